Background: an optimization exercise with open tools, aiming at small area. Do not read the settings as production practice. RTL that was checked went through simulation tests only; none was proved equivalent to the original. Runs are listed by start time; runs that overlapped did not see each other's results, and the first one shown may already differ from the original design. The series may have gaps, and a smaller design here may also do less where the tests do not look. The RTL of run 8 was laid out without a check of its function. Power is estimated from default activity; no workload was simulated.

### design/flow/run.sh
#!/bin/bash
# synth_recipe.tcl (not shown) runs the flow's synth.tcl, then flattens the netlist and writes it again
# the make line also repeats each setting of config.mk as NAME=value (left out here)
make -C /OpenROAD-flow-scripts/flow DESIGN_CONFIG=/design/flow/config.mk WORK_HOME=/design/flow/orfs CLKGATE_MAP_FILE= SYNTH_SCRIPT=/design/flow/synth_recipe.tcl finish
### design/flow/config.mk
export PLATFORM = sky130hd
export DESIGN_NAME = PongWithSound
export DESIGN_NICKNAME = PongWithSound
export VERILOG_FILES = /design/flow/design.v
export SDC_FILE = /design/flow/constraint.sdc
export NUM_CORES = 4
export LEC_CHECK = 0
export CAP_MARGIN = 20
export CORE_MARGIN = 2
export CORE_UTILIZATION = 40
export SLEW_MARGIN = 20
### design/flow/design.v
`timescale 1ns / 1ps
module UniversalCounter10bitsV5(P,BeginCount, EndCount, Q,S1,S0,TerminalCount, Reset, CLOCK) ;
parameter	length = 10;
input		S1, S0, Reset, CLOCK;
input	[length-1:0]	P, BeginCount, EndCount;
output 	reg [length-1:0]	Q;
output reg TerminalCount;	 
reg	[length-1:0]	NextQ;
always @ (posedge CLOCK or posedge Reset)
	if(Reset==1)	Q <= BeginCount;
	else	Q<=NextQ;
always@(Q or S1 or S0 or P or EndCount or BeginCount)
	case ({S1,S0})
	2'b00:	begin NextQ <= Q;	TerminalCount<=0; end  
	2'b01:	begin if (Q>=EndCount) begin TerminalCount<=1; NextQ<=0; end
		else begin TerminalCount<=0; NextQ <= Q+1'b1;	end
		end  
	2'b10:	begin if (Q==BeginCount) begin TerminalCount<=1; NextQ<=EndCount; end
		else begin TerminalCount<=0; NextQ <= Q-1'b1;	end
		end  
	2'b11:	begin NextQ <= P; TerminalCount<=1'b0; end				 
	endcase
endmodule
`timescale 1ns / 1ps
module ClockedNegativeOneShot(InputPulse, OneShot, Reset, CLOCK) ;
input		InputPulse, Reset, CLOCK;
output reg OneShot;
parameter State0=0, State1=1, State2=2, State3=3;
reg [1:0] State;
always@(State)
	if(State==State1) OneShot<=1;
	else OneShot<=0;
always @ (posedge CLOCK)
	if(Reset==1)	State <= 1; else
	case (State)
	0:	if (InputPulse==1) State<=State0; else State<=State1;
	1:	if (InputPulse==1) State<=State0; else State<=State3;
	2:	State<=State0;
	3:	if (InputPulse==1) State<=State0; else State<=State3;
	endcase
endmodule
`timescale 1ns / 1ps
module CRTClock(SystemClockFreq, CRTClockFreq, PixelClock, Reset, Clock);
	parameter SystemClockSize=10;
	input  [SystemClockSize-1:0] SystemClockFreq;
	input  [SystemClockSize-1:0] CRTClockFreq;
	output PixelClock;
	input  Reset;
	input  Clock;
	reg  [SystemClockSize-1:0] counter;
	wire [SystemClockSize-1:0] MaxCounter;
	assign MaxCounter = (SystemClockFreq / CRTClockFreq) - 1;
	assign PixelClock = counter > (MaxCounter >> 1);
	always @ (posedge Clock or posedge Reset)
		if (Reset) counter <= 0;
		else begin
			if (counter == MaxCounter) counter <= 0;
			else counter <= counter + 1'd1;
			end
endmodule
`timescale 1ns / 1ps
module hsyncModule(PixelClock, SynchPulse, BackPorch, ActiveVideo, FrontPorch, hsync, LineEnd, xposition, reset, clock);
	parameter xresolution=10;
	input [xresolution-1:0] SynchPulse, FrontPorch, ActiveVideo, BackPorch;
	input PixelClock, reset, clock;
	output hsync, LineEnd;
	output reg [xresolution-1:0] xposition;
	wire [xresolution-1:0] xcount;
	ClockedNegativeOneShot PixelClockUnit(PixelClock, PixelClockOneShot, reset, clock);
	assign LineEnd=xcount==EndCount;	 
	wire [xresolution-1:0] EndCount=SynchPulse+FrontPorch+ActiveVideo+BackPorch;
	assign hsync = ~(xcount>=(ActiveVideo+FrontPorch)&&xcount<=(ActiveVideo+FrontPorch+SynchPulse));
	always@(xcount, SynchPulse, BackPorch, ActiveVideo, FrontPorch) 
		xposition<=xcount;	 
	UniversalCounter10bitsV5 XPositionCounter(10'd0,10'd0, EndCount, xcount, LineEnd,LineEnd||PixelClockOneShot,   , reset, clock) ;
endmodule
`timescale 1ns / 1ps
module vsyncModule(LineEnd, SynchPulse, FrontPorch, ActiveVideo, BackPorch, vsync, yposition, reset, clock);
	parameter yresolution=10;
	input [yresolution-1:0] SynchPulse, FrontPorch, ActiveVideo, BackPorch;
	input reset, clock, LineEnd;
	output vsync;
	output reg [yresolution-1:0] yposition;
	wire [yresolution-1:0] ycount;
	ClockedNegativeOneShot RestartUnit(LineEnd, NextLineOneShot, reset, clock);
	assign vsync = ~((ycount > ActiveVideo+FrontPorch) && (ycount <= ActiveVideo+FrontPorch+SynchPulse));
	always@(ycount, SynchPulse, BackPorch, ActiveVideo, FrontPorch) 
		yposition<=ycount;
	wire [yresolution-1:0] EndCount = SynchPulse + FrontPorch + ActiveVideo + BackPorch;
	assign done = ycount == EndCount;
	UniversalCounter10bitsV5 YPositionCounter(10'd0,10'd0, EndCount, ycount, done,done||NextLineOneShot,   , reset, clock) ;
endmodule
`timescale 1ns / 1ps
module CRTcontroller2015fall(Xresolution, Yresolution, SystemClockFreq, CRTClockFreq, hsync, vsync, xpos, ypos, reset, clock);
	parameter ResolutionSize=10, SystemClockSize=10;
	input [ResolutionSize-1:0] Xresolution, Yresolution;
	input [SystemClockSize-1:0] SystemClockFreq, CRTClockFreq;
	input reset, clock;
	output hsync, vsync;
	output [ResolutionSize-1:0] xpos, ypos;	 
	parameter vSynchPulse=10'd2, vFrontPorch=10'd9, vBackPorch=10'd29;  
	parameter hSynchPulse=10'd95, hFrontPorch=10'd25, hBackPorch=10'd40;  
	wire LineEnd;
	wire PixelClock;
	hsyncModule hsyncModule(PixelClock, hSynchPulse, hBackPorch,  Xresolution, hFrontPorch, hsync, LineEnd, xpos, reset, clock);
	vsyncModule vsyncModule(LineEnd, vSynchPulse, vFrontPorch, Yresolution, vBackPorch, vsync, ypos, reset, clock);
	CRTClock CRTclockUnit2015fall(SystemClockFreq, CRTClockFreq, PixelClock, reset, clock);
endmodule
`timescale 1ns / 1ps
module GameWithSound(input clk25, input Reset,
				input [9:0] xpos,
				input [9:0] ypos,
				input rota,
				input rotb,
				output [2:0] red,
				output [2:0] green,
				output [1:0] blue);
reg [8:0] paddlePosition;
reg [2:0] quadAr, quadBr;
always @(posedge clk25) quadAr <= Reset ? 3'b000 : {quadAr[1:0], rota};
always @(posedge clk25) quadBr <= Reset ? 3'b000 : {quadBr[1:0], rotb};
always @(posedge clk25)
if(Reset)
	paddlePosition <= 0;
else if(quadAr[2] ^ quadAr[1] ^ quadBr[2] ^ quadBr[1])
begin
	if(quadAr[2] ^ quadBr[1]) begin
		if(paddlePosition < 508)         
			paddlePosition <= paddlePosition + 3'd4;
	end
	else begin
		if(paddlePosition > 2'd3)         
			paddlePosition <= paddlePosition - 3'd4;
	end
end
reg [9:0] ballX;
reg [8:0] ballY;
reg ballXdir, ballYdir;
reg bounceX, bounceY;
wire endOfFrame = (xpos == 0 && ypos == 480);
always @(posedge clk25) begin
	if (Reset) begin
		ballX <= 0;
		ballY <= 0;
	end
	else if (endOfFrame) begin  
		if (ballX == 0 && ballY == 0) begin  
			ballX <= 480;
			ballY <= 300;
		end
		else begin
			if (ballXdir ^ bounceX) 
				ballX <= ballX + 2'd2;
			else 
				ballX <= ballX - 2'd2;	
			if (ballYdir ^ bounceY) 
				ballY <= ballY + 2'd2;
			else
				ballY <= ballY - 2'd2;	
		end
	end	
end		
reg [5:0] missTimer;	
wire visible = (xpos < 640 && ypos < 480);
wire top = (visible && ypos <= 3);
wire bottom = (visible && ypos >= 476);
wire left = (visible && xpos <= 3);
wire right = (visible && xpos >= 636);
wire border = (visible && (left || right || top));
wire paddle = (xpos >= paddlePosition+4 && xpos <= paddlePosition+124 && ypos >= 440 && ypos <= 447);
wire ball = (xpos >= ballX && xpos <= ballX+7 && ypos >= ballY && ypos <= ballY+7);
wire background = (visible && !(border || paddle || ball));
wire checkerboard = (xpos[5] ^ ypos[5]);
wire missed = visible && missTimer != 0;
assign red   = { missed || border || paddle, 2'b00 };
assign green = { !missed && (border || paddle || ball), 2'b00 };
assign blue  = { !missed && (border || ball), background && checkerboard}; 
always @(posedge clk25) begin
	if (Reset) begin
		ballXdir <= 0;
		ballYdir <= 0;
		bounceX <= 0;
		bounceY <= 0;
		missTimer <= 0;
	end
	else if (!endOfFrame) begin
		if (ball && (left || right))
			bounceX <= 1;
		if (ball && (top || bottom || (paddle && ballYdir)))
			bounceY <= 1;
		if (ball && bottom)
			missTimer <= 63;
	end
	else begin
		if (ballX == 0 && ballY == 0) begin  
			ballXdir <= 1;
			ballYdir <= 1;
			bounceX <= 0;
			bounceY <= 0;
		end 
		else begin
			if (bounceX)
				ballXdir <= ~ballXdir;
			if (bounceY)
				ballYdir <= ~ballYdir;			
			bounceX <= 0;
			bounceY <= 0;
			if (missTimer != 0)
				missTimer <= missTimer - 1'b1;
		end
	end
end
endmodule
`timescale 1ns / 1ps
module PongWithSound(
   input Clock, Reset, rota, rotb,
	output [2:0] red,
   output [2:0] green,
   output [1:0] blue,
   output hsync, vsync
);
	wire [9:0] xpos;
	wire [9:0] ypos;
	parameter [9:0] NumberofPixels=10'd640, NumberofLines=10'd480;
	parameter [9:0] SystemClockFreq=10'd100, CRTClockFreq=10'd25;  
	CRTcontroller2015fall VGAdisplay(NumberofPixels, NumberofLines, SystemClockFreq, CRTClockFreq, hsync, vsync, xpos, ypos, Reset, Clock);
	GameWithSound game_inst(Clock, Reset, xpos, ypos, rota, rotb, red, green, blue);
endmodule
### design/flow/constraint.sdc
create_clock -name core_clock -period 10.0 [get_ports {Clock}]
set_input_delay 2.0000 -clock core_clock [delete_from_list [all_inputs] [get_ports {Clock}]]
set_output_delay 2.0000 -clock core_clock [all_outputs]
set_load 0.01 [all_outputs]
==> flow_summary_export.csv, run 1 <==
group,metric,value,unit
sta,final-hold-violation-count,0,
synth,syn-instance-count,678,
critical_path,crit_chain,"inv_1 -> ha_1 -> nor3_1 -> nand3_1 -> xnor2_1 -> ha_1 -> a211oi_1 -> o21ai_0 -> a221oi_1 -> a211oi_1 -> nand4bb_1 -> a21oi_1 -> clkdlybuf4s50_1",
floorplanning,die_area,15500,sq um
critical_path,path_max_fanout,8,
critical_path,critPathKind,"reg -> out",
placed_design,port_buffers,9,
critical_path,end_kind,"output port",
floorplanning,core_area,14400,sq um
clock_tree,postCtsHoldBufs,0,
floorplanning,start_util,40.4,%
clock_tree,worstSkewPairLatency,0.34,ns
synth,synthFlopType,"dfxtp_1",
sta,tns,0,ns
grt,grt_pass1_vias,4739,
critical_path,cp_slowest_cell,"clkdlybuf4s50_1",
clock_tree,cts_buffer_depth,2,
clock_tree,cts_made_buffers,9,
run,cap_violations,0,
clock_tree,root_buffer,"clkbuf_16",
sta,rsz0062_at_grt,"false",
critical_path,worst-endpoint-arrival,3.96,ns
synth,synth_edf_count,0,
route,wirelength_met1,6660,microns
grt,grt_pass1_wl,23600,microns
grt,grt_max_degree,40,
cells_and_area,multiInputGateArea,3900,sq um
synth,synth_area_per_cell,8.57,sq um
cells_and_area,fin_nets,773,
route,drt-vias-per-instance,5.49,
placed_design,dp.final_hpwl,10400,microns
route,wire_per_inst,15.7,microns
floorplanning,ios,14,
synth,synth_top_family_by_area,"simple AND/OR/NAND/NOR gates",
synth,ys_seq_area_share,28.1,%
cells_and_area,register_area,1630,sq um
placed_design,place_area,6060,sq um
grt,grtUsageTotal,18.4,%
sta,finalSetupViolCount,0,
synth,synth_adder_area_share,19.5,%
synth,synth_compound_area_share,16.1,%
power,leakagePower,2.76,nW
sta,min_period_over_period,59.6,%
status,status,"complete, no violations",
clock_tree,cts_resized,0,
cells_and_area,fillers,1400,
min_path,hp-class,"reg -> reg",
synth,synthXorXnorAreaFrac,9.49,%
sta,clock.fmax,168,MHz
clock_tree,ctsHtreeMaxLevel,3,
cells_and_area,drive_gt1_share,4.23,%
sta,worst_slew_pin_slew,0.897,ns
clock_tree,cts_setup_buffers,0,
route,ant_nets,0,
route,drc,0,
synth,synth_top_area_share,18.5,%
route,drt_wl_total,13700,microns
floorplanning,die_y,125,microns
critical_path,slowest_delay,0.55,ns
power,power_density,185,nW/um^2
synth,yosys.area.top_type,"ha_1",
power,ir_drop,92.4,uV
critical_path,required,8.00,ns
synth,synth_cell_type_count,63,
synth,ys_warn_count,10,
clock_tree,clock-sinks,74,
sta,relSlewSlack,39.8,%
grt,grt_overflow_total,0,
floorplanning,rows,44,
synth,synthSimpleGateAreaFrac,19.8,%
cells_and_area,area_growth_syn_to_layout,9.52,%
synth,synthTopCellsByArea,"ha_1 (19%), dfxtp_1 (15%), dfrtp_1 (13%), xnor2_1 (5.7%), nor2_1 (4.4%)",
sta,slew_violations,0,
synth,synth_area,5810,sq um
floorplanning,fp.dieW,125,microns
sta,fin_crit,5.96,ns
cells_and_area,diodes,0,
critical_path,worstSetupStartpointType,"flop",
route,met2_length,6280,microns
sta,skew,0.00752,ns
clock_tree,cts_tree,"done",
route,drtPass1Iterations,5,
route,drtIter0Drc,278,
route,dr_total_vias,4773,
grt,antenna_found_initial,0,
synth,synth_mux_area_share,1.74,%
clock_tree,path_clk_slew,0.06,ns
synth,yosys_register_bits,74,
route,met3_length,465,microns
route,routed.top_layer,"met4",
synth,synthArstFlopShare,40.5,%
cells_and_area,final_area,6360,sq um
placed_design,gp_congestion,0.889,
[placed cells by master (no fill, tap or decap), types with 24 or more instances in the layout]
cell / synthesis / routed
inv_1: 48 / 48
nor3_1: 24 / 24
nor2_1: 68 / 68
dfxtp_1: 44 / 44
a21oi_1: 31 / 31
xnor2_1: 38 / 38
nand3_1: 28 / 28
nand2_1: 36 / 36
xor2_1: 25 / 25
ha_1: 86 / 86
o21ai_0: 28 / 28
dfrtp_1: 30 / 30
[per-layer routing]
layer  track usage, %  up-vias
li1                 -     2428
met4             5.95        0
met2             30.0       69
met5                0        -
met1             24.8     2257
met3             3.26       19
[where the power goes]
group | total [mW] | internal [mW] | switching (mW)
combinational | 0.442 | 0.214 | 0.228
sequential | 0.401 | 0.325 | 0.0755
clock | 0.336 | 0.201 | 0.136
[state kept, by name, indices dropped and copies added, names as in the netlist]
name	count
game_inst.quadAr	3
game_inst.ballX	9
game_inst.missTimer	6
game_inst.ballXdir	1
VGAdisplay.vsyncModule.YPositionCounter.Q	10
game_inst.bounceX	1
VGAdisplay.vsyncModule.RestartUnit.State	2
game_inst.paddlePosition	7
VGAdisplay.CRTclockUnit2015fall.counter	10
VGAdisplay.hsyncModule.XPositionCounter.Q	10
game_inst.ballY	8
VGAdisplay.hsyncModule.PixelClockUnit.State	2
game_inst.ballYdir	1
game_inst.quadBr	3
game_inst.bounceY	1
[cell usage after synthesis (8+ instances only)]
master / instances
a211oi_1: 13
a21o_1: 9
a21oi_1: 31
a221oi_1: 8
and3_1: 9
clkbuf_1: 18
dfrtp_1: 30
dfxtp_1: 44
ha_1: 86
inv_1: 48
mux2i_1: 9
nand2_1: 36
nand3_1: 28
nand4_1: 14
nor2_1: 68
nor2b_1: 14
nor3_1: 24
nor4_1: 8
o21ai_0: 28
xnor2_1: 38
xor2_1: 25
[path summary, 6_finish.rpt]
path / startpoint / cells past startpoint / slack (ns) / to
worst max-delay path: game_inst.ballX[1]$_SDFFE_PP0P_ / 13 / 4.04 / blue[1]
worst min-delay path: game_inst.quadAr[0]$_SDFF_PP0_ / 1 / 0.44 / game_inst.quadAr[1]$_SDFF_PP0_
worst max register to register: game_inst.ballX[1]$_SDFFE_PP0P_ / 12 / 6.49 / game_inst.bounceY$_SDFFE_PP0P_
worst min register to register: game_inst.quadAr[0]$_SDFF_PP0_ / 1 / 0.44 / game_inst.quadAr[1]$_SDFF_PP0_
max in group asynchronous: Reset / 4 / 7.05 / VGAdisplay.CRTclockUnit2015fall.counter[5]$_DFF_PP0_
min in group asynchronous: Reset / 3 / 2.25 / VGAdisplay.hsyncModule.XPositionCounter.Q[2]$_DFFE_PP0P_
[stage by stage]
step           hold WS, ns  power [mW]  setup slack (ns)  instances  util (%)
2_1_floorplan        0.414       0.718              5.28        681         -
3_3_place_gp         0.432       0.835              4.49        853      42.2
4_1_cts              0.439        1.19              4.01        869      44.3
6_report             0.437        1.18              4.04        869      44.3
5_1_grt              0.456        1.27              3.72        869      44.3
3_5_place_dp         0.425       0.847              4.39        853      42.2
[kinds of logic after synthesis]
logic type               count (synthesis)
AO/OA/AOI/OAI                          139
XOR/XNOR                                63
adder cells (fa/ha/maj)                 89
buffers and inverters                   74
flip-flops                              74
multiplexers                            10
other                                    1
AND/OR/NAND/NOR                        228
[critical path, delay by kind of cell (launching register included)]
kind	cells	cell delay, ns
buffers and inverters	2	0.70
adder cells (fa/ha/maj)	2	0.56
AO/OA/AOI/OAI	5	0.89
XOR/XNOR	1	0.15
AND/OR/NAND/NOR	3	0.83
flip-flops	1	0.48
[area by class of cell]
cell class	instances	area share, %
flip-flops and latches	74	25.6
multi-input cells	533	61.2
clock inverters	6	1.00
repair buffers	13	1.89
inverters	49	2.89
well taps	184	3.62
clock buffers	10	3.75
==> inputs of run 2 (changes only) <==
==> design/flow/design.v (replaced) <==
`timescale 1ns / 1ps
module PongWithSound(
	input Clock, Reset, rota, rotb,
	output [2:0] red,
	output [2:0] green,
	output [1:0] blue,
	output hsync, vsync
);
	reg [11:0] c;
	reg [9:0]  y;
	wire [9:0] x = c[11:2];
	wire lineEnd = c[11] & c[10] & c[7];         
	wire yEnd    = y[9] & y[3];                  
	wire x0      = (x == 10'd0);
	always @(posedge Clock or posedge Reset)
		if (Reset) c <= 12'd2;
		else if (lineEnd) c <= 12'd1;
		else c <= c + 1'b1;
	always @(posedge Clock or posedge Reset)
		if (Reset) y <= 10'd0;
		else if (yEnd) y <= 10'd0;
		else if (x0 && c[1:0] == 2'd2) y <= y + 1'b1;
	assign hsync = ~(x >= 10'd665 && x <= 10'd760);
	assign vsync = ~(y[9:1] == 9'd245);          
	reg [2:0] quadAr, quadBr;
	reg [6:0] pad;
	always @(posedge Clock) begin
		quadAr <= Reset ? 3'b000 : {quadAr[1:0], rota};
		quadBr <= Reset ? 3'b000 : {quadBr[1:0], rotb};
	end
	always @(posedge Clock)
		if (Reset) pad <= 7'd0;
		else if (quadAr[2] ^ quadAr[1] ^ quadBr[2] ^ quadBr[1]) begin
			if (quadAr[2] ^ quadBr[1]) begin
				if (pad != 7'd127) pad <= pad + 1'b1;
			end
			else begin
				if (pad != 7'd0) pad <= pad - 1'b1;
			end
		end
	reg [8:0] bx;
	reg [7:0] by;
	reg ballXdir, ballYdir, bounceX, bounceY;
	reg [5:0] miss;      
	wire endOfFrame = x0 && (y == 10'd480);
	wire ballZero   = (bx == 9'd0) && (by == 8'd0);
	always @(posedge Clock)
		if (Reset) begin
			bx <= 9'd0;
			by <= 8'd0;
		end
		else if (endOfFrame) begin
			if (ballZero) begin
				bx <= 9'd240;
				by <= 8'd150;
			end
			else begin
				bx <= (ballXdir ^ bounceX) ? bx + 1'b1 : bx - 1'b1;
				by <= (ballYdir ^ bounceY) ? by + 1'b1 : by - 1'b1;
			end
		end
	wire yvis    = ~y[9] & ~(y[8] & y[7] & y[6] & y[5]);     
	wire xvis    = ~(x[9] & (x[8] | x[7]));                  
	wire visible = xvis & yvis;
	wire top     = visible & (y[9:2] == 8'd0);
	wire bottom  = visible & (y[9:2] == 8'd119);
	wire left    = visible & (x[9:2] == 8'd0);
	wire right   = visible & (x[9:2] == 8'd159);
	wire border  = left | right | top;
	wire [8:0] pd = {1'b0, x[9:2]} - {2'b00, pad};             
	wire paddle  = (y[9:3] == 7'd55) && (pd[8:5] == 4'd0) && (pd[4:0] != 5'd0)
	               && !(pd[4:0] == 5'd31 && x[1:0] != 2'd0);
	wire [9:0] bdx = {1'b0, x[9:1]} - {1'b0, bx};
	wire [9:0] bdy = {1'b0, y[9:1]} - {2'b00, by};
	wire ball    = (bdx[9:2] == 8'd0) && (bdy[9:2] == 8'd0);
	wire missing    = (miss != 6'd0);
	wire missed     = visible & missing;
	wire background = visible & ~(border | paddle | ball);
	wire checkerboard    = x[5] ^ y[5];
	assign red   = { missed | border | paddle, 2'b00 };
	assign green = { ~missed & (border | paddle | ball), 2'b00 };
	assign blue  = { ~missed & (border | ball), background & checkerboard };
	always @(posedge Clock)
		if (Reset) begin
			ballXdir <= 1'b0;
			ballYdir <= 1'b0;
			bounceX <= 1'b0;
			bounceY <= 1'b0;
			miss <= 6'd0;
		end
		else if (!endOfFrame) begin
			if (ball && (left || right))
				bounceX <= 1'b1;
			if (ball && (top || bottom || (paddle && ballYdir)))
				bounceY <= 1'b1;
			if (ball && bottom)
				miss <= 6'b000001;
		end
		else begin
			if (ballZero) begin
				ballXdir <= 1'b1;
				ballYdir <= 1'b1;
			end
			else begin
				if (bounceX) ballXdir <= ~ballXdir;
				if (bounceY) ballYdir <= ~ballYdir;
				miss <= {miss[4:0], (miss[5] ^ miss[4]) & (miss[4:0] != 5'd0)};
			end
			bounceX <= 1'b0;
			bounceY <= 1'b0;
		end
endmodule
==> flow_summary_export.csv, run 2 <==
group,metric,value,unit
route,wire_per_inst,15.5,microns
synth,synthTopCellsByArea,"dfxtp_1 (17%), ha_1 (12%), dfrtp_1 (11%), xnor2_1 (4.8%), nor2_1 (4.8%)",
synth,synth_edf_count,0,
cells_and_area,register_area,1350,sq um
route,drtPass1Iterations,4,
sta,fin_crit,5.69,ns
synth,ys_warn_count,1,
grt,gr-max-usage-layer,"met2",
synth,ys_seq_area_share,28.7,%
placed_design,gp_congestion,0.865,
power,p_sw_share,26.5,%
clock_tree,ctsHtreeMaxLevel,3,
power,power_density,137,nW/um^2
cells_and_area,diodes,0,
grt,grt_use_met1,23.9,%
cells_and_area,fillers,1118,
synth,synthFlopType,"dfxtp_1",
critical_path,cp_slowest_cell,"clkdlybuf4s50_1",
grt,met2_usage,30.3,%
placed_design,port_buffers,9,
grt,grt_pass1_wl,19200,microns
route,drt-vias-per-instance,5.66,
route,drc,0,
sta,finalSetupViolCount,0,
sta,slew_violations,0,
power,intPower,529,uW
grt,grtUsageTotal,18.7,%
clock_tree,root_buffer,"clkbuf_16",
cells_and_area,area_growth_syn_to_layout,11.5,%
critical_path,required,8.00,ns
status,status,"complete, no violations",
cells_and_area,final_area,5260,sq um
critical_path,crit_top_cell,"inv_1",
power,switchingPower,191,uW
grt,grt_max_degree,29,
power,clkPwrFrac,48.0,%
clock_tree,clock-sinks,62,
clock_tree,cts_tree,"done",
run,cap_violations,0,
synth,yosysMostFrequentCell,"nor2_1",
synth,netlist_top_cells_count,"nor2_1 (60), ha_1 (45), inv_1 (42)",
sta,rsz0062_at_grt,"false",
cells_and_area,largest-register,"c",
critical_path,critical_path.top_delay_family,"simple AND/OR/NAND/NOR gates",
cells_and_area,final_cell_mix,"nor2_1 (60), ha_1 (45), inv_1 (42), dfxtp_1 (40), nand2_1 (36)",
clock_tree,postCtsHoldBufs,0,
grt,use_met3,4.64,%
min_path,hp-class,"reg -> reg",
synth,synth_cell_type_count,67,
placed_design,dp.final_hpwl,8490,microns
sta,relSlewSlack,33.4,%
sta,tns,0,ns
critical_path,worst-endpoint-arrival,3.69,ns
cells_and_area,fin_nets,627,
route,drtIter0Drc,234,
route,dr_total_vias,4083,
critical_path,crit_buf_inv,3,
critical_path,rrSetupSlack,6.37,ns
clock_tree,cts_setup_buffers,0,
floorplanning,die_y,113,microns
power,ir_drop,95.1,uV
synth,yosys.area.top_type,"dfxtp_1",
grt,grt_overflow_total,0,
route,ant_nets,0,
sta,skew,0.00851,ns
cells_and_area,multiInputGateArea,3110,sq um
clock_tree,cts_made_buffers,9,
floorplanning,core_area,11500,sq um
clock_tree,worstSkewPairLatency,0.35,ns
synth,synthArstFlopShare,35.5,%
floorplanning,die_area,12700,sq um
cells_and_area,drive_gt1_share,6.22,%
synth,yosys_register_bits,62,
cells_and_area,final_common_cell,"nor2_1",
floorplanning,rows,39,
clock_tree,cts_buffer_depth,2,
synth,syn-instance-count,570,
power,leakagePower,2.23,nW
sta,clock.fmax,176,MHz
critical_path,worstSetupStartpointType,"flop",
grt,grt_pass1_vias,4037,
synth,synth_top_area_share,17.0,%
sta,min_period_over_period,56.9,%
critical_path,crit_chain,"inv_1 -> ha_1 -> inv_1 -> fa_1 -> a211oi_1 -> nor2_1 -> nand4_1 -> or4_1 -> a31o_2 -> o31a_1 -> a21oi_1 -> clkdlybuf4s50_1",
power,combPwrFrac,15.5,%
floorplanning,ios,14,
sta,worst_slew_pin_slew,0.990,ns
floorplanning,start_util,41.1,%
critical_path,slowest_delay,0.55,ns
critical_path,path_max_fanout,7,
floorplanning,fp.dieW,113,microns
sta,final-hold-violation-count,0,
cells_and_area,largest_register_ff_count,12,
placed_design,place_area,4920,sq um
synth,synth_area_per_cell,8.27,sq um
critical_path,end_kind,"output port",
critical_path,critPathKind,"reg -> out",
cells_and_area,largestRegisters,"c x12, y x10, bx x9",
clock_tree,path_clk_slew,0.06,ns
power,seqPwrFrac,36.5,%
synth,synth_area,4710,sq um
grt,antenna_found_initial,0,
clock_tree,cts_resized,0,
route,drt_wl_total,11200,microns
run 2: changes by cell type in the layout (fill, tap and decap cells not counted), moves of 6 or more:
cell / before / now
ha_1: 86 / 45
dfrtp_1: 30 / 21
xnor2_1: 38 / 26
inv_1: 48 / 42
nor2_1: 68 / 60
a32o_1: 0 / 6
xor2_1: 25 / 16
nor3_1: 24 / 14
nand3_1: 28 / 14
a211oi_1: 13 / 6
run 2: cells by family after synthesis:
logic type | count (synthesis) | synth area share (%)
multiplexers | 6 | 1.30
flip-flops | 62 | 28.7
AO/OA/AOI/OAI | 143 | 21.0
buffers and inverters | 66 | 5.68
AND/OR/NAND/NOR | 201 | 21.8
XOR/XNOR | 42 | 7.80
other | 1 | 0.0795
adder cells (fa/ha/maj) | 49 | 13.6
run 2: final timing paths:
kind / from / to / cells after the start
setup / recovery: c[4]$_DFF_PP0_ / green[2] / 12
hold reg to reg: quadBr[0]$_SDFF_PP0_ / quadBr[1]$_SDFF_PP0_ / 1
max in group asynchronous: Reset / c[1]$_DFF_PP1_ / 4
setup reg to reg: c[6]$_DFF_PP0_ / miss[0]$_SDFFE_PP0P_ / 7
min in group asynchronous: Reset / y[6]$_DFFE_PP0P_ / 4
hold / removal: quadBr[0]$_SDFF_PP0_ / quadBr[1]$_SDFF_PP0_ / 1
run 2: metal layers:
metal | share of wire [%] | routed length (microns)
met3 | 3.3 | 368
met2 | 46 | 5200
met5 | 0 | 0
met4 | 2.8 | 310
met1 | 48 | 5350
run 2: power by group through the flow:
stage               registers (mW)  clock network [mW]  logic [mW]
floorplan                    0.265                   0      0.0898
global placement             0.267                   0       0.107
detailed placement           0.267                   0       0.111
CTS                          0.262               0.354       0.112
global route                 0.263               0.366       0.126
finish                       0.262               0.346       0.112
run 2: worst reg2reg max path, cell delays in order (launching register included):
cell and delay (ns):
dfrtp_1 0.47, or4_4 0.60, nor4b_4 0.41, nand4_1 0.67, nor2_1 0.69, buf_4 0.27, a21oi_2 0.08, o311a_1 0.34
run 2: area by class of cell:
class	instances	area share, %
clock inverter	5	1.17
sequential	62	25.7
inverter	43	3.07
multi-input combinational	445	59.1
timing repair buffer	13	2.29
tap	143	3.40
clock buffer	11	5.24
run 2: metrics by stage:
stage / cells / hold WS (ns) / setup WS [ns] / util, % / power (mW)
after floorplan: 573 / 0.414 / 5.41 / - / 0.355
after global placement: 706 / 0.426 / 4.79 / 42.9 / 0.374
after detailed placement: 706 / 0.429 / 4.70 / 42.9 / 0.378
after CTS: 722 / 0.442 / 4.31 / 45.8 / 0.728
after global routing: 722 / 0.459 / 4.13 / 45.8 / 0.755
final: 722 / 0.436 / 4.31 / 45.8 / 0.720
==> inputs of run 3 (changes only) <==
==> design/flow/design.v (replaced) <==
`timescale 1ns / 1ps
module PongWithSound(
	input Clock, Reset, rota, rotb,
	output [2:0] red,
	output [2:0] green,
	output [1:0] blue,
	output hsync, vsync
);
	reg [11:0] c;
	reg [9:0]  y;
	wire [9:0] x = c[11:2];
	wire lineEnd = c[11] & c[10] & c[7];         
	wire yEnd    = y[9] & y[3];                  
	wire x0      = ~|x;
	wire yInc    = x0 & c[1] & ~c[0];            
	reg [11:0] cNext;
	reg [9:0]  yNext;
	always @* begin : comb1
		reg t;
		integer i;
		t = 1'b1;
		for (i = 0; i < 12; i = i + 1) begin
			cNext[i] = c[i] ^ t;
			t = t & c[i];
		end
		if (lineEnd) begin              
			cNext[11] = 1'b0;
			cNext[10] = 1'b0;
			cNext[7]  = 1'b0;
		end
		t = yInc;
		for (i = 0; i < 10; i = i + 1) begin
			yNext[i] = y[i] ^ t;
			t = t & y[i];
		end
		if (yEnd) begin                 
			yNext[9] = 1'b0;
			yNext[3] = 1'b0;
		end
	end
	always @(posedge Clock or posedge Reset)
		if (Reset) begin
			c <= 12'd2;
			y <= 10'd0;
		end
		else begin
			c <= cNext;
			y <= yNext;
		end
	wire [7:0] xl = x[7:0];
	wire hsArea = x[9] & ~x[8] & (xl >= 8'd153) & (xl <= 8'd248);
	assign hsync = ~hsArea;
	assign vsync = ~(y[8] & y[7] & y[6] & y[5] & ~y[4] & y[3] & ~y[2] & y[1]);
	reg [2:0] quadAr, quadBr;
	reg [6:0] npad;
	always @(posedge Clock or posedge Reset)
		if (Reset) begin
			quadAr <= 3'b000;
			quadBr <= 3'b000;
		end
		else begin
			quadAr <= {quadAr[1:0], rota};
			quadBr <= {quadBr[1:0], rotb};
		end
	wire padUp = quadAr[2] ^ quadBr[1];                  
	wire padEn = padUp ^ quadAr[1] ^ quadBr[2];
	reg [6:0] npadNext;
	always @* begin : comb2
		reg t;
		integer i;
		t = padEn;
		for (i = 0; i < 7; i = i + 1) t = t & (npad[i] ^ padUp);
		t = padEn & ~t;
		for (i = 0; i < 7; i = i + 1) begin
			npadNext[i] = npad[i] ^ t;
			t = t & (npad[i] ^ padUp);
		end
	end
	always @(posedge Clock or posedge Reset)
		if (Reset) npad <= 7'h7f;
		else npad <= npadNext;
	reg [8:0] nbx;
	reg [7:0] nby;
	reg ballXdir, ballYdir, bounceX, bounceY;
	reg [5:0] miss;      
	wire y480       = y[8] & y[7] & y[6] & y[5] & ~|y[4:0];
	wire endOfFrame = x0 & y480;
	wire ballZero   = &nbx & &nby;
	wire xUp = ballXdir ^ bounceX;
	wire yUp = ballYdir ^ bounceY;
	reg [8:0] nbxStep;
	reg [7:0] nbyStep;
	always @* begin : comb3
		reg t;
		integer i;
		t = 1'b1;
		for (i = 0; i < 9; i = i + 1) begin
			nbxStep[i] = nbx[i] ^ t;
			t = t & (nbx[i] ^ xUp);
		end
		t = 1'b1;
		for (i = 0; i < 8; i = i + 1) begin
			nbyStep[i] = nby[i] ^ t;
			t = t & (nby[i] ^ yUp);
		end
	end
	always @(posedge Clock)
		if (Reset) begin
			nbx <= 9'h1ff;
			nby <= 8'hff;
		end
		else if (endOfFrame) begin
			if (ballZero) begin
				nbx <= ~9'd240;
				nby <= ~8'd150;
			end
			else begin
				nbx <= nbxStep;
				nby <= nbyStep;
			end
		end
	wire yvis    = ~y[9] & ~(y[8] & y[7] & y[6] & y[5]);     
	wire xvis    = ~(x[9] & (x[8] | x[7]));                  
	wire visible = xvis & yvis;
	wire top     = visible & ~|y[9:2];
	wire bottom  = visible & (y[9:2] == 8'd119);
	wire left    = visible & ~|x[9:2];
	wire right   = visible & (x[9:2] == 8'd159);
	wire border  = left | right | top;
	reg [8:0] s;
	always @* begin : comb4
		reg t;
		integer i;
		t = 1'b0;
		for (i = 0; i < 8; i = i + 1) begin
			s[i] = x[i+2] ^ (i < 7 ? npad[i] : 1'b0) ^ t;
			t = (x[i+2] & (i < 7 ? npad[i] : 1'b0)) | ((x[i+2] ^ (i < 7 ? npad[i] : 1'b0)) & t);
		end
		s[8] = t;
	end
	wire paddleRow = (y[9:3] == 7'd55);
	wire paddle = paddleRow & ~s[8] & s[7] & ~s[6] & ~s[5]
	              & ~(s[4] & s[3] & s[2] & s[1] & (s[0] | x[1] | x[0]));
	reg [8:0] dx, dy;
	reg cx, cy;
	always @* begin : comb5
		reg t;
		integer i;
		cx = 1'b1;
		for (i = 0; i < 9; i = i + 1) begin
			dx[i] = x[i+1] ^ nbx[i] ^ cx;
			cx = (x[i+1] & nbx[i]) | ((x[i+1] ^ nbx[i]) & cx);
		end
		cy = 1'b1;
		for (i = 0; i < 9; i = i + 1) begin
			dy[i] = y[i+1] ^ (i < 8 ? nby[i] : 1'b1) ^ cy;
			cy = (y[i+1] & (i < 8 ? nby[i] : 1'b1)) | ((y[i+1] ^ (i < 8 ? nby[i] : 1'b1)) & cy);
		end
	end
	wire ball = cx & ~|dx[8:2] & cy & ~|dy[8:2];
	wire missed     = visible & |miss;
	wire background = visible & ~(border | paddle | ball);
	wire checkerboard = x[5] ^ y[5];
	assign red   = { missed | border | paddle, 2'b00 };
	assign green = { ~missed & (border | paddle | ball), 2'b00 };
	assign blue  = { ~missed & (border | ball), background & checkerboard };
	always @(posedge Clock)
		if (Reset) begin
			ballXdir <= 1'b0;
			ballYdir <= 1'b0;
			bounceX <= 1'b0;
			bounceY <= 1'b0;
			miss <= 6'd0;
		end
		else if (!endOfFrame) begin
			if (ball && (left || right))
				bounceX <= 1'b1;
			if (ball && (top || bottom || (paddle && ballYdir)))
				bounceY <= 1'b1;
			if (ball && bottom)
				miss <= 6'b000001;
		end
		else begin
			if (ballZero) begin
				ballXdir <= 1'b1;
				ballYdir <= 1'b1;
			end
			else begin
				if (bounceX) ballXdir <= ~ballXdir;
				if (bounceY) ballYdir <= ~ballYdir;
				miss <= {miss[4:0], (miss[5] ^ miss[4]) & |miss[4:0]};
			end
			bounceX <= 1'b0;
			bounceY <= 1'b0;
		end
endmodule
==> flow_summary_export.csv, run 3 <==
group,metric,value,unit
status,status,"complete, no violations",
synth,yosys.area.top_type,"dfrtp_1",
clock_tree,cts_tree,"done",
floorplanning,core_area,9640,sq um
route,dr_total_vias,2970,
floorplanning,rows,36,
floorplanning,ios,14,
grt,grt_pass1_wl,14200,microns
sta,skew,0.0149,ns
critical_path,cp_slowest_cell,"clkdlybuf4s50_1",
synth,netlist_top_cells_count,"dfrtp_1 (27), dfxtp_1 (27), ha_1 (25)",
route,drt-vias-per-instance,5.55,
power,ir_drop,71.6,uV
synth,synth_top_area_share,17.3,%
route,wire_per_inst,15.7,microns
synth,ys_seq_area_share,36.5,%
sta,final-hold-violation-count,0,
cells_and_area,drive_gt1_share,10.2,%
placed_design,port_buffers,9,
critical_path,end_kind,"output port",
synth,synth_cell_type_count,74,
floorplanning,start_util,40.5,%
cells_and_area,largest-register,"c",
route,drt_wl_total,8400,microns
critical_path,worstSetupStartpointType,"flop",
cells_and_area,fillers,951,
grt,grt_max_degree,46,
clock_tree,cts_made_buffers,9,
synth,synth_area,3900,sq um
route,drc,0,
clock_tree,cts_setup_buffers,0,
sta,min_period_over_period,74.7,%
grt,grt_overflow_total,0,
floorplanning,die_y,103,microns
placed_design,dpl.cell_count,519,
synth,ys_warn_count,1,
grt,grt_pass1_vias,2759,
synth,synthTopCellsByArea,"dfrtp_1 (17%), dfxtp_1 (14%), fa_1 (9.7%), ha_1 (8.0%), dfstp_2 (5.4%)",
critical_path,required,8.00,ns
route,drtPass1Iterations,5,
grt,grtUsageTotal,17.7,%
critical_path,slowest_delay,0.61,ns
placed_design,dp.final_hpwl,6000,microns
sta,rsz0062_at_grt,"false",
critical_path,critPathKind,"reg -> out",
cells_and_area,largestRegisters,"c x12, y x10, nbx x9",
cells_and_area,largest_register_ff_count,12,
sta,worst_slew_pin_slew,0.878,ns
clock_tree,path_clk_slew,0.08,ns
grt,antenna_found_initial,0,
sta,fin_crit,7.47,ns
synth,synth_edf_count,0,
synth,synth_area_per_cell,9.91,sq um
critical_path,crit_chain,"ha_1 -> o21ai_0 -> nand2b_1 -> fa_1 -> fa_1 -> fa_1 -> fa_1 -> fa_1 -> fa_1 -> inv_1 -> fa_1 -> nor4b_1 -> nand4_1 -> nand4_1 -> nor3_1 -> clkdlybuf4s50_1",
min_path,hp-class,"reg -> reg",
sta,relSlewSlack,41.4,%
clock_tree,postCtsHoldBufs,0,
cells_and_area,multiInputGateArea,2270,sq um
critical_path,worst-endpoint-arrival,5.47,ns
floorplanning,die_area,10600,sq um
synth,syn-instance-count,394,
clock_tree,worstSkewPairLatency,0.36,ns
cells_and_area,register_area,1430,sq um
power,power_density,147,nW/um^2
sta,slew_violations,0,
cells_and_area,area_growth_syn_to_layout,9.07,%
cells_and_area,final_cell_mix,"dfxtp_1 (27), dfrtp_1 (27), ha_1 (25), nand2_1 (24), inv_1 (23)",
run,cap_violations,0,
sta,finalSetupViolCount,0,
placed_design,gp_congestion,0.909,
clock_tree,ctsHtreeMaxLevel,3,
floorplanning,fp.dieW,103,microns
synth,synthFlopType,"dfxtp_1",
route,drtIter0Drc,148,
synth,yosys_register_bits,62,
clock_tree,cts_resized,0,
cells_and_area,diodes,0,
critical_path,path_max_fanout,10,
synth,synthArstFlopShare,56.5,%
clock_tree,clock-sinks,62,
clock_tree,cts_buffer_depth,2,
cells_and_area,fin_cells,535,
clock_tree,root_buffer,"clkbuf_8",
route,ant_nets,0,
cells_and_area,fin_nets,445,
critical_path,crit_top_cell,"fa_1",
power,leakagePower,1.82,nW
sta,tns,0,ns
sta,clock.fmax,134,MHz
==> run 3: cell count changes after synthesis, sizes merged, moves of 10 or more <==
cell   change
a21o      -10
a21oi     -12
dfxtp     -13
fa        +15
ha        -20
inv       -19
nand2     -13
nor2      -41
nor2b     -11
nor3      -10
xnor2     -14
xor2      -12
==> run 3: layout make-up <==
cell class	instances	share of cell area (%)
Clock buffer	11	3.56
Clock inverter	5	1.32
Timing Repair Buffer	11	2.47
Multi-Input combinational cell	290	53.2
Inverter	23	2.03
Sequential cell	62	33.5
Tap cell	133	3.91
==> run 3: routing by layer <==
layer / track usage (%) / share of wire (%) / vias up
li1: - / - / 1449
met2: 26.5 / 46 / 71
met5: 0 / 0 / -
met3: 4.27 / 5.2 / 14
met1: 24.8 / 47 / 1436
met4: 6.88 / 1.8 / 0
==> run 3: where the power goes <==
group          internal, mW  total (mW)  switching, mW
combinational        0.0401      0.0864         0.0464
sequential            0.275       0.303         0.0274
clock                 0.128       0.235          0.107
total                 0.444       0.624          0.181
==> run 3: cell families (layout without fill, tap and decap cells) <==
kind of cell,after synthesis,in the layout,synth area share (%)
compound gates,86,86,15.0
mux,2,2,0.545
other cells,1,4,0.0961
buf+inv,45,50,5.71
flops,62,62,36.5
fa+ha+maj,44,44,17.8
simple gates,138,138,20.8
xor+xnor,16,16,3.59
==> run 3: path summary, 6_finish.rpt <==
kind                                           from                   end  slack (ns)  depth (start not counted)
worst max-delay path            nbx[1]$_SDFFE_PP1P_               blue[0]        2.53                         16
worst min-delay path            quadAr[0]$_DFF_PP0_   quadAr[1]$_DFF_PP0_        0.36                          0
worst max register to register  nby[1]$_SDFFE_PP1P_  miss[0]$_SDFFE_PP0P_        5.03                         16
worst min register to register  quadAr[0]$_DFF_PP0_   quadAr[1]$_DFF_PP0_        0.36                          0
max in group asynchronous                     Reset   quadBr[0]$_DFF_PP0_        6.89                          3
min in group asynchronous                     Reset        y[0]$_DFF_PP0_        2.71                          3
==> run 3: metrics by stage <==
stage	total power [mW]	setup slack [ns]	util [%]	hold WS, ns	area, sq um
6_report	0.624	2.53	44.2	0.356	4260
5_1_grt	0.662	2.32	44.2	0.363	4260
4_1_cts	0.632	2.55	44.2	0.360	4260
3_3_place_gp	0.392	3.08	42.0	0.343	4050
2_1_floorplan	0.373	3.76	-	0.331	3920
3_5_place_dp	0.393	2.96	42.0	0.339	4050
==> run 3: critical path: cells and delay by family (launching register included) <==
family / cells / cell delay [ns]
AO/OA/AOI/OAI: 1 / 0.07
adder cells (fa/ha/maj): 8 / 2.96
buffers and inverters: 2 / 0.68
flip-flops: 1 / 0.50
AND/OR/NAND/NOR: 5 / 0.90
==> inputs of run 4 (changes only) <==
==> design/flow/flow/run.sh (new file) <==
#!/bin/bash
# Layout flow: the standard ORFS flow with three changes that only
# affect cell area:
#  - input/output ports are buffered with buf_1 instead of the default cell,
#  - clock tree built from clkbuf_4 without dummy loads,
#  - power recovery (downsizing of cells with positive slack) after global route.
# Each tool's output goes to a log file in the work folder.
set -euo pipefail
export BUFFER_PORTS_ARGS="-buffer_cell sky130_fd_sc_hd__buf_1"
export CTS_ARGS="-sink_clustering_enable -repair_clock_nets -dont_use_dummy_load -buf_list sky130_fd_sc_hd__clkbuf_4"
export RECOVER_POWER=100
bash standard.sh synth > synth.log 2>&1
bash standard.sh floorplan > floorplan.log 2>&1
bash standard.sh place > place.log 2>&1
bash standard.sh cts > cts.log 2>&1
bash standard.sh route > route.log 2>&1
bash standard.sh finish > finish.log 2>&1
test -f out/final.def
==> design/flow/standard.sh (new file) <==
#!/bin/bash
# synth_recipe.tcl (not shown) runs the flow's synth.tcl, then flattens the netlist and writes it again
# the make line also repeats each setting of config.mk as NAME=value (left out here)
make -C /OpenROAD-flow-scripts/flow DESIGN_CONFIG=/design/flow/config.mk WORK_HOME=/design/flow/orfs CLKGATE_MAP_FILE= SYNTH_SCRIPT=/design/flow/synth_recipe.tcl "${@:-finish}"
removed: design/flow/run.sh
==> flow_summary_export.csv, run 4 <==
group,metric,value,unit
cells_and_area,largestRegisters,"c x12, y x10, nbx x9",
cells_and_area,final_area,4030,sq um
cells_and_area,register_area,1430,sq um
sta,worst_slew_pin_slew,2.35,ns
route,dr_total_vias,2938,
cells_and_area,final_cell_mix,"dfxtp_1 (27), dfrtp_1 (27), ha_1 (25), nand2_1 (24), inv_1 (23)",
placed_design,dpl.cell_count,520,
placed_design,gp_congestion,0.925,
clock_tree,cts_buffer_depth,2,
clock_tree,clock-sinks,62,
synth,syn-instance-count,394,
clock_tree,cts_setup_buffers,0,
clock_tree,ctsHtreeMaxLevel,3,
floorplanning,rows,36,
cells_and_area,area_growth_syn_to_layout,3.27,%
clock_tree,postCtsHoldBufs,0,
cells_and_area,fin_nets,446,
sta,final-hold-violation-count,0,
synth,ys_warn_count,1,
sta,relSlewSlack,-56.9,%
critical_path,worstSetupStartpointType,"flop",
grt,grt_pass1_vias,2846,
cells_and_area,multiInputGateArea,2240,sq um
synth,synthArstFlopShare,56.5,%
route,wire_per_inst,15.5,microns
status,status,"failed layout checks",
synth,yosys_register_bits,62,
power,power_density,127,nW/um^2
cells_and_area,largest_register_ff_count,12,
synth,synth_top_area_share,17.3,%
status,violations,"capacitance limit, slew limit",
clock_tree,worstSkewPairLatency,0.43,ns
critical_path,required,8.00,ns
cells_and_area,largest-register,"c",
clock_tree,root_buffer,"clkbuf_4",
clock_tree,path_clk_slew,0.10,ns
clock_tree,cts_resized,0,
cells_and_area,fillers,973,
synth,yosys.area.top_type,"dfrtp_1",
power,leakagePower,1.72,nW
clock_tree,cts_made_buffers,9,
sta,min_period_over_period,71.5,%
critical_path,cp_slowest_cell,"dfxtp_1",
placed_design,pre_cts_ws,3.35,ns
sta,clock.fmax,140,MHz
floorplanning,core_area,9640,sq um
cells_and_area,fin_cells,529,
critical_path,path_max_fanout,10,
critical_path,slowest_delay,0.51,ns
synth,ys_seq_area_share,36.5,%
sta,fin_crit,7.15,ns
run,cap_violations,2,
critical_path,crit_chain,"ha_1 -> o21ai_0 -> nand2b_1 -> fa_1 -> fa_1 -> fa_1 -> fa_1 -> fa_1 -> fa_1 -> inv_1 -> fa_1 -> nor4b_1 -> nand4_1 -> nand4_1 -> nor3_1 -> buf_1",
grt,grt_overflow_total,0,
route,drc,0,
critical_path,worst-endpoint-arrival,5.15,ns
route,drtPass1Iterations,4,
floorplanning,ios,14,
synth,netlist_top_cells_count,"dfrtp_1 (27), dfxtp_1 (27), ha_1 (25)",
grt,grt_pass1_wl,14100,microns
route,drtIter0Drc,157,
synth,synthFlopType,"dfxtp_1",
sta,tns,0,ns
power,ir_drop,67.5,uV
synth,synth_cell_type_count,74,
floorplanning,die_area,10600,sq um
placed_design,place_area,4000,sq um
min_path,hp-class,"reg -> reg",
route,drt_wl_total,8210,microns
floorplanning,start_util,40.5,%
sta,skew,0.0308,ns
placed_design,port_buffers,9,
route,ant_nets,0,
synth,synth_edf_count,0,
grt,grtUsageTotal,17.5,%
placed_design,dp.final_hpwl,5960,microns
cells_and_area,diodes,0,
critical_path,end_kind,"output port",
synth,synth_area_per_cell,9.91,sq um
grt,antenna_found_initial,0,
floorplanning,die_y,103,microns
sta,slew_violations,62,
sta,worst_slack,2.85,ns
floorplanning,fp.dieW,103,microns
critical_path,critPathKind,"reg -> out",
synth,synth_area,3900,sq um
grt,grt_max_degree,46,
clock_tree,cts_tree,"done",
sta,finalSetupViolCount,0,
sta,rsz0062_at_grt,"false",
route,drt-vias-per-instance,5.55,
synth,synthTopCellsByArea,"dfrtp_1 (17%), dfxtp_1 (14%), fa_1 (9.7%), ha_1 (8.0%), dfstp_2 (5.4%)",
cells_and_area,drive_gt1_share,6.57,%
critical_path,crit_top_cell,"fa_1",
-- run 4: metal layers --
| layer | track usage (%) | up-vias | share of wire [%] |
|---|---|---|---|
| li1 | - | 1444 | - |
| met1 | 23.9 | 1435 | 49 |
| met2 | 27.0 | 45 | 45 |
| met3 | 4.54 | 14 | 3.5 |
| met4 | 6.07 | 0 | 1.9 |
| met5 | 0 | - | 0 |
-- run 4: area by class of cell --
class	count	share of cell area [%]
timing repair buffer	12	1.12
inverter	23	2.14
tap	133	4.13
clock buffer	9	1.68
sequential	62	35.4
multi-input combinational	290	55.6
-- run 4: kinds of logic (layout without fill, tap and decap cells) --
| group | count (synthesis) | in the layout | synth area share, % |
|---|---|---|---|
| XOR/XNOR | 16 | 16 | 3.59 |
| flip-flops | 62 | 62 | 36.5 |
| buffers and inverters | 45 | 44 | 5.71 |
| AO/OA/AOI/OAI | 86 | 86 | 15.0 |
| other | 1 | 4 | 0.0961 |
| adder cells (fa/ha/maj) | 44 | 44 | 17.8 |
| AND/OR/NAND/NOR | 138 | 138 | 20.8 |
| multiplexers | 2 | 2 | 0.545 |
-- run 4: worst paths after layout --
| check | start | to | slack (ns) | cells after the start |
|---|---|---|---|---|
| max in group asynchronous | Reset | y[1]$_DFF_PP0_ | 5.72 | 4 |
| hold / removal | quadAr[0]$_DFF_PP0_ | quadAr[1]$_DFF_PP0_ | 0.37 | 0 |
| setup reg to reg | nby[1]$_SDFFE_PP1P_ | miss[0]$_SDFFE_PP0P_ | 5.03 | 16 |
| setup / recovery | nbx[1]$_SDFFE_PP1P_ | blue[0] | 2.85 | 16 |
| min in group asynchronous | Reset | c[10]$_DFF_PP0_ | 2.93 | 4 |
| hold reg to reg | quadAr[0]$_DFF_PP0_ | quadAr[1]$_DFF_PP0_ | 0.37 | 0 |
-- run 4: worst max-delay path: cells and delay by family, from the launching register on --
| family | cells | cell delay, ns |
|---|---|---|
| adder cells (fa/ha/maj) | 8 | 2.98 |
| AND/OR/NAND/NOR | 5 | 0.90 |
| AO/OA/AOI/OAI | 1 | 0.08 |
| flip-flops | 1 | 0.51 |
| buffers and inverters | 2 | 0.26 |
-- run 4: through the flow --
step / hold slack [ns] / power (mW) / utilization (%)
floorplan: 0.331 / 0.373 / -
global placement: 0.344 / 0.392 / 41.5
detailed placement: 0.341 / 0.394 / 41.5
CTS: 0.376 / 0.520 / 42.2
global route: 0.388 / 0.547 / 41.8
finish: 0.373 / 0.512 / 41.8
-- run 4: report_power, final --
group	internal (mW)	switching [mW]
logic	0.0397	0.0473
registers	0.275	0.0269
clock network	0.0417	0.0823
total	0.356	0.156
==> inputs of run 5 (changes only) <==
--- a/design/flow/design.v
+++ b/design/flow/design.v
@@ -54,3 +54,3 @@
 	reg [2:0] quadAr, quadBr;
-	reg [6:0] npad;
+	reg [6:0] pad;
 	always @(posedge Clock or posedge Reset)
@@ -66,4 +66,4 @@
 	wire padEn = padUp ^ quadAr[1] ^ quadBr[2];
-	reg [6:0] npadNext;
-	always @* begin : comb2
+	reg [6:0] padNext;
+	always @* begin : padstep
 		reg t;
@@ -71,7 +71,7 @@
 		t = padEn;
-		for (i = 0; i < 7; i = i + 1) t = t & (npad[i] ^ padUp);
+		for (i = 0; i < 7; i = i + 1) t = t & (pad[i] ^ ~padUp);
 		t = padEn & ~t;
 		for (i = 0; i < 7; i = i + 1) begin
-			npadNext[i] = npad[i] ^ t;
-			t = t & (npad[i] ^ padUp);
+			padNext[i] = pad[i] ^ t;
+			t = t & (pad[i] ^ ~padUp);
 		end
@@ -79,6 +79,6 @@
 	always @(posedge Clock or posedge Reset)
-		if (Reset) npad <= 7'h7f;
-		else npad <= npadNext;
-	reg [8:0] nbx;
-	reg [7:0] nby;
+		if (Reset) pad <= 7'd0;
+		else pad <= padNext;
+	reg [8:0] bx;
+	reg [7:0] by;
 	reg ballXdir, ballYdir, bounceX, bounceY;
@@ -87,35 +87,33 @@
 	wire endOfFrame = x0 & y480;
-	wire ballZero   = &nbx & &nby;
+	wire ballZero   = ~|bx & ~|by;
 	wire xUp = ballXdir ^ bounceX;
 	wire yUp = ballYdir ^ bounceY;
-	reg [8:0] nbxStep;
-	reg [7:0] nbyStep;
-	always @* begin : comb3
+	wire ballGo   = endOfFrame & ~ballZero;
+	wire ballLoad = endOfFrame & ballZero;
+	localparam [8:0] LOADX = 9'd240;
+	localparam [7:0] LOADY = 8'd150;
+	reg [8:0] bxNext;
+	reg [7:0] byNext;
+	always @* begin : ballstep
 		reg t;
 		integer i;
-		t = 1'b1;
+		t = ballGo;
 		for (i = 0; i < 9; i = i + 1) begin
-			nbxStep[i] = nbx[i] ^ t;
-			t = t & (nbx[i] ^ xUp);
+			bxNext[i] = bx[i] ^ (t | (LOADX[i] & ballLoad));
+			t = t & (bx[i] ^ ~xUp);
 		end
-		t = 1'b1;
+		t = ballGo;
 		for (i = 0; i < 8; i = i + 1) begin
-			nbyStep[i] = nby[i] ^ t;
-			t = t & (nby[i] ^ yUp);
+			byNext[i] = by[i] ^ (t | (LOADY[i] & ballLoad));
+			t = t & (by[i] ^ ~yUp);
 		end
 	end
-	always @(posedge Clock)
+	always @(posedge Clock or posedge Reset)
 		if (Reset) begin
-			nbx <= 9'h1ff;
-			nby <= 8'hff;
+			bx <= 9'd0;
+			by <= 8'd0;
 		end
-		else if (endOfFrame) begin
-			if (ballZero) begin
-				nbx <= ~9'd240;
-				nby <= ~8'd150;
-			end
-			else begin
-				nbx <= nbxStep;
-				nby <= nbyStep;
-			end
+		else begin
+			bx <= bxNext;
+			by <= byNext;
 		end
@@ -129,4 +127,5 @@
 	wire border  = left | right | top;
-	reg [8:0] s;
-	always @* begin : comb4
+	wire [8:0] nxh = ~x[9:1];
+	reg [8:0] u;
+	always @* begin : padcmp
 		reg t;
@@ -135,27 +134,28 @@
 		for (i = 0; i < 8; i = i + 1) begin
-			s[i] = x[i+2] ^ (i < 7 ? npad[i] : 1'b0) ^ t;
-			t = (x[i+2] & (i < 7 ? npad[i] : 1'b0)) | ((x[i+2] ^ (i < 7 ? npad[i] : 1'b0)) & t);
+			u[i] = (i < 7 ? pad[i] : 1'b0) ^ nxh[i+1] ^ t;
+			t = ((i < 7 ? pad[i] : 1'b0) & nxh[i+1]) | (((i < 7 ? pad[i] : 1'b0) ^ nxh[i+1]) & t);
 		end
-		s[8] = t;
+		u[8] = t;
 	end
 	wire paddleRow = (y[9:3] == 7'd55);
-	wire paddle = paddleRow & ~s[8] & s[7] & ~s[6] & ~s[5]
-	              & ~(s[4] & s[3] & s[2] & s[1] & (s[0] | x[1] | x[0]));
-	reg [8:0] dx, dy;
-	reg cx, cy;
-	always @* begin : comb5
+	wire paddle = paddleRow & ~u[8] & u[7] & u[6] & u[5] & ~(&u[4:0])
+	              & ~(~|u[4:0] & (x[1] | x[0]));
+	reg [9:0] vx, vy;
+	always @* begin : ballcmp
 		reg t;
 		integer i;
-		cx = 1'b1;
+		t = 1'b0;
 		for (i = 0; i < 9; i = i + 1) begin
-			dx[i] = x[i+1] ^ nbx[i] ^ cx;
-			cx = (x[i+1] & nbx[i]) | ((x[i+1] ^ nbx[i]) & cx);
+			vx[i] = bx[i] ^ nxh[i] ^ t;
+			t = (bx[i] & nxh[i]) | ((bx[i] ^ nxh[i]) & t);
 		end
-		cy = 1'b1;
+		vx[9] = t;
+		t = 1'b0;
 		for (i = 0; i < 9; i = i + 1) begin
-			dy[i] = y[i+1] ^ (i < 8 ? nby[i] : 1'b1) ^ cy;
-			cy = (y[i+1] & (i < 8 ? nby[i] : 1'b1)) | ((y[i+1] ^ (i < 8 ? nby[i] : 1'b1)) & cy);
+			vy[i] = (i < 8 ? by[i] : 1'b0) ^ ~y[i+1] ^ t;
+			t = ((i < 8 ? by[i] : 1'b0) & ~y[i+1]) | (((i < 8 ? by[i] : 1'b0) ^ ~y[i+1]) & t);
 		end
+		vy[9] = t;
 	end
-	wire ball = cx & ~|dx[8:2] & cy & ~|dy[8:2];
+	wire ball = ~vx[9] & (&vx[8:2]) & ~vy[9] & (&vy[8:2]);
 	wire missed     = visible & |miss;
@@ -166,11 +166,11 @@
 	assign blue  = { ~missed & (border | ball), background & checkerboard };
+	always @(posedge Clock or posedge Reset)
+		if (Reset) miss <= 6'd0;
+		else if (!endOfFrame) begin
+			if (ball && bottom) miss <= 6'b000001;
+		end
+		else if (!ballZero)
+			miss <= {miss[4:0], (miss[5] ^ miss[4]) & |miss[4:0]};
 	always @(posedge Clock)
-		if (Reset) begin
-			ballXdir <= 1'b0;
-			ballYdir <= 1'b0;
-			bounceX <= 1'b0;
-			bounceY <= 1'b0;
-			miss <= 6'd0;
-		end
-		else if (!endOfFrame) begin
+		if (!endOfFrame) begin
 			if (ball && (left || right))
@@ -179,4 +179,2 @@
 				bounceY <= 1'b1;
-			if (ball && bottom)
-				miss <= 6'b000001;
 		end
@@ -190,3 +188,2 @@
 				if (bounceY) ballYdir <= ~ballYdir;
-				miss <= {miss[4:0], (miss[5] ^ miss[4]) & |miss[4:0]};
 			end
--- a/design/flow/flow/run.sh
+++ b/design/flow/flow/run.sh
@@ -5,3 +5,3 @@
 #  - clock tree built from clkbuf_4 without dummy loads,
-#  - power recovery (downsizing of cells with positive slack) after global route.
+
 # Each tool's output goes to a log file in the work folder.
@@ -10,3 +10,2 @@
 export CTS_ARGS="-sink_clustering_enable -repair_clock_nets -dont_use_dummy_load -buf_list sky130_fd_sc_hd__clkbuf_4"
-export RECOVER_POWER=100
 bash standard.sh synth > synth.log 2>&1
==> flow_summary_export.csv, run 5 <==
group,metric,value,unit
cells_and_area,fillers,922,
sta,min_period_over_period,76.6,%
clock_tree,cts_setup_buffers,0,
sta,hold_ws,0.332,ns
floorplanning,start_util,41.3,%
synth,synth_area,3830,sq um
status,status,"complete, no violations",
power,ir_drop,83.7,uV
route,drt_wl_total,7130,microns
synth,yosysMostFrequentCell,"dfrtp_1",
cells_and_area,fin_nets,394,
synth,ys_seq_area_share,40.5,%
synth,synth_area_per_cell,11.5,sq um
cells_and_area,largest-register,"c",
power,seqPwrFrac,59.9,%
placed_design,pre_cts_ws,2.82,ns
route,ant_nets,0,
clock_tree,worstSkewPairLatency,0.42,ns
clock_tree,cts_resized,0,
route,drc,0,
floorplanning,fp.dieW,102,microns
cells_and_area,area_growth_syn_to_layout,3.30,%
sta,skew,0.0278,ns
synth,synth_edf_count,2,
cells_and_area,multiInputGateArea,2040,sq um
critical_path,required,8.00,ns
run,cap_violations,0,
sta,worst_slew_pin_slew,0.960,ns
clock_tree,path_clk_slew,0.11,ns
synth,synthArstFlopShare,93.5,%
power,clkPwrFrac,25.5,%
sta,fin_crit,7.66,ns
critical_path,worst-endpoint-arrival,5.66,ns
synth,ys_warn_count,1,
route,drtPass1Iterations,4,
critical_path,path_max_fanout,5,
clock_tree,root_buffer,"clkbuf_4",
min_path,hp-class,"reg -> reg",
clock_tree,cts_buffer_depth,2,
critical_path,r2r_cells,15,
cells_and_area,drive_gt1_share,9.01,%
floorplanning,ios,14,
grt,grt_max_degree,59,
power,p_sw_share,29.9,%
grt,grt_pass1_vias,2567,
synth,synthFlopType,"dfrtp_1",
power,intPower,345,uW
clock_tree,ctsHtreeMaxLevel,3,
sta,clock.fmax,131,MHz
route,wire_per_inst,15.1,microns
grt,antenna_found_initial,0,
sta,tns,0,ns
floorplanning,rows,35,
clock_tree,cts_tree,"done",
clock_tree,clock-sinks,62,
power,total_power,492,uW
critical_path,worstSetupStartpointType,"flop",
floorplanning,die_area,10400,sq um
synth,synth_cell_type_count,60,
grt,grtUsageTotal,15.7,%
cells_and_area,largest_register_ff_count,12,
cells_and_area,finish.utilization,42.7,%
synth,synthTopCellsByArea,"dfrtp_1 (37%), fa_1 (9.9%), ha_1 (8.2%), xor2_1 (4.1%), xnor2_1 (3.9%)",
power,leakagePower,1.80,nW
route,drt-vias-per-instance,5.27,
sta,worst_slack,2.34,ns
sta,finalSetupViolCount,0,
clock_tree,postCtsHoldBufs,0,
sta,slew_violations,0,
power,power_density,124,nW/um^2
floorplanning,core_area,9280,sq um
sta,relSlewSlack,35.8,%
critical_path,end_kind,"output port",
cells_and_area,diodes,0,
route,drtIter0Drc,97,
min_path,hold_depth,0,
cells_and_area,final_common_cell,"dfrtp_1",
grt,grt_pass1_wl,12700,microns
route,dr_total_vias,2491,
cells_and_area,largestRegisters,"c x12, y x10, bx x9",
power,combPwrFrac,14.6,%
cells_and_area,register_area,1550,sq um
power,switchingPower,147,uW
synth,yosys_register_bits,62,
synth,syn-instance-count,334,
synth,synth_top_area_share,37.2,%
placed_design,dp.final_hpwl,5350,microns
cells_and_area,final_cell_mix,"dfrtp_1 (57), ha_1 (25), inv_1 (24), fa_1 (19)",
synth,netlist_top_cells_count,"dfrtp_1 (57), ha_1 (25), inv_1 (25)",
grt,grt_overflow_total,0,
clock_tree,cts_made_buffers,9,
placed_design,gp_congestion,0.790,
synth,yosys.area.top_type,"dfrtp_1",
placed_design,port_buffers,9,
floorplanning,die_y,102,microns
critical_path,critPathKind,"reg -> out",
sta,final-hold-violation-count,0,
sta,rsz0062_at_grt,"false",
[run 5: cell count changes in the layout (fill, tap and decap cells not counted), moves of 14 or more]
| cell | delta |
|---|---|
| a21oi_1 | -14 |
| dfrtp_1 | +30 |
| dfxtp_1 | -25 |
| nand2_1 | -14 |
| o21ai_0 | -16 |
| xor2_1 | +14 |
[run 5: critical path, cell delays in order (launching register included)]
cell and delay [ns]:
dfrtp_1 0.44, inv_1 0.10, ha_1 0.30, a31o_2 0.25
fa_1 0.38, fa_1 0.39, fa_1 0.40, fa_1 0.39
fa_1 0.39, fa_1 0.39, fa_1 0.44, nand4_1 0.10
or4_1 0.15, inv_1 0.07, nor4_1 0.54, nor3b_1 0.31
buf_1 0.20
[run 5: final timing paths]
check	start	endpoint	slack (ns)
setup / recovery	c[4]$_DFF_PP0_	blue[0]	2.34
hold / removal	quadAr[0]$_DFF_PP0_	quadAr[1]$_DFF_PP0_	0.33
setup reg to reg	c[4]$_DFF_PP0_	miss[3]$_DFFE_PP0P_	4.67
hold reg to reg	quadAr[0]$_DFF_PP0_	quadAr[1]$_DFF_PP0_	0.33
max in group asynchronous	Reset	pad[1]$_DFF_PP0_	7.71
min in group asynchronous	Reset	bx[2]$_DFF_PP0_	1.73
[run 5: metal layers]
metal | wire length [microns] | GRT usage, %
met1 | 3620 | 23.0
met2 | 3120 | 22.9
met3 | 257 | 3.21
met4 | 137 | 6.26
met5 | 0 | 0
[run 5: layout make-up]
cell class | instances | area share, %
tap | 129 | 4.07
inverter | 25 | 2.37
multi-input combinational | 238 | 51.6
timing repair buffer | 10 | 1.04
clock buffer | 9 | 1.71
sequential | 62 | 39.2
[run 5: cells by family (layout without fill, tap and decap cells)]
kind of cell,after synthesis,in the layout,share of synthesized area (%)
flops,62,62,40.5
xor+xnor,36,36,8.42
compound gates,43,43,8.55
fa+ha+maj,44,44,18.1
other cells,1,4,0.0978
mux,7,7,1.89
buf+inv,37,44,6.49
simple gates,104,104,16.0
[run 5: per-stage QoR]
stage / std cells / area (sq um)
floorplan: 337 / 3850
global placement: 464 / 3890
detailed placement: 464 / 3890
CTS: 473 / 3960
global route: 473 / 3960
finish: 473 / 3960
[run 5: power groups by stage]
stage          clock network (mW)  registers, mW  logic (mW)
2_1_floorplan                   0          0.293      0.0615
3_3_place_gp                    0          0.299      0.0692
3_5_place_dp                    0          0.300      0.0728
4_1_cts                     0.131          0.295      0.0731
5_1_grt                     0.143          0.299      0.0857
6_report                    0.126          0.295      0.0720
==> inputs of run 6 (changes only) <==
--- a/design/flow/flow/run.sh
+++ b/design/flow/flow/run.sh
@@ -1,8 +1,7 @@
 #!/bin/bash
-# Layout flow: the standard ORFS flow with three changes that only
-# affect cell area:
+# Layout flow: the standard ORFS flow (standard.sh, unchanged synthesis)
+# with two changes that only affect cell area:
 #  - input/output ports are buffered with buf_1 instead of the default cell,
-#  - clock tree built from clkbuf_4 without dummy loads,
-
-# Each tool's output goes to a log file in the work folder.
+#  - the clock tree is built from clkbuf_4 without dummy loads.
+# Each step's output goes to a log file of its own in the work folder.
 set -euo pipefail
==> flow_summary_export.csv, run 6 <==
group,metric,value,unit
placed_design,dpl.cell_count,464,
critical_path,crit_buf_inv,3,
synth,synth_area_per_cell,11.5,sq um
sta,slew_violations,0,
sta,worst_slack,2.34,ns
cells_and_area,final_common_cell,"dfrtp_1",
power,ir_drop,83.7,uV
critical_path,cp_slowest_cell,"nor4_1",
critical_path,worst-endpoint-arrival,5.66,ns
synth,ys_warn_count,1,
synth,synth_cell_type_count,60,
clock_tree,postCtsHoldBufs,0,
min_path,hold_path_end,"quadAr[1]$_DFF_PP0_",
synth,synthTopCellsByArea,"dfrtp_1 (37%), fa_1 (9.9%), ha_1 (8.2%), xor2_1 (4.1%), xnor2_1 (3.9%)",
critical_path,end_kind,"output port",
cells_and_area,largest_register_ff_count,12,
synth,synth_mux_area_share,1.89,%
cells_and_area,diodes,0,
synth,synth_compound_area_share,8.55,%
critical_path,critPathKind,"reg -> out",
sta,clock.fmax,131,MHz
clock_tree,ctsHtreeMaxLevel,3,
floorplanning,ios,14,
sta,skew,0.0278,ns
grt,grt_pass1_wl,12700,microns
clock_tree,root_buffer,"clkbuf_4",
sta,worst_slew_pin_slew,0.960,ns
clock_tree,cts_made_buffers,9,
critical_path,crit_chain,"inv_1 -> ha_1 -> a31o_2 -> fa_1 -> fa_1 -> fa_1 -> fa_1 -> fa_1 -> fa_1 -> fa_1 -> nand4_1 -> or4_1 -> inv_1 -> nor4_1 -> nor3b_1 -> buf_1",
synth,synthXorXnorAreaFrac,8.42,%
placed_design,port_buffers,9,
sta,hold_ws,0.332,ns
cells_and_area,register_area,1550,sq um
synth,synth_area,3830,sq um
grt,grt_overflow_total,0,
sta,min_period_over_period,76.6,%
route,drtPass1Iterations,4,
route,ant_nets,0,
clock_tree,cts_tree,"done",
placed_design,gp_congestion,0.790,
cells_and_area,largest-register,"c",
synth,synthSimpleGateAreaFrac,16.0,%
floorplanning,die_y,102,microns
critical_path,crit_top_cell,"fa_1",
critical_path,required,8.00,ns
cells_and_area,finish.utilization,42.7,%
floorplanning,rows,35,
cells_and_area,drive_gt1_share,9.01,%
grt,grt_max_degree,59,
critical_path,r2r_cells,15,
clock_tree,cts_setup_buffers,0,
floorplanning,die_area,10400,sq um
placed_design,dp.final_hpwl,5350,microns
synth,synth_adder_area_share,18.1,%
synth,synthArstFlopShare,93.5,%
sta,final-hold-violation-count,0,
min_path,hold_depth,0,
synth,netlist_top_cells_count,"dfrtp_1 (57), ha_1 (25), inv_1 (25)",
critical_path,slowest_delay,0.54,ns
status,status,"complete, no violations",
floorplanning,core_area,9280,sq um
synth,synth_edf_count,2,
clock_tree,cts_resized,0,
power,leakagePower,1.80,nW
grt,grtUsageTotal,15.7,%
synth,yosys.area.top_type,"dfrtp_1",
sta,relSlewSlack,35.8,%
floorplanning,fp.dieW,102,microns
synth,synthFlopType,"dfrtp_1",
synth,syn-instance-count,334,
critical_path,r2r_start,"c[4]$_DFF_PP0_",
sta,tns,0,ns
critical_path,rrSetupSlack,4.67,ns
cells_and_area,largestRegisters,"c x12, y x10, bx x9",
synth,ys_seq_area_share,40.5,%
floorplanning,start_util,41.3,%
critical_path,worstSetupStartpointType,"flop",
route,drt-vias-per-instance,5.27,
sta,fin_crit,7.66,ns
clock_tree,worstSkewPairLatency,0.42,ns
route,drc,0,
sta,finalSetupViolCount,0,
critical_path,critical_path.top_delay_family,"adder cells",
cells_and_area,fillers,922,
clock_tree,clock-sinks,62,
min_path,hp-class,"reg -> reg",
cells_and_area,multiInputGateArea,2040,sq um
power,power_density,124,nW/um^2
critical_path,path_max_fanout,5,
cells_and_area,fin_nets,394,
sta,rsz0062_at_grt,"false",
synth,yosysMostFrequentCell,"dfrtp_1",
critical_path,r2r-end,"miss[3]$_DFFE_PP0P_",
run,cap_violations,0,
route,dr_total_vias,2491,
clock_tree,path_clk_slew,0.11,ns
synth,synth_top_area_share,37.2,%
grt,grt_pass1_vias,2567,
grt,antenna_found_initial,0,
synth,yosys_register_bits,62,
route,drtIter0Drc,97,
synth,synth_top_family_by_area,"adder cells",
cells_and_area,area_growth_syn_to_layout,3.30,%
route,drt_wl_total,7130,microns
cells_and_area,fin_cells,473,
cells_and_area,final_cell_mix,"dfrtp_1 (57), ha_1 (25), inv_1 (24), fa_1 (19)",
route,wire_per_inst,15.1,microns
min_path,min-delay-start,"quadAr[0]$_DFF_PP0_",
clock_tree,cts_buffer_depth,2,
placed_design,pre_cts_ws,2.82,ns
## run 6: through the flow
stage	cell area (sq um)	power, mW
after floorplan	3850	0.354
after global placement	3890	0.368
after detailed placement	3890	0.373
after CTS	3960	0.499
after global routing	3960	0.527
final	3960	0.492
## run 6: how the worst max path moves through the flow
stage / startpoint / endpoint / slack [ns] / cells after the start
2_1_floorplan: c[4]$_DFF_PP0_ / green[2] / 3.31 / 15
3_5_place_dp: c[4]$_DFF_PP0_ / blue[0] / 2.82 / 16
3_3_place_gp: c[4]$_DFF_PP0_ / green[2] / 3.00 / 16
6_report: c[4]$_DFF_PP0_ / blue[0] / 2.34 / 16
4_1_cts: c[4]$_DFF_PP0_ / blue[0] / 2.33 / 16
5_1_grt: c[4]$_DFF_PP0_ / blue[0] / 2.12 / 16
## run 6: cell type report
| class | instances | share of cell area, % |
|---|---|---|
| clock buffers | 9 | 1.71 |
| repair buffers | 10 | 1.04 |
| flip-flops and latches | 62 | 39.2 |
| well taps | 129 | 4.07 |
| inverters | 25 | 2.37 |
| multi-input cells | 238 | 51.6 |
## run 6: cell families (layout without fill, tap and decap cells)
group           Yosys count  after routing
fa+ha+maj                44             44
other cells               1              4
xor+xnor                 36             36
compound gates           43             43
flops                    62             62
buf+inv                  37             44
mux                       7              7
simple gates            104            104
## run 6: routing by layer
metal | up-vias | share of wire (%) | track usage [%]
li1 | 1204 | - | -
met2 | 44 | 44 | 22.9
met3 | 12 | 3.6 | 3.21
met1 | 1231 | 51 | 23.0
met4 | 0 | 1.9 | 6.26
met5 | - | 0 | 0
## run 6: power by group
group / internal, mW / switching, mW / total, mW
clock: 0.0418 / 0.0837 / 0.126
sequential: 0.267 / 0.0280 / 0.295
combinational: 0.0365 / 0.0355 / 0.0720
==> inputs of run 7 (changes only) <==
==> design/flow/flow/run.sh (replaced) <==
#!/bin/bash
# Layout flow: the standard ORFS flow (standard.sh) with changes that
# only affect cell area:
#  - synthesis runs the standard flow's synthesis script on a copy of ORFS's scripts in
#    which ABC maps the logic with an area-oriented script (flow/abc.script)
#    and Yosys does not extract full/half adder cells; everything before
#    technology mapping (and so every register, its name and its cell) is
#    the same as in the standard synthesis,
#  - input/output ports are buffered with buf_1 instead of the default cell,
#  - the clock tree is built from clkbuf_2/clkbuf_4 without dummy loads.
# Each step's output goes to a log file of its own in the work folder.
set -euo pipefail
W=$PWD
rm -rf "$W/scripts_area"
cp -r "$FLOW_HOME/scripts" "$W/scripts_area"
cp "$W/flow/abc.script" "$W/scripts_area/abc_speed.script"
sed -i '/^[[:space:]]*extract_fa /d' "$W/scripts_area/synth.tcl"
export BUFFER_PORTS_ARGS="-buffer_cell sky130_fd_sc_hd__buf_1"
export CTS_ARGS="-sink_clustering_enable -repair_clock_nets -dont_use_dummy_load -buf_list {sky130_fd_sc_hd__clkbuf_2 sky130_fd_sc_hd__clkbuf_4}"
bash standard.sh SCRIPTS_DIR="$W/scripts_area" synth > synth.log 2>&1
bash standard.sh floorplan > floorplan.log 2>&1
bash standard.sh place > place.log 2>&1
bash standard.sh cts > cts.log 2>&1
bash standard.sh route > route.log 2>&1
bash standard.sh finish > finish.log 2>&1
test -f out/final.def
==> design/flow/flow/abc.script (new file) <==
strash
&get -n
&fraig -x
&put
scorr
dc2
strash
dch -f
amap
topo
==> flow_summary_export.csv, run 7 <==
group,metric,value,unit
placed_design,port_buffers,9,
route,drc,0,
clock_tree,postCtsHoldBufs,0,
critical_path,required,8.00,ns
critical_path,r2r_start,"c[9]$_DFF_PP0_",
power,switchingPower,154,uW
critical_path,end_kind,"output port",
sta,worst_slack,4.59,ns
sta,finalSetupViolCount,0,
clock_tree,worstSkewPairLatency,0.40,ns
grt,grt_overflow_total,0,
sta,rsz0062_at_grt,"false",
route,drtIter0Drc,225,
route,ant_nets,0,
clock_tree,path_clk_slew,0.11,ns
synth,syn-instance-count,454,
placed_design,gp_congestion,0.879,
critical_path,r2r-end,"by[7]$_DFF_PP0_",
synth,yosys.area.top_type,"dfrtp_1",
run,cap_violations,0,
cells_and_area,register_area,1550,sq um
floorplanning,die_area,9440,sq um
cells_and_area,multiInputGateArea,1620,sq um
sta,relSlewSlack,50.9,%
power,p_sw_share,31.2,%
route,drt_wl_total,8260,microns
power,ir_drop,56.7,uV
synth,synth_cell_type_count,36,
placed_design,pre_cts_ws,5.04,ns
critical_path,worstSetupStartpointType,"flop",
sta,tns,0,ns
floorplanning,ios,14,
power,leakagePower,1.45,nW
critical_path,path_max_fanout,6,
clock_tree,ctsHtreeMaxLevel,3,
sta,skew,0.0271,ns
synth,synth_edf_count,2,
critical_path,r2r_cells,15,
cells_and_area,largest_register_ff_count,12,
sta,clock.fmax,185,MHz
floorplanning,die_y,97.2,microns
synth,synth_area,3470,sq um
cells_and_area,final_cell_mix,"nor2_1 (75), clkinv_1 (74), dfrtp_1 (57), nand2_1 (50), o21ai_0 (39)",
clock_tree,cts_made_buffers,9,
grt,grt_pass1_wl,14400,microns
power,intPower,339,uW
cells_and_area,fillers,843,
floorplanning,fp.dieW,97.2,microns
min_path,min-delay-start,"quadAr[0]$_DFF_PP0_",
clock_tree,root_buffer,"clkbuf_4",
synth,synth_area_per_cell,7.65,sq um
cells_and_area,area_growth_syn_to_layout,6.38,%
floorplanning,rows,33,
power,combPwrFrac,18.3,%
sta,fin_crit,5.41,ns
synth,ys_warn_count,1,
power,seqPwrFrac,57.3,%
cells_and_area,largest-register,"c",
cells_and_area,fin_nets,478,
power,clkPwrFrac,24.3,%
cells_and_area,finish.utilization,44.5,%
power,power_density,134,nW/um^2
cells_and_area,largestRegisters,"c x12, y x10, bx x9",
sta,slew_violations,0,
synth,synthArstFlopShare,93.5,%
route,drt-vias-per-instance,5.50,
cells_and_area,diodes,0,
placed_design,dp.final_hpwl,6300,microns
synth,ys_seq_area_share,44.7,%
sta,final-hold-violation-count,0,
critical_path,critPathKind,"reg -> out",
synth,netlist_top_cells_count,"clkinv_1 (75), nor2_1 (75), dfrtp_1 (57)",
power,total_power,493,uW
clock_tree,cts_resized,0,
min_path,hp-class,"reg -> reg",
synth,yosys_register_bits,62,
min_path,hold_path_end,"quadAr[1]$_DFF_PP0_",
clock_tree,cts_buffer_depth,2,
synth,synth_top_area_share,41.1,%
cells_and_area,final_common_cell,"nor2_1",
grt,antenna_found_initial,0,
floorplanning,start_util,41.9,%
clock_tree,clock-sinks,62,
synth,synthFlopType,"dfrtp_1",
route,dr_total_vias,3171,
sta,min_period_over_period,54.1,%
clock_tree,cts_setup_buffers,0,
min_path,hold_depth,0,
grt,grt_pass1_vias,2912,
clock_tree,cts_tree,"done",
synth,synthTopCellsByArea,"dfrtp_1 (41%), clkinv_1 (8.1%), nor2_1 (8.1%), o21ai_0 (5.6%), nand2_1 (5.4%)",
floorplanning,core_area,8300,sq um
grt,grtUsageTotal,18.9,%
critical_path,rrSetupSlack,6.06,ns
route,drtPass1Iterations,4,
sta,worst_slew_pin_slew,0.736,ns
grt,grt_max_degree,59,
route,wire_per_inst,14.3,microns
critical_path,worst-endpoint-arrival,3.41,ns
status,status,"complete, no violations",
cells_and_area,drive_gt1_share,2.54,%
-- run 7: worst max path at each step --
stage / to / cells after the start / from
final: green[2] / 15 / c[5]$_DFF_PP0_
after global routing: green[2] / 15 / c[5]$_DFF_PP0_
after CTS: green[2] / 15 / c[5]$_DFF_PP0_
after detailed placement: green[2] / 15 / c[5]$_DFF_PP0_
after global placement: green[2] / 15 / c[5]$_DFF_PP0_
after floorplan: blue[0] / 14 / c[5]$_DFF_PP0_
-- run 7: logic make-up after synthesis --
family / after synthesis / synth area share [%]
AND/OR/NAND/NOR: 170 / 21.1
flip-flops: 62 / 44.7
buffers and inverters: 79 / 8.97
AO/OA/AOI/OAI: 142 / 25.1
other: 1 / 0.108
-- run 7: metrics by stage --
step | hold slack [ns] | cells | area, sq um
final | 0.362 | 577 | 3690
after global routing | 0.362 | 577 | 3690
after CTS | 0.366 | 577 | 3690
after detailed placement | 0.350 | 568 | 3630
after global placement | 0.334 | 568 | 3630
after floorplan | 0.331 | 457 | 3480
-- run 7: layout make-up --
cell class	instances	area share, %
Timing Repair Buffer	10	1.12
Multi-Input combinational cell	316	43.9
Tap cell	105	3.56
Clock buffer	9	1.83
Sequential cell	62	42.0
Inverter	75	7.62
-- run 7: per-layer routing --
layer	vias to the layer above	part of all wire, %	GRT usage [%]
li1	1638	-	-
met1	1483	49	26.5
met2	44	47	29.5
met3	6	3.0	4.75
met4	0	1.2	4.33
met5	-	0	0
-- run 7: critical path: stages (launching register included) --
cell      delay [ns]
dfrtp_1         0.45
clkinv_1        0.20
o22ai_1         0.25
nor3_1          0.09
o21bai_1        0.17
nand2_1         0.07
o21ai_0         0.10
nand2_1         0.09
o21ai_0         0.10
nand2_1         0.09
o21ai_0         0.10
and4_1          0.22
nor4_1          0.55
clkinv_1        0.20
a21oi_1         0.17
buf_1           0.16
-- run 7: power groups by stage --
| stage | clock network [mW] | logic (mW) | registers, mW |
|---|---|---|---|
| 3_5_place_dp | 0 | 0.0893 | 0.287 |
| 5_1_grt | 0.139 | 0.104 | 0.286 |
| 2_1_floorplan | 0 | 0.0746 | 0.283 |
| 3_3_place_gp | 0 | 0.0867 | 0.288 |
| 6_report | 0.120 | 0.0904 | 0.283 |
| 4_1_cts | 0.129 | 0.0899 | 0.282 |
==> inputs of run 8 (changes only) <==
--- a/design/flow/design.v
+++ b/design/flow/design.v
@@ -40,3 +40,3 @@
 	end
-	always @(posedge Clock or posedge Reset)
+	always @(posedge Clock)
 		if (Reset) begin
@@ -49,4 +49,4 @@
 		end
-	wire [7:0] xl = x[7:0];
-	wire hsArea = x[9] & ~x[8] & (xl >= 8'd153) & (xl <= 8'd248);
+	wire hsArea = x[9] & ~x[8] & x[7] & (x[6] | x[5] | (x[4] & x[3] & |x[2:0]))
+	              & ~(x[6] & x[5] & x[4] & x[3] & |x[2:0]);
 	assign hsync = ~hsArea;
@@ -55,3 +55,3 @@
 	reg [6:0] pad;
-	always @(posedge Clock or posedge Reset)
+	always @(posedge Clock)
 		if (Reset) begin
@@ -78,3 +78,3 @@
 	end
-	always @(posedge Clock or posedge Reset)
+	always @(posedge Clock)
 		if (Reset) pad <= 7'd0;
@@ -110,3 +110,3 @@
 	end
-	always @(posedge Clock or posedge Reset)
+	always @(posedge Clock)
 		if (Reset) begin
@@ -166,3 +166,3 @@
 	assign blue  = { ~missed & (border | ball), background & checkerboard };
-	always @(posedge Clock or posedge Reset)
+	always @(posedge Clock)
 		if (Reset) miss <= 6'd0;
==> flow_summary_export.csv, run 8 <==
group,metric,value,unit
sta,clock.fmax,179,MHz
clock_tree,cts_made_buffers,9,
synth,yosys_register_bits,62,
critical_path,worst-endpoint-arrival,3.59,ns
synth,synth_edf_count,2,
floorplanning,ios,14,
cells_and_area,largestRegisters,"c x12, y x10, bx x9",
cells_and_area,diodes,0,
critical_path,worstSetupStartpointType,"flop",
clock_tree,cts_buffer_depth,2,
critical_path,rrSetupSlack,6.03,ns
grt,grtUsageTotal,20.1,%
clock_tree,clock-sinks,62,
sta,skew,0.0327,ns
cells_and_area,multiInputGateArea,1850,sq um
placed_design,gp_congestion,0.884,
floorplanning,fp.dieW,95.9,microns
cells_and_area,final_common_cell,"nor2_1",
critical_path,endpoint,"green[2]",
cells_and_area,drive_gt1_share,2.21,%
grt,grt_max_degree,42,
synth,ys_warn_count,1,
critical_path,end_kind,"output port",
cells_and_area,register_area,1260,sq um
route,drc,0,
synth,synth_top_area_share,35.6,%
critical_path,path_max_fanout,7,
critical_path,crit_top_cell,"o21ai_0",
route,dr_total_vias,3378,
cells_and_area,fillers,865,
cells_and_area,largest-register,"c",
clock_tree,cts_tree,"done",
synth,syn-instance-count,479,
cells_and_area,largest_register_ff_count,12,
synth,synthFlopType,"dfxtp_1",
critical_path,critPathKind,"reg -> out",
cells_and_area,area_growth_syn_to_layout,6.59,%
synth,synth_area_per_cell,7.05,sq um
floorplanning,rows,33,
synth,synth_cell_type_count,34,
critical_path,r2r_cells,19,
clock_tree,path_clk_slew,0.12,ns
critical_path,r2r-end,"pad[6]$_SDFF_PP0_",
critical_path,slowest_delay,0.76,ns
synth,ys_seq_area_share,37.3,%
grt,grt_overflow_total,0,
route,drt-vias-per-instance,5.61,
sta,min_period_over_period,55.9,%
sta,fin_crit,5.59,ns
floorplanning,die_y,95.9,microns
clock_tree,cts_setup_buffers,0,
sta,rsz0062_at_grt,"false",
critical_path,cp_slowest_cell,"a2111oi_0",
power,leakagePower,1.17,nW
placed_design,port_buffers,9,
sta,tns,0,ns
route,drt_wl_total,8500,microns
floorplanning,start_util,41.1,%
floorplanning,core_area,8220,sq um
grt,grt_pass1_vias,3060,
synth,netlist_top_cells_count,"nor2_1 (91), clkinv_1 (66), dfxtp_1 (60)",
sta,finalSetupViolCount,0,
cells_and_area,final_cell_mix,"nor2_1 (91), clkinv_1 (66), dfxtp_1 (60), o21ai_0 (40), nand2_1 (34)",
synth,synth_area,3380,sq um
synth,yosys.area.top_type,"dfxtp_1",
cells_and_area,final_area,3600,sq um
clock_tree,postCtsHoldBufs,0,
route,wire_per_inst,14.1,microns
critical_path,crit_chain,"clkinv_1 -> o22ai_1 -> o22ai_1 -> nand2_1 -> o21ai_0 -> nand2_1 -> o21ai_0 -> nand2_1 -> o21ai_0 -> nand4_1 -> o21ai_0 -> a2111oi_0 -> clkinv_1 -> a21oi_1 -> buf_1",
clock_tree,worstSkewPairLatency,0.42,ns
sta,final-hold-violation-count,0,
sta,slew_violations,0,
run,cap_violations,0,
floorplanning,die_area,9200,sq um
synth,yosysMostFrequentCell,"nor2_1",
min_path,hp-class,"reg -> reg",
synth,synthArstFlopShare,0,%
grt,antenna_found_initial,0,
sta,relSlewSlack,34.9,%
critical_path,r2r_start,"quadBr[1]$_SDFF_PP0_",
critical_path,required,8.00,ns
clock_tree,cts_resized,0,
clock_tree,root_buffer,"clkbuf_4",
cells_and_area,fin_nets,503,
route,drtPass1Iterations,4,
status,status,"complete, no violations",
synth,synthTopCellsByArea,"dfxtp_1 (36%), nor2_1 (10%), clkinv_1 (7.3%), o21ai_0 (5.9%), a211oi_1 (4.7%)",
critical_path,cp-startpoint,"c[5]$_SDFF_PP0_",
power,power_density,121,nW/um^2
power,ir_drop,66.4,uV
sta,worst_slew_pin_slew,0.952,ns
placed_design,dp.final_hpwl,6360,microns
placed_design,place_area,3530,sq um
grt,grt_pass1_wl,14300,microns
route,drtIter0Drc,198,
clock_tree,ctsHtreeMaxLevel,3,
route,ant_nets,0,
[run 8: cell count changes after synthesis, moves of 3 or more]
cell / before / now
nand2_1: 50 / 34
dfxtp_1: 2 / 60
o32ai_1: 5 / 0
dfrtp_1: 57 / 0
nand4_1: 4 / 8
clkinv_1: 75 / 66
o22ai_1: 22 / 19
nor2b_1: 3 / 9
a21oi_1: 36 / 29
a211oi_1: 6 / 21
nor3_1: 12 / 23
a221oi_1: 5 / 11
nor2_1: 75 / 91
a22oi_1: 7 / 11
[run 8: final cells by class]
type	count	area share, %
multi-input cells	350	51.4
flip-flops and latches	62	35.0
inverters	66	6.88
well taps	105	3.65
clock buffers	9	1.88
repair buffers	10	1.18
[run 8: worst min path at each step]
stage	slack, ns	cells past startpoint	end	start
2_1_floorplan	0.41	1	quadAr[1]$_SDFF_PP0_	quadAr[0]$_SDFF_PP0_
3_3_place_gp	0.42	1	quadAr[1]$_SDFF_PP0_	quadAr[0]$_SDFF_PP0_
3_5_place_dp	0.42	1	quadBr[1]$_SDFF_PP0_	quadBr[0]$_SDFF_PP0_
4_1_cts	0.45	1	quadBr[1]$_SDFF_PP0_	quadBr[0]$_SDFF_PP0_
5_1_grt	0.46	1	quadBr[1]$_SDFF_PP0_	quadBr[0]$_SDFF_PP0_
6_report	0.45	1	quadAr[1]$_SDFF_PP0_	quadAr[0]$_SDFF_PP0_
[run 8: critical path: cells and delay by family (launching register included)]
kind	cells	cell delay [ns]
simple gates	4	0.36
buf+inv	3	0.57
compound gates	8	1.79
flops	1	0.45
[run 8: per-layer routing]
layer  track usage (%)  wire (microns)
met4              6.90             130
met3              3.99             432
met5                 0               0
met1              27.8            4250
met2              31.2            3690
[run 8: cell families after synthesis]
logic type      synth area share (%)
compound gates                  28.6
xor+xnor                       0.259
buf+inv                         8.22
flops                           37.3
other cells                    0.111
simple gates                    25.5
[run 8: power by group]
| group | internal [mW] | switching, mW |
|---|---|---|
| Sequential | 0.255 | 0.00628 |
| Clock | 0.0417 | 0.0804 |
| Combinational | 0.0184 | 0.0341 |
[run 8: through the flow]
step	setup slack [ns]	total power, mW	utilization, %	hold WS, ns	cells
floorplan	5.54	0.307	-	0.414	482
global placement	4.91	0.317	43.0	0.419	593
detailed placement	4.82	0.319	43.0	0.424	593
CTS	4.36	0.441	43.8	0.453	602
global route	4.06	0.461	43.8	0.461	602
finish	4.41	0.436	43.8	0.449	602
==> inputs of run 9 (changes only) <==
--- a/design/flow/design.v
+++ b/design/flow/design.v
@@ -53,15 +53,22 @@
 	assign vsync = ~(y[8] & y[7] & y[6] & y[5] & ~y[4] & y[3] & ~y[2] & y[1]);
-	reg [2:0] quadAr, quadBr;
+	reg qa, qb, en1, up1, en2, up2;
 	reg [6:0] pad;
-	always @(posedge Clock)
+	always @(posedge Clock) begin
 		if (Reset) begin
-			quadAr <= 3'b000;
-			quadBr <= 3'b000;
-		end
-		else begin
-			quadAr <= {quadAr[1:0], rota};
-			quadBr <= {quadBr[1:0], rotb};
-		end
-	wire padUp = quadAr[2] ^ quadBr[1];                  
-	wire padEn = padUp ^ quadAr[1] ^ quadBr[2];
+			qa <= 1'b0;
+			qb <= 1'b0;
+			en1 <= 1'b0;
+			en2 <= 1'b0;
+		end
+		else begin
+			qa <= rota;
+			qb <= rotb;
+			en1 <= qa ^ rota ^ qb ^ rotb;
+			en2 <= en1;
+		end
+		up1 <= qa ^ rotb;
+		up2 <= up1;
+	end
+	wire padUp = up2;                                    
+	wire padEn = en2;
 	reg [6:0] padNext;
==> flow_summary_export.csv, run 9 <==
group,metric,value,unit
synth,synth_top_area_share,35.5,%
route,dr_total_vias,3314,
sta,fin_crit,5.57,ns
critical_path,critPathKind,"reg -> out",
route,drc,0,
placed_design,gp_congestion,0.896,
power,leakagePower,1.20,nW
cells_and_area,largestRegisters,"c x12, y x10, bx x9",
clock_tree,root_buffer,"clkbuf_4",
clock_tree,cts_made_buffers,9,
critical_path,cp_slowest_cell,"a2111oi_1",
route,drtIter0Drc,205,
grt,grt_pass1_vias,2988,
sta,rsz0062_at_grt,"false",
clock_tree,cts_buffer_depth,2,
synth,synth_area,3380,sq um
clock_tree,path_clk_slew,0.11,ns
synth,synthTopCellsByArea,"dfxtp_1 (36%), nor2_1 (10%), clkinv_1 (8.0%), o21ai_0 (6.4%), a21oi_1 (4.7%)",
cells_and_area,fin_cells,607,
route,drt_wl_total,8600,microns
cells_and_area,final_common_cell,"nor2_1",
clock_tree,clock-sinks,62,
grt,grt_pass1_wl,14300,microns
grt,grt_max_degree,38,
grt,grtUsageTotal,20.2,%
synth,ys_warn_count,1,
cells_and_area,register_area,1260,sq um
synth,synth_area_per_cell,7.00,sq um
sta,final-hold-violation-count,0,
clock_tree,cts_tree,"done",
route,wire_per_inst,14.2,microns
synth,synthFlopType,"dfxtp_1",
clock_tree,ctsHtreeMaxLevel,3,
synth,yosys_register_bits,62,
cells_and_area,multiInputGateArea,1830,sq um
critical_path,crit_chain,"clkinv_1 -> o22ai_1 -> o22ai_1 -> nand2_1 -> o21ai_0 -> nand2_1 -> o21ai_0 -> o21ai_0 -> nor2_1 -> a2111oi_1 -> clkinv_1 -> nand2_1 -> nor3_1 -> buf_1",
floorplanning,fp.dieW,95.9,microns
route,drtPass1Iterations,5,
placed_design,dp.final_hpwl,6600,microns
route,drt-vias-per-instance,5.46,
power,total_power,407,uW
critical_path,worst-endpoint-arrival,3.57,ns
synth,syn-instance-count,483,
cells_and_area,area_growth_syn_to_layout,6.81,%
synth,synthArstFlopShare,0,%
critical_path,required,8.00,ns
critical_path,slowest_delay,0.86,ns
sta,worst_slew_pin_slew,0.949,ns
grt,antenna_found_initial,0,
synth,synth_cell_type_count,37,
grt,grt_overflow_total,0,
synth,yosys.area.top_type,"dfxtp_1",
cells_and_area,drive_gt1_share,2.19,%
floorplanning,ios,14,
placed_design,pre_cts_ws,4.92,ns
floorplanning,die_y,95.9,microns
power,ir_drop,70.8,uV
sta,min_period_over_period,55.7,%
min_path,hp-class,"reg -> reg",
placed_design,dpl.cell_count,598,
critical_path,end_kind,"output port",
synth,yosysMostFrequentCell,"nor2_1",
floorplanning,die_area,9200,sq um
sta,finalSetupViolCount,0,
cells_and_area,final_cell_mix,"nor2_1 (92), clkinv_1 (72), dfxtp_1 (60), o21ai_0 (42), nand2_1 (35)",
synth,synth_edf_count,2,
floorplanning,start_util,41.1,%
sta,skew,0.0357,ns
sta,clock.fmax,180,MHz
floorplanning,core_area,8220,sq um
cells_and_area,diodes,0,
synth,ys_seq_area_share,37.3,%
sta,slew_violations,0,
clock_tree,cts_setup_buffers,0,
sta,relSlewSlack,36.5,%
clock_tree,cts_resized,0,
sta,worst_slack,4.43,ns
sta,tns,0,ns
run,cap_violations,0,
power,power_density,113,nW/um^2
clock_tree,postCtsHoldBufs,0,
route,ant_nets,0,
cells_and_area,fillers,903,
cells_and_area,fin_nets,508,
status,status,"complete, no violations",
synth,netlist_top_cells_count,"nor2_1 (92), clkinv_1 (72), dfxtp_1 (60)",
critical_path,worstSetupStartpointType,"flop",
critical_path,path_max_fanout,5,
clock_tree,worstSkewPairLatency,0.42,ns
cells_and_area,largest-register,"c",
cells_and_area,largest_register_ff_count,12,
placed_design,port_buffers,9,
floorplanning,rows,33,
==> run 9: cell types whose count changed in the layout (fill, tap and decap cells not counted), sizes merged, moves of 2 or more <==
cell	change
nor4	-2
nor2b	-5
buf	+2
o22ai	-2
clkinv	+6
a221oi	-3
or3	+2
a211oi	-2
or4	-2
a21oi	+3
nand4	-5
o21ai	+3
==> run 9: routing by layer <==
metal  vias up  routed length (microns)  share of wire (%)  GRT usage [%]
li1       1790                        -                  -              -
met4         0                      126                1.5           5.83
met2        57                     3990                 46           33.7
met1      1457                     4130                 48           25.6
met3        10                      355                4.1           5.40
met5         -                        0                  0              0
==> run 9: kinds of logic (layout without fill, tap and decap cells) <==
| family | Yosys count | in the layout | share of synthesized area, % |
|---|---|---|---|
| other | 1 | 4 | 0.111 |
| buffers and inverters | 76 | 92 | 8.88 |
| flip-flops | 62 | 62 | 37.3 |
| AND/OR/NAND/NOR | 184 | 184 | 23.7 |
| AO/OA/AOI/OAI | 159 | 159 | 29.8 |
| XOR/XNOR | 1 | 1 | 0.259 |
==> run 9: power by group <==
part           internal (mW)  switching, mW  total [mW]
Combinational        0.00956         0.0192      0.0287
Clock                 0.0417         0.0793       0.121
Sequential             0.253        0.00434       0.257
Total                  0.304          0.103       0.407
==> run 9: layout make-up <==
type	instances	share of cell area (%)
Timing Repair Buffer	11	1.35
Sequential cell	62	34.9
Multi-Input combinational cell	348	50.7
Tap cell	105	3.64
Inverter	72	7.48
Clock buffer	9	1.87
==> run 9: through the flow <==
step	utilization (%)	hold WS [ns]	cell area (sq um)
4_1_cts	43.9	0.369	3610
2_1_floorplan	-	0.310	3390
6_report	43.9	0.365	3610
5_1_grt	43.9	0.383	3610
3_3_place_gp	43.1	0.313	3540
3_5_place_dp	43.1	0.321	3540
==> run 9: worst paths after layout <==
path	depth (start not counted)	slack (ns)	from	end
worst min register to register	0	0.37	up1$_DFF_P_	up2$_DFF_P_
worst max-delay path	14	4.43	c[5]$_SDFF_PP0_	blue[0]
worst max register to register	14	5.99	c[4]$_SDFF_PP0_	by[7]$_SDFF_PP0_
worst min-delay path	0	0.37	up1$_DFF_P_	up2$_DFF_P_
==> run 9: worst max-delay path: cells and delay by family (launching register included) <==
kind / cells / cell delay (ns)
AO/OA/AOI/OAI: 6 / 1.72
flip-flops: 1 / 0.43
AND/OR/NAND/NOR: 5 / 0.50
buffers and inverters: 3 / 0.53
==> inputs of run 10 (changes only) <==
--- a/design/flow/design.v
+++ b/design/flow/design.v
@@ -90,3 +90,3 @@
 	reg [7:0] by;
-	reg ballXdir, ballYdir, bounceX, bounceY;
+	reg dirX, dirY, bounceX, bounceY;    
 	reg [5:0] miss;      
@@ -95,4 +95,5 @@
 	wire ballZero   = ~|bx & ~|by;
-	wire xUp = ballXdir ^ bounceX;
-	wire yUp = ballYdir ^ bounceY;
+	wire xUp = dirX;
+	wire yUp = dirY;
+	wire ballYdir = dirY ^ bounceY;
 	wire ballGo   = endOfFrame & ~ballZero;
@@ -182,6 +183,10 @@
 		if (!endOfFrame) begin
-			if (ball && (left || right))
+			if (ball && (left || right) && !bounceX) begin
 				bounceX <= 1'b1;
-			if (ball && (top || bottom || (paddle && ballYdir)))
+				dirX <= ~dirX;
+			end
+			if (ball && (top || bottom || (paddle && ballYdir)) && !bounceY) begin
 				bounceY <= 1'b1;
+				dirY <= ~dirY;
+			end
 		end
@@ -189,8 +194,4 @@
 			if (ballZero) begin
-				ballXdir <= 1'b1;
-				ballYdir <= 1'b1;
-			end
-			else begin
-				if (bounceX) ballXdir <= ~ballXdir;
-				if (bounceY) ballYdir <= ~ballYdir;
+				dirX <= 1'b1;
+				dirY <= 1'b1;
 			end
--- a/design/flow/flow/run.sh
+++ b/design/flow/flow/run.sh
@@ -4,6 +4,7 @@
 #  - synthesis runs the standard flow's synthesis script on a copy of ORFS's scripts in
-#    which ABC maps the logic with an area-oriented script (flow/abc.script)
-#    and Yosys does not extract full/half adder cells; everything before
-#    technology mapping (and so every register, its name and its cell) is
-#    the same as in the standard synthesis,
+#    which ABC restructures and maps the logic with an area-oriented script
+#    (flow/abc.script: AIG rewriting, a 20 s &deepsyn search, then the amap
+#    area mapper) and Yosys does not extract full/half adder cells;
+#    everything before technology mapping (and so every register, its name
+#    and its cell) is the same as in the standard synthesis,
 #  - input/output ports are buffered with buf_1 instead of the default cell,
==> design/flow/flow/abc.script (replaced) <==
strash
&get -n
&fraig -x
&put
scorr
dc2
&get -n
&deepsyn -T 20
&put
dch -f
amap
topo
==> flow_summary_export.csv, run 10 <==
group,metric,value,unit
status,status,"complete, no violations",
synth,yosys.area.top_type,"dfxtp_1",
grt,met2_usage,32.9,%
floorplanning,rows,32,
power,total_power,408,uW
cells_and_area,largestRegisters,"c x12, y x10, bx x9",
placed_design,dp.final_hpwl,6640,microns
route,drt_wl_total,8770,microns
synth,synth_cell_type_count,33,
run,cap_violations,0,
synth,yosys_register_bits,62,
sta,rsz0062_at_grt,"false",
route,wire_per_inst,15.1,microns
sta,min_period_over_period,49.2,%
grt,grt_use_met1,31.4,%
clock_tree,ctsHtreeMaxLevel,3,
sta,slew_violations,0,
synth,synth_mux_area_share,0,%
critical_path,crit_buf_inv,3,
critical_path,slowest_delay,0.40,ns
power,power_density,118,nW/um^2
cells_and_area,drive_gt1_share,2.08,%
route,drc,0,
route,drt-vias-per-instance,5.65,
grt,grt_max_degree,37,
synth,netlist_top_cells_count,"nor2_1 (116), clkinv_1 (78), dfxtp_1 (60)",
clock_tree,postCtsHoldBufs,0,
synth,synth_compound_area_share,25.6,%
cells_and_area,area_growth_syn_to_layout,6.72,%
sta,tns,0,ns
power,leakagePower,1.17,nW
min_path,hp-class,"reg -> reg",
synth,ys_seq_area_share,38.9,%
floorplanning,fp.dieW,94.0,microns
synth,synthSimpleGateAreaFrac,25.4,%
synth,synthXorXnorAreaFrac,0,%
floorplanning,start_util,41.5,%
grt,grt_pass1_wl,15200,microns
grt,grt_pass1_vias,3055,
clock_tree,cts_tree,"done",
sta,finalSetupViolCount,0,
cells_and_area,final_area,3460,sq um
synth,synth_top_area_share,37.1,%
cells_and_area,fillers,828,
synth,synth_top_family_by_area,"compound AO/OA/AOI/OAI gates",
route,ant_nets,0,
clock_tree,path_clk_slew,0.11,ns
clock_tree,cts_setup_buffers,0,
route,dr_total_vias,3289,
sta,final-hold-violation-count,0,
clock_tree,cts_made_buffers,9,
clock_tree,clock-sinks,62,
synth,yosysMostFrequentCell,"nor2_1",
placed_design,gp_congestion,0.909,
cells_and_area,largest_register_ff_count,12,
synth,synth_edf_count,2,
grt,grt_overflow_total,0,
power,ir_drop,72.5,uV
critical_path,required,8.00,ns
floorplanning,die_area,8840,sq um
clock_tree,worstSkewPairLatency,0.42,ns
critical_path,cp_slowest_cell,"dfxtp_1",
cells_and_area,diodes,0,
sta,worst_slew_pin_slew,0.489,ns
synth,syn-instance-count,462,
cells_and_area,final_common_cell,"nor2_1",
critical_path,end_kind,"output port",
clock_tree,cts_resized,0,
floorplanning,die_y,94.0,microns
sta,clock.fmax,203,MHz
grt,use_met3,3.37,%
floorplanning,ios,14,
floorplanning,core_area,7810,sq um
synth,synth_adder_area_share,0,%
sta,relSlewSlack,67.1,%
cells_and_area,largest-register,"c",
synth,synth_area,3240,sq um
critical_path,path_max_fanout,7,
critical_path,worst-endpoint-arrival,2.92,ns
critical_path,critPathKind,"reg -> out",
route,drtIter0Drc,295,
critical_path,worstSetupStartpointType,"flop",
synth,synthFlopType,"dfxtp_1",
clock_tree,root_buffer,"clkbuf_4",
sta,fin_crit,4.92,ns
route,drtPass1Iterations,4,
synth,ys_warn_count,1,
grt,antenna_found_initial,0,
synth,synth_area_per_cell,7.02,sq um
synth,synthTopCellsByArea,"dfxtp_1 (37%), nor2_1 (13%), clkinv_1 (9.0%), o21ai_0 (4.9%), a211oi_1 (4.2%)",
sta,skew,0.0385,ns
synth,synthArstFlopShare,0,%
placed_design,port_buffers,9,
critical_path,crit_chain,"clkinv_1 -> nor4_1 -> clkinv_1 -> o211ai_1 -> o21bai_1 -> nor2b_1 -> o31ai_1 -> nor4_1 -> buf_1",
cells_and_area,fin_nets,486,
grt,grtUsageTotal,22.0,%
clock_tree,cts_buffer_depth,2,
placed_design,place_area,3390,sq um
cells_and_area,final_cell_mix,"nor2_1 (116), clkinv_1 (78), dfxtp_1 (60), o21ai_0 (32), nor3_1 (22)",
grt,gr-max-usage-layer,"met2",
critical_path,critical_path.top_delay_family,"simple AND/OR/NAND/NOR gates",
run 10: final cells by class:
cell class	count	area, sq um	area share (%)
Multi-Input combinational cell	321	1670	48.2
Inverter	78	293	8.46
Clock buffer	9	67.6	1.95
Sequential cell	62	1260	36.5
Tap cell	102	128	3.69
Timing Repair Buffer	10	41.3	1.19
run 10: worst register-to-register path: cells and delay by family, from the launching register on:
kind / cells / cell delay (ns)
flops: 1 / 0.40
buf+inv: 8 / 1.31
compound gates: 3 / 0.62
simple gates: 8 / 2.17
run 10: final timing paths:
| path | startpoint | end | slack, ns | cells past startpoint |
|---|---|---|---|---|
| setup / recovery | y[5]$_SDFF_PP0_ | blue[0] | 5.08 | 9 |
| setup reg to reg | y[5]$_SDFF_PP0_ | bx[7]$_SDFF_PP0_ | 5.47 | 19 |
| hold reg to reg | up1$_DFF_P_ | up2$_DFF_P_ | 0.34 | 0 |
| hold / removal | up1$_DFF_P_ | up2$_DFF_P_ | 0.34 | 0 |
run 10: per-layer routing:
metal  wire [microns]  vias up
met5                0        -
met4              207        0
met3              454       18
met2             3820      101
met1             4280     1495
li1                 -     1675
run 10: kinds of logic after synthesis:
logic type	count (synthesis)
buf+inv	82
compound gates	127
simple gates	190
flops	62
other cells	1
run 10: through the flow:
step           hold WS (ns)  setup WS (ns)  instances  util [%]
3_3_place_gp          0.311           5.60        573      43.4
4_1_cts               0.342           5.11        582      44.3
6_report              0.339           5.08        582      44.3
2_1_floorplan         0.310           5.98        465         -
3_5_place_dp          0.314           5.55        573      43.4
5_1_grt               0.354           4.85        582      44.3
run 10: power breakdown:
group          switching [mW]  internal [mW]
clock                  0.0822         0.0418
combinational          0.0171        0.00902
sequential            0.00445          0.253
total                   0.104          0.304
==> inputs of run 11 (changes only) <==
--- a/design/flow/flow/run.sh
+++ b/design/flow/flow/run.sh
@@ -11,2 +11,3 @@
 #  - the clock tree is built from clkbuf_2/clkbuf_4 without dummy loads.
+#  - the constant-0 outputs share one tie cell (no tie fanout repair).
 # Each step's output goes to a log file of its own in the work folder.
@@ -19,2 +20,3 @@
 export BUFFER_PORTS_ARGS="-buffer_cell sky130_fd_sc_hd__buf_1"
+export SKIP_REPAIR_TIE_FANOUT=1
 export CTS_ARGS="-sink_clustering_enable -repair_clock_nets -dont_use_dummy_load -buf_list {sky130_fd_sc_hd__clkbuf_2 sky130_fd_sc_hd__clkbuf_4}"
==> flow_summary_export.csv, run 11 <==
group,metric,value,unit
placed_design,dpl.cell_count,570,
cells_and_area,drive_gt1_share,2.10,%
placed_design,pre_cts_ws,5.40,ns
power,leakagePower,1.16,nW
synth,synth_edf_count,2,
route,drtPass1Iterations,5,
critical_path,r2r_cells,19,
critical_path,path_max_fanout,7,
sta,relSlewSlack,63.9,%
placed_design,gp_congestion,0.891,
clock_tree,cts_setup_buffers,0,
cells_and_area,final_cell_mix,"nor2_1 (116), clkinv_1 (78), dfxtp_1 (60), o21ai_0 (32), nor3_1 (22)",
cells_and_area,largest_register_ff_count,12,
floorplanning,fp.dieW,94.0,microns
cells_and_area,largestRegisters,"c x12, y x10, bx x9",
route,drtIter0Drc,245,
cells_and_area,area_growth_syn_to_layout,6.37,%
synth,netlist_top_cells_count,"nor2_1 (116), clkinv_1 (78), dfxtp_1 (60)",
floorplanning,die_area,8840,sq um
critical_path,rrSetupSlack,5.32,ns
clock_tree,worstSkewPairLatency,0.41,ns
sta,fin_crit,4.94,ns
synth,ys_seq_area_share,38.9,%
sta,skew,0.0307,ns
critical_path,required,8.00,ns
cells_and_area,diodes,0,
cells_and_area,final_area,3450,sq um
critical_path,cp-startpoint,"y[5]$_SDFF_PP0_",
power,power_density,118,nW/um^2
grt,grt_pass1_wl,15000,microns
grt,grt_max_degree,37,
grt,grtUsageTotal,21.7,%
route,ant_nets,0,
sta,rsz0062_at_grt,"false",
floorplanning,die_y,94.0,microns
floorplanning,ios,14,
critical_path,worst-endpoint-arrival,2.94,ns
sta,finalSetupViolCount,0,
cells_and_area,largest-register,"c",
floorplanning,core_area,7810,sq um
placed_design,place_area,3380,sq um
sta,worst_slack,5.06,ns
placed_design,dp.final_hpwl,6700,microns
route,wire_per_inst,15.1,microns
cells_and_area,fin_nets,483,
synth,yosys.area.top_type,"dfxtp_1",
run,cap_violations,0,
grt,grt_pass1_vias,3108,
clock_tree,cts_resized,0,
synth,synthArstFlopShare,0,%
cells_and_area,final_common_cell,"nor2_1",
synth,synth_area_per_cell,7.02,sq um
clock_tree,cts_tree,"done",
synth,synthTopCellsByArea,"dfxtp_1 (37%), nor2_1 (13%), clkinv_1 (9.0%), o21ai_0 (4.9%), a211oi_1 (4.2%)",
placed_design,port_buffers,9,
sta,slew_violations,0,
clock_tree,clock-sinks,62,
min_path,hp-class,"reg -> reg",
route,drt-vias-per-instance,5.68,
min_path,min-delay-start,"up1$_DFF_P_",
sta,worst_slew_pin_slew,0.537,ns
critical_path,worstSetupStartpointType,"flop",
power,ir_drop,65.1,uV
critical_path,r2r_start,"y[5]$_SDFF_PP0_",
synth,ys_warn_count,1,
synth,syn-instance-count,462,
clock_tree,ctsHtreeMaxLevel,3,
synth,yosys_register_bits,62,
sta,tns,0,ns
critical_path,end_kind,"output port",
clock_tree,postCtsHoldBufs,0,
sta,clock.fmax,203,MHz
sta,min_period_over_period,49.4,%
synth,yosysMostFrequentCell,"nor2_1",
status,status,"complete, no violations",
clock_tree,root_buffer,"clkbuf_4",
synth,synth_area,3240,sq um
cells_and_area,fin_cells,579,
clock_tree,path_clk_slew,0.11,ns
synth,synthFlopType,"dfxtp_1",
floorplanning,start_util,41.5,%
critical_path,r2r-end,"bx[7]$_SDFF_PP0_",
synth,synth_cell_type_count,33,
synth,synth_top_area_share,37.1,%
route,drc,0,
grt,grt_overflow_total,0,
clock_tree,cts_made_buffers,9,
grt,antenna_found_initial,0,
route,drt_wl_total,8750,microns
sta,final-hold-violation-count,0,
clock_tree,cts_buffer_depth,2,
route,dr_total_vias,3287,
critical_path,endpoint,"blue[0]",
critical_path,critPathKind,"reg -> out",
floorplanning,rows,32,
run 11: how the worst min path moves through the flow:
stage                              to  slack [ns]  cells past startpoint
after CTS                 up2$_DFF_P_        0.34                      0
after global routing      up2$_DFF_P_        0.35                      0
after global placement    up2$_DFF_P_        0.31                      0
final                     up2$_DFF_P_        0.34                      0
after detailed placement  up2$_DFF_P_        0.31                      0
after floorplan           up2$_DFF_P_        0.31                      0
run 11: logic make-up (layout without fill, tap and decap cells):
kind of cell | Yosys count | after routing | share of synthesized area (%)
AOI/OAI and AO/OA | 127 | 127 | 25.6
other | 1 | 1 | 0.116
and+or+nand+nor | 190 | 190 | 25.4
DFF | 62 | 62 | 38.9
buffers and inverters | 82 | 97 | 9.96
run 11: critical path: stages (launching register included):
cell and delay, ns:
dfxtp_1 0.40, clkinv_1 0.21, nor4_1 0.40, clkinv_1 0.18
o211ai_1 0.20, o21bai_1 0.22, nor2b_1 0.26, o31ai_1 0.16
nor4_1 0.33, buf_1 0.20
run 11: metrics by stage:
stage / utilization [%] / power, mW / hold WS, ns
3_5_place_dp: 43.3 / 0.290 / 0.313
6_report: 44.2 / 0.406 / 0.337
4_1_cts: 44.2 / 0.409 / 0.341
3_3_place_gp: 43.3 / 0.290 / 0.311
5_1_grt: 44.2 / 0.425 / 0.346
2_1_floorplan: - / 0.282 / 0.310
run 11: layout make-up:
type / instances / area [sq um]
clock buffers: 9 / 67.6
fillers: 825 / 4360
inverters: 78 / 293
multi-input cells: 318 / 1660
flip-flops and latches: 62 / 1260
well taps: 102 / 128
repair buffers: 10 / 41.3
run 11: per-layer routing:
layer | routed length, microns | GRT usage, % | part of all wire [%] | up-vias
met5 | 0 | 0 | 0 | -
met4 | 138 | 7.49 | 1.6 | 0
met3 | 439 | 4.25 | 5.0 | 16
met2 | 3910 | 32.9 | 45 | 108
met1 | 4260 | 30.7 | 49 | 1503
li1 | - | - | - | 1660
run 11: where the power goes:
| group | total [mW] | internal, mW | switching [mW] |
|---|---|---|---|
| Clock | 0.122 | 0.0418 | 0.0806 |
| Sequential | 0.258 | 0.253 | 0.00438 |
| Combinational | 0.0265 | 0.00902 | 0.0175 |

-- separate check: timing with driven ports --
How much do the figures lean on ideal ports? The routed layouts below were timed once more, with nothing changed but the port constraints.
Step 1: set_driving_cell puts a clkbuf_16 on Clock and a buf_2 on each other input, an assumption about the parent block.
Step 2, shift: input delay + t, output delay - t, t = (earliest + latest rising clock arrival at the registers) / 2. This alone moves slack from input paths to output paths.
Three values: no drivers, after step 1, after step 2; two values: the first two.
run	shift t [ns]	setup WS [ns]	hold WS [ns]	clock arrival spread, ns	worst data-port slew with drivers (ns)
run 1	0.380	4.043 / 4.002 / 4.382	0.437 / 0.437 / 0.437	0.008 / 0.008	0.03
run 2	0.377	4.315 / 4.278 / 4.655	0.436 / 0.436 / 0.436	0.011 / 0.010	0.03
run 3	0.383	2.525 / 2.495 / 2.877	0.356 / 0.356 / 0.356	0.015 / 0.015	0.03
run 4	0.447	2.849 / 2.820 / 3.267	0.373 / 0.373 / 0.373	0.031 / 0.030	0.03
run 5	0.435	2.343 / 2.314 / 2.749	0.332 / 0.332 / 0.332	0.028 / 0.028	0.03
run 6	0.435	2.343 / 2.314 / 2.749	0.332 / 0.332 / 0.332	0.028 / 0.028	0.03
run 7	0.418	4.595 / 4.566 / 4.984	0.362 / 0.362 / 0.362	0.028 / 0.028	0.03
run 8	0.435	4.405 / 4.376 / 4.812	0.449 / 0.449 / 0.449	0.033 / 0.033	0.03
run 9	0.432	4.430 / 4.401 / 4.833	0.365 / 0.365 / 0.365	0.036 / 0.035	0.03
run 10	0.428	5.083 / 5.054 / 5.473	0.339 / 0.339 / 0.339	0.038 / 0.039	0.03
run 11	0.423	5.065 / 5.040 / 5.325	0.337 / 0.337 / 0.337	0.033 / 0.033	0.03
